This design comes from an exercise in tuning for small area on the open sky130 flow, not from production work. The RTL was checked by simulation tests, not by an equivalence proof against the original design. The runs stand in the order in which they began. Some may have run side by side, so a run need not build on the results above it, and the first need not be the original design. Some runs may be left out. An edit can pass the tests and still lose a function that they never use. The clock cells of runs 3 to 10 come from the design's own scripts or RTL, not from TritonCTS. No driver is modelled on the clock port, so clock power and skew are understated where the tree is cut down; a real chip needs a root buffer or a tree. No activity file was given, so power comes from the tool's default toggle rates.

==> flow/config.mk <==
export PLATFORM = sky130hd
export DESIGN_NAME = keyboard
export DESIGN_NICKNAME = keyboard
export VERILOG_FILES = /design/flow/design.v
export SDC_FILE = /design/flow/constraint.sdc
export NUM_CORES = 4
export LEC_CHECK = 0
export CAP_MARGIN = 20
export CORE_MARGIN = 2
export CORE_UTILIZATION = 40
export PLACE_DENSITY = 0.6
export SLEW_MARGIN = 20
==> flow/constraint.sdc <==
create_clock -name core_clock -period 10.0 [get_ports {clk}]
set_input_delay 2.0000 -clock core_clock [delete_from_list [all_inputs] [get_ports {clk}]]
set_output_delay 2.0000 -clock core_clock [all_outputs]
set_load 0.01 [all_outputs]
==> flow/design.v <==
module keyboard_scan(
    input                clk,
    input                rstn,
    input        [3 :0]  col,
    output  reg  [3 :0]  row,
    output  reg  [15:0]  key  
);
reg [31:0] cnt;
reg scan_clk;
always@(posedge clk) begin
    if (!rstn) begin
        cnt <= 0;
        scan_clk <= 1'b0;
    end else begin
        if(cnt == 2499) begin
            cnt <= 0;
            scan_clk <= ~scan_clk;
        end else begin
            cnt <= cnt + 1;
        end         
    end
end
wire scan_rise = (cnt == 2499) & ~scan_clk;
wire scan_fall = (cnt == 2499) &  scan_clk;
always@(posedge clk) begin
    if (!rstn)
        row <= 4'b1110;
    else if (scan_rise)
        row <= {row[2:0],row[3]}; 
end
always@(posedge clk) begin
    if (!rstn)
        key <= 16'hffff;
    else if (scan_fall) begin
        case(row)
            4'b1110 : key[3:0] <= col;
            4'b1101 : key[7:4] <= col;
            4'b1011 : key[11:8] <= col;
            4'b0111 : key[15:12] <= col;
            default : key <= 0;
        endcase
    end
end
endmodule
module keyboard_filter(
    input           clk,
    input           rstn,
    input  [15: 0]  key_in,
    output [15: 0]  key_pulse  
);
wire [15: 0] key;
assign key = ~key_in;
reg  [19 : 0] treg0;
reg  [19 : 0] treg1;
reg  [19 : 0] treg2;
reg  [19 : 0] treg3;
reg  [19 : 0] treg4;
reg  [19 : 0] treg5;
reg  [19 : 0] treg6;
reg  [19 : 0] treg7;
reg  [19 : 0] treg8;
reg  [19 : 0] treg9;
reg  [19 : 0] treg10;
reg  [19 : 0] treg11;
reg  [19 : 0] treg12;
reg  [19 : 0] treg13;
reg  [19 : 0] treg14;
reg  [19 : 0] treg15;
wire [19 : 0] treg0_nxt = treg0 + 1'b1;
wire [19 : 0] treg1_nxt = treg1 + 1'b1;
wire [19 : 0] treg2_nxt = treg2 + 1'b1;
wire [19 : 0] treg3_nxt = treg3 + 1'b1;
wire [19 : 0] treg4_nxt = treg4 + 1'b1;
wire [19 : 0] treg5_nxt = treg5 + 1'b1;
wire [19 : 0] treg6_nxt = treg6 + 1'b1;
wire [19 : 0] treg7_nxt = treg7 + 1'b1;
wire [19 : 0] treg8_nxt = treg8 + 1'b1;
wire [19 : 0] treg9_nxt = treg9 + 1'b1;
wire [19 : 0] treg10_nxt = treg10 + 1'b1;
wire [19 : 0] treg11_nxt = treg11 + 1'b1;
wire [19 : 0] treg12_nxt = treg12 + 1'b1;
wire [19 : 0] treg13_nxt = treg13 + 1'b1;
wire [19 : 0] treg14_nxt = treg14 + 1'b1;
wire [19 : 0] treg15_nxt = treg15 + 1'b1;
always @ (posedge clk or negedge rstn) begin
    if (~rstn) begin
        treg0 <= 20'b0;
        treg1 <= 20'b0;
        treg2 <= 20'b0;
        treg3 <= 20'b0;
        treg4 <= 20'b0;
        treg5 <= 20'b0;
        treg6 <= 20'b0;
        treg7 <= 20'b0;
        treg8 <= 20'b0;
        treg9 <= 20'b0;
        treg10 <= 20'b0;
        treg11 <= 20'b0;
        treg12 <= 20'b0;
        treg13 <= 20'b0;
        treg14 <= 20'b0;
        treg15 <= 20'b0;        
    end
    else begin
        if (key[0]) begin 
            if (treg0 != 20'hfffff)
                treg0 <= treg0_nxt;
        end
        else begin
            treg0 <= 20'b0;
        end
        if (key[1]) begin
            if (treg1 != 20'hfffff)
                treg1 <= treg1_nxt;
        end
        else begin   
            treg1 <= 20'b0;
        end
        if (key[2]) begin
            if (treg2 != 20'hfffff)
                treg2 <= treg2_nxt;
        end
        else begin
            treg2 <= 20'b0;
        end
        if (key[3]) begin
            if (treg3 != 20'hfffff) 
                treg3 <= treg3_nxt;
        end
        else begin        
            treg3 <= 20'b0;
        end
        if (key[4]) begin 
            if (treg4 != 20'hfffff)
                treg4 <= treg4_nxt;
        end
        else begin
            treg4 <= 20'b0;
        end
        if (key[5]) begin 
            if (treg5 != 20'hfffff)
                treg5 <= treg5_nxt;
        end
        else begin
            treg5 <= 20'b0;
        end
        if (key[6]) begin 
            if (treg6 != 20'hfffff)
                treg6 <= treg6_nxt;
        end
        else begin
            treg6 <= 20'b0;
        end
        if (key[7]) begin 
            if (treg7 != 20'hfffff)
                treg7 <= treg7_nxt;
        end
        else begin
            treg7 <= 20'b0;
        end
        if (key[8]) begin 
            if (treg8 != 20'hfffff)
                treg8 <= treg8_nxt;
        end
        else begin
            treg8 <= 20'b0;
        end
        if (key[9]) begin
            if (treg9 != 20'hfffff)
                treg9 <= treg9_nxt;
        end
        else begin   
            treg9 <= 20'b0;
        end
        if (key[10]) begin
            if (treg10 != 20'hfffff)
                treg10 <= treg10_nxt;
        end
        else begin
            treg10 <= 20'b0;
        end
        if (key[11]) begin
            if (treg11 != 20'hfffff) 
                treg11 <= treg11_nxt;
        end
        else begin        
            treg11 <= 20'b0;
        end
        if (key[12]) begin 
            if (treg12 != 20'hfffff)
                treg12 <= treg12_nxt;
        end
        else begin
            treg12 <= 20'b0;
        end
        if (key[13]) begin 
            if (treg13 != 20'hfffff)
                treg13 <= treg13_nxt;
        end
        else begin
            treg13 <= 20'b0;
        end
        if (key[14]) begin 
            if (treg14 != 20'hfffff)
                treg14 <= treg14_nxt;
        end
        else begin
            treg14 <= 20'b0;
        end
        if (key[15]) begin 
            if (treg15 != 20'hfffff)
                treg15 <= treg15_nxt;
        end
        else begin
            treg15 <= 20'b0;
        end                
    end
end
assign key_pulse[15] = (treg15 != 20'hfffff) & (treg15_nxt == 20'hfffff); 
assign key_pulse[14] = (treg14 != 20'hfffff) & (treg14_nxt == 20'hfffff);
assign key_pulse[13] = (treg13 != 20'hfffff) & (treg13_nxt == 20'hfffff);
assign key_pulse[12] = (treg12 != 20'hfffff) & (treg12_nxt == 20'hfffff);
assign key_pulse[11] = (treg11 != 20'hfffff) & (treg11_nxt == 20'hfffff); 
assign key_pulse[10] = (treg10 != 20'hfffff) & (treg10_nxt == 20'hfffff);
assign key_pulse[9] = (treg9 != 20'hfffff) & (treg9_nxt == 20'hfffff);
assign key_pulse[8] = (treg8 != 20'hfffff) & (treg8_nxt == 20'hfffff);
assign key_pulse[7] = (treg7 != 20'hfffff) & (treg7_nxt == 20'hfffff); 
assign key_pulse[6] = (treg6 != 20'hfffff) & (treg6_nxt == 20'hfffff);
assign key_pulse[5] = (treg5 != 20'hfffff) & (treg5_nxt == 20'hfffff);
assign key_pulse[4] = (treg4 != 20'hfffff) & (treg4_nxt == 20'hfffff);
assign key_pulse[3] = (treg3 != 20'hfffff) & (treg3_nxt == 20'hfffff); 
assign key_pulse[2] = (treg2 != 20'hfffff) & (treg2_nxt == 20'hfffff);
assign key_pulse[1] = (treg1 != 20'hfffff) & (treg1_nxt == 20'hfffff);
assign key_pulse[0] = (treg0 != 20'hfffff) & (treg0_nxt == 20'hfffff);
endmodule         
module keyboard(
    input             clk,
    input             rstn,
    input    [3 :0]   col,
    output   [3 :0]   row,
    output   [15:0]   key_pulse
);
wire  [15:0]  key;
keyboard_scan keyboard_scan(
     .clk(clk)
    ,.rstn(rstn)
    ,.col(col)
    ,.row(row)
    ,.key(key)
);
keyboard_filter keyboard_filter(
     .clk(clk)
    ,.rstn(rstn)
    ,.key_in(key)
    ,.key_pulse(key_pulse)
);
endmodule
==> flow/run.sh <==
#!/bin/bash
# synth_recipe.tcl (not shown) runs the flow's synth.tcl, then flattens the netlist and writes it again
# the make line also repeats each setting of config.mk as NAME=value (left out here)
make -C /OpenROAD-flow-scripts/flow DESIGN_CONFIG=/design/flow/config.mk WORK_HOME=/design/flow/orfs CLKGATE_MAP_FILE= SYNTH_SCRIPT=/design/flow/synth_recipe.tcl finish
==> impl_metrics.csv, run 1 <==
group,metric,value,unit
sta,finalSetupViolations,0,
clock_network,cts_setup_buffers,0,
sta,slew_viol_final,0,
sta,finalCritPeriodShare,56.2,%
sta,setup_ws,4.38,ns
placed_design,dp.cells,3085,
floorplan,ios,26,
critical_path,cp_data_required_time,8.00,ns
synthesis,yosys.area.top_type,"dfrtp_1",
clock_network,clk_pin_slew,0.06,ns
cells_and_area,stdcell_count,3169,
clock_network,cts_buffers,45,
cells_and_area,largest_reg_flops,32,
critical_path,r2r_slack,7.05,ns
synthesis,netlist_instances,2478,
sta,fmax,178,MHz
cells_and_area,drive_above_1_share,5.96,%
route,routed_wl,48400,um
flow_run,maxCapViolCount,0,
synthesis,synthFlopType,"dfrtp_1",
sta,tightest_slew,0.938,ns
critical_path,crit_path_end_kind,"primary output",
clock_network,clk_latency,0.58,ns
synthesis,syn_area,0.0221,mm2
synthesis,synth_edf_count,0,
global_routing,grt_overflow_total,0,
route,drt_iter0_drc,973,
route,ant_nets,0,
floorplan,num_rows,86,
clock_network,ctsHoldBuffers,0,
synthesis,synth-async-reset-ratio,85.8,%
clock_network,cts_max_level,2,
cells_and_area,fillCellCount,5298,
clock_network,cts_tree,"done",
cells_and_area,area_growth,10.4,%
synthesis,synth_top_cell_area_share,36.3,%
floorplan,initial_core_util,40.2,%
sta,fin_setup_tns,0,ns
cells_and_area,top_register,"keyboard_scan.cnt",
global_routing,grt_max_degree,99,
sta,final.min_clock_period,5.62,ns
synthesis,yosysWarnings,2,
cells_and_area,antenna_cells,0,
synthesis,syn_area_per_cell,8.91,um2
outcome,status,"no timing/DRC/antenna violations",
global_routing,grtUsageTotal,17.0,%
clock_network,clock_sinks,373,
floorplan,die_h,239,um
cells_and_area,layout_common_cells,"dfrtp_1 (320), a21oi_1 (278), nand2_1 (194), xnor2_1 (162), nor2_1 (161)",
cells_and_area,nNetsFinal,2467,
placed_design,portBuffers,25,
route,drc,0,
synthesis,synth-seq-cells,373,
cells_and_area,final_common_cell,"dfrtp_1",
sta,relSlewSlack,37.4,%
critical_path,worstSetupPathType,"reg2out",
placed_design,gp_congestion,0.891,
cells_and_area,multi_input_area,0.0122,mm2
sta,rsz0062_at_grt,"no",
clock_network,cts_buffer_depth,3,
placed_design,pre_cts_slack,4.99,ns
sta,finalHoldViolations,0,
floorplan,coreArea,0.0549,mm2
cells_and_area,final-seq-area,0.00907,mm2
critical_path,cp.arrival,3.62,ns
floorplan,dieArea,0.0571,mm2
synthesis,synth_area_leaders,"dfrtp_1 (36%), xnor2_1 (6.4%), a21oi_1 (6.3%)",
floorplan,chipWidth,239,um
route,firstDrtPassIters,5,
global_routing,grt_pass1_vias,17310,
critical_path,crit_fanout,10,
sta,fin_skew,0.0141,ns
synthesis,ys_seq_area_share,41.1,%
route,wl_per_cell,15.3,um
clock_network,cts_root_buf,"clkbuf_16",
global_routing,antenna_found_initial,0,
placed_design,place_hpwl,32300,um
route,vias,18169,
clock_network,post_cts_resize_count,0,
route,via_per_inst,5.73,
global_routing,grt_pass1_wl,83400,um
synthesis,syn_nets,2517,
critical_path,cp-start-kind,"flip-flop",
worst_hold_path,hold_class,"reg2reg",
synthesis,synth.distinct_cells,95,
routing by layer:
| layer | vias to the layer above | track usage [%] | part of all wire (%) |
|---|---|---|---|
| met3 | 61 | 2.98 | 4.1 |
| met2 | 290 | 27.6 | 46 |
| met5 | - | 0 | 0 |
| met1 | 8801 | 23.3 | 48 |
| met4 | 0 | 4.91 | 1.9 |
| li1 | 9017 | - | - |
critical path, stage by stage, from the launching register on:
cell	delay, ns
dfrtp_1	0.47
ha_1	0.40
nand4_1	0.32
nor4_1	0.58
xor2_1	0.19
o211ai_1	0.11
nor4_1	0.37
clkdlybuf4s50_1	0.61
layout make-up:
class	count	share of cell area, %
clock buffer	67	5.56
multi-input combinational	1905	50.1
timing repair buffer	30	1.20
clock inverter	17	1.23
sequential	373	37.2
tap	704	3.61
inverter	73	1.12
synthesized netlist by cell type, types with 33 or more instances:
cell type,number
a21oi_1,278
a31oi_1,38
and3_1,37
and4_1,38
clkbuf_1,87
dfrtp_1,320
dfxtp_1,53
ha_1,33
inv_1,73
nand2_1,194
nand3_1,139
nand4_1,104
nor2_1,161
nor3_1,72
nor4_1,74
o21ai_0,41
xnor2_1,162
xor2_1,117
final timing paths:
check	endpoint	start	cells after the start
setup / recovery	key_pulse[7]	keyboard_filter.treg7[0]	7
hold / removal	keyboard_scan.cnt[31]	keyboard_scan.cnt[31]	2
setup reg to reg	keyboard_filter.treg7[0]	keyboard_filter.treg7[0]	6
hold reg to reg	keyboard_scan.cnt[31]	keyboard_scan.cnt[31]	2
max in group asynchronous	keyboard_filter.treg1[13]	rstn	3
min in group asynchronous	keyboard_filter.treg7[12]	rstn	1
stage by stage:
step / instance area, um2 / utilization [%] / hold slack, ns
floorplan: 22100 / - / 0.458
global placement: 22700 / 41.4 / 0.478
detailed placement: 22700 / 41.4 / 0.501
CTS: 24400 / 44.4 / 0.514
global route: 24400 / 44.4 / 0.536
finish: 24400 / 44.4 / 0.504
cells by family after synthesis:
| logic type | share of synthesized area [%] |
|---|---|
| simple gates | 26.1 |
| compound gates | 15.6 |
| flops | 41.1 |
| xor+xnor | 11.1 |
| buf+inv | 3.70 |
| fa+ha+maj | 1.87 |
| mux | 0.601 |
Power of run 1 is not shown: the default activity estimate is doubtful for this run.
==> run 2, diff against run 1 <==
==> flow/design.v (replaced) <==
module keyboard_scan(
    input                clk,
    input                rstn,
    input        [3 :0]  col,
    output       [3 :0]  row,
    output reg   [3 :0]  cap,
    output reg           init,
    output               upd,
    output       [1 :0]  sel,
    output       [3 :0]  phase
);
reg [12:0] m;
reg [1:0]  ri;
wire smp = (m == 13'd4999);
wire rot = (m == 13'd2499);
wire pls = (m == 13'd3574);
always @(posedge clk) begin
    if (!rstn) begin
        m    <= 13'd0;
        ri   <= 2'd0;
        init <= 1'b1;
    end else begin
        m <= smp ? 13'd0 : m + 13'd1;
        if (rot) begin
            ri   <= ri + 2'd1;
            init <= 1'b0;
        end
    end
end
always @(posedge clk)
    if (smp) cap <= col;
assign upd   = (m[12:3] == 10'd0) & (m[2] == ri[1]);
assign sel   = m[1:0];
assign row   = ~(4'b0001 << ri);
wire [3:0] oh = 4'b0001 << ri;
assign phase = {4{pls}} & {oh[1:0], oh[3:2]};
endmodule
module keyboard_filter(
    input           clk,
    input  [3 : 0]  cap,
    input           init,
    input           upd,
    input  [1 : 0]  sel,
    input  [3 : 0]  phase,
    output [15: 0]  key_pulse
);
localparam [5:0] REL = 6'd0;
localparam [5:0] SAT = 6'd1;
localparam [5:0] TOP = 6'd56;
reg  [95:0] ring;    
wire [5:0] cur = ring[95:90];
wire       rel = cap[sel];
reg  [5:0] nxt;
always @(*) begin
    if (init | (upd & rel))
        nxt = REL;
    else if (upd)
        nxt = (cur == REL) ? 6'd4 : (cur == TOP || cur == SAT) ? SAT : cur + 6'd1;
    else
        nxt = cur;
end
always @(posedge clk)
    ring <= {ring[89:0], nxt};
genvar c;
generate
    for (c = 0; c < 4; c = c + 1) begin : g_pulse
        wire t01 = &ring[6*(13 - c) + 3 +: 3];
        wire t23 = &ring[6*(9 - c) + 3 +: 3];
        assign key_pulse[c]      = phase[0] & t01;
        assign key_pulse[4 + c]  = phase[1] & t01;
        assign key_pulse[8 + c]  = phase[2] & t23;
        assign key_pulse[12 + c] = phase[3] & t23;
    end
endgenerate
endmodule
module keyboard(
    input             clk,
    input             rstn,
    input    [3 :0]   col,
    output   [3 :0]   row,
    output   [15:0]   key_pulse
);
wire [3:0] cap;
wire       init;
wire       upd;
wire [1:0] sel;
wire [3:0] phase;
keyboard_scan keyboard_scan(
     .clk(clk)
    ,.rstn(rstn)
    ,.col(col)
    ,.row(row)
    ,.cap(cap)
    ,.init(init)
    ,.upd(upd)
    ,.sel(sel)
    ,.phase(phase)
);
keyboard_filter keyboard_filter(
     .clk(clk)
    ,.cap(cap)
    ,.init(init)
    ,.upd(upd)
    ,.sel(sel)
    ,.phase(phase)
    ,.key_pulse(key_pulse)
);
endmodule
==> impl_metrics.csv, run 2 <==
group,metric,value,unit
outcome,status,"no timing/DRC/antenna violations",
power,total_leakage_power,1.61,nW
synthesis,yosys.area.top_type,"dfxtp_1",
critical_path,r2r_cells,3,
global_routing,grtUsageTotal,13.2,%
sta,setup_ws,5.34,ns
global_routing,grt_pass1_vias,1815,
sta,fin_skew,0.00773,ns
clock_network,cts_root_buf,"clkbuf_8",
worst_hold_path,hold_start,"keyboard_filter.ring[79]",
synthesis,netlist_instances,270,
critical_path,crit_family,"simple AND/OR/NAND/NOR gates",
cells_and_area,layout_common_cells,"dfxtp_1 (112), nor2_1 (33), clkdlybuf4s50_1 (25), nand2_1 (16), clkbuf_16 (16)",
placed_design,place_hpwl,3310,um
critical_path,crit_path_end_kind,"primary output",
synthesis,syn_area,0.00333,mm2
cells_and_area,largest_reg_flops,96,
critical_path,cp_num_buf_inv,1,
power,p_per_area,256,mW/mm2
cells_and_area,area_growth,30.0,%
clock_network,clock_sinks,116,
global_routing,antenna_found_initial,0,
placed_design,gp_congestion,0.818,
clock_network,cts_setup_buffers,0,
synthesis,syn_area_per_cell,12.3,um2
sta,rsz0062_at_grt,"no",
cells_and_area,largestRegisters,"keyboard_filter.ring: 96 flops, keyboard_scan.m: 13 flops, keyboard_scan.cap: 4 flops",
route,via_per_inst,4.56,
synthesis,yosysWarnings,2,
clock_network,cts_max_level,4,
sta,final.min_clock_period,4.66,ns
critical_path,crit_fanout,4,
cells_and_area,top_register,"keyboard_filter.ring",
clock_network,cts_tree,"done",
synthesis,synth_top_cell_area_share,67.3,%
critical_path,cp-start-kind,"flip-flop",
synthesis,synthTopCellsByCount,"dfxtp_1 (112), nor2_1 (33), nand2_1 (16), nand3_1 (13), inv_1 (11)",
floorplan,dieArea,0.00907,mm2
clock_network,clk_latency,0.50,ns
global_routing,grt_pass1_wl,8630,um
critical_path,cp.arrival,2.66,ns
critical_path,crit_chain,"or3b_2 > nor4_2 > nand2_1 > nor2_1 > clkdlybuf4s50_1",
route,drc,0,
route,routed_wl,5090,um
sta,finalSetupViolations,0,
route,wl_per_cell,11.9,um
clock_network,clk_pin_slew,0.06,ns
floorplan,coreArea,0.00813,mm2
route,drt_iter0_drc,57,
critical_path,cpPeakStageDelay,0.55,ns
clock_network,cts_buffer_depth,2,
global_routing,grt_overflow_total,0,
worst_hold_path,whs_path_depth,0,
synthesis,synthFlopType,"dfxtp_1",
floorplan,chipWidth,95.3,um
sta,tightest_slew,0.922,ns
worst_hold_path,hold_end,"keyboard_filter.ring[85]",
critical_path,r2r_slack,7.93,ns
global_routing,grt_max_degree,17,
sta,fmax,214,MHz
sta,relSlewSlack,38.0,%
synthesis,synth_most_common_cell,"dfxtp_1",
cells_and_area,final_common_cell,"dfxtp_1",
clock_network,post_cts_resize_count,0,
synthesis,synth-async-reset-ratio,0,%
flow_run,maxCapViolCount,0,
synthesis,synth_edf_count,4,
cells_and_area,fillCellCount,688,
sta,finalHoldViolations,0,
synthesis,ys_seq_area_share,70.9,%
route,firstDrtPassIters,4,
critical_path,r2r-end,"keyboard_scan.cap[2]",
cells_and_area,final_core_utilization,53.2,%
cells_and_area,nNetsFinal,325,
floorplan,num_rows,33,
floorplan,initial_core_util,40.9,%
synthesis,synth_area_leaders,"dfxtp_1 (67%), nor2_1 (3.7%), edfxtp_1 (3.6%)",
route,vias,1953,
floorplan,ios,26,
clock_network,cts_buffers,17,
sta,fin_setup_tns,0,ns
synthesis,synth-seq-cells,116,
critical_path,worstSetupPathType,"reg2out",
route,ant_nets,0,
worst_hold_path,hold_class,"reg2reg",
placed_design,pre_cts_slack,5.84,ns
critical_path,r2r_start,"keyboard_scan.m[10]",
sta,finalCritPeriodShare,46.6,%
power,peakVddDrop,0.203,mV
cells_and_area,drive_above_1_share,13.9,%
synthesis,synth.distinct_cells,40,
synthesis,syn_nets,285,
cells_and_area,antenna_cells,0,
floorplan,die_h,95.3,um
critical_path,cpMaxStageDelayCell,"clkdlybuf4s50_1",
critical_path,cp_data_required_time,8.00,ns
placed_design,portBuffers,25,
sta,slew_viol_final,0,
clock_network,ctsHoldBuffers,0,
==> run 2: metal layers <==
layer  global-route usage [%]  routed length, um
met1                     17.2               2570
met2                     17.8               2200
met3                     6.01                270
met4                     7.97                 46
met5                        0                  0
==> run 2: kinds of logic (layout without fill, tap and decap cells) <==
kind of cell / count (synthesis) / in the layout / share of synthesized area [%]
adder cells (fa/ha/maj): 9 / 9 / 3.38
multiplexers: 5 / 5 / 1.92
flip-flops: 116 / 116 / 70.9
XOR/XNOR: 12 / 12 / 3.16
AND/OR/NAND/NOR: 93 / 93 / 14.8
AO/OA/AOI/OAI: 19 / 19 / 3.91
buffers and inverters: 16 / 69 / 1.88
==> run 2: area by class of cell <==
type | count | area (um2) | area share (%)
clock inverters | 15 | 219 | 5.06
inverters | 11 | 41.3 | 0.954
repair buffers | 26 | 255 | 5.90
clock buffers | 17 | 414 | 9.57
flip-flops and latches | 116 | 2360 | 54.6
multi-input cells | 138 | 906 | 20.9
well taps | 105 | 131 | 3.03
==> run 2: stage by stage <==
stage | cell area [um2] | hold slack, ns | std cells | power, mW
6_report | 4330 | 0.321 | 428 | 1.11
3_3_place_gp | 3690 | 0.310 | 395 | 0.488
2_1_floorplan | 3330 | 0.310 | 270 | 0.484
3_5_place_dp | 3690 | 0.312 | 395 | 0.488
5_1_grt | 4330 | 0.326 | 428 | 1.15
4_1_cts | 4320 | 0.322 | 427 | 1.12
==> run 2: worst max-delay path by stage <==
stage / end / cells after the start / from
floorplan: key_pulse[0] / 4 / keyboard_scan.m[11]
global placement: key_pulse[11] / 5 / keyboard_scan.m[11]
detailed placement: key_pulse[10] / 5 / keyboard_scan.m[11]
CTS: key_pulse[10] / 5 / keyboard_scan.m[11]
global route: key_pulse[5] / 5 / keyboard_scan.m[11]
finish: key_pulse[2] / 5 / keyboard_scan.m[11]
==> run 2: where the power goes <==
part	leakage [nW]	switching [mW]	internal (mW)
clock	0.310	0.220	0.412
combinational	0.365	0.00463	0.00530
sequential	0.938	0.00222	0.466
==> run 2: worst register-to-register path, stage by stage (launching register included) <==
cell     delay [ns]
dfxtp_1        0.37
nor4_4         0.37
nand2_1        0.13
nor4_1         0.81
==> run 3, diff against run 2 <==
--- a/flow/design.v
+++ b/flow/design.v
@@ -9,30 +9,31 @@
     output       [1 :0]  sel,
     output       [3 :0]  phase
 );
-reg [12:0] m;
+reg [11:0] v;
+reg        hp;
 reg [1:0]  ri;
-wire smp = (m == 13'd4999);
-wire rot = (m == 13'd2499);
-wire pls = (m == 13'd3574);
+wire wrap = &v;
+wire rot  = wrap & hp;
 always @(posedge clk) begin
     if (!rstn) begin
-        m    <= 13'd0;
+        v    <= 12'd1596;
+        hp   <= 1'b1;
         ri   <= 2'd0;
         init <= 1'b1;
     end else begin
-        m <= smp ? 13'd0 : m + 13'd1;
-        if (rot) begin
-            ri   <= ri + 2'd1;
+        v <= wrap ? 12'd1596 : v + 12'd1;
+        {ri, hp} <= {ri, hp} + wrap;
+        if (rot)
             init <= 1'b0;
-        end
     end
 end
 always @(posedge clk)
-    if (smp) cap <= col;
-assign upd   = (m[12:3] == 10'd0) & (m[2] == ri[1]);
-assign sel   = m[1:0];
+    if (!hp) cap <= col;
+assign upd   = hp & (v[11:3] == 9'd200) & (v[2] == ri[1]);
+assign sel   = v[1:0];
 assign row   = ~(4'b0001 << ri);
-wire [3:0] oh = 4'b0001 << ri;
+wire       pls = ~hp & (v == 12'd2670);
+wire [3:0] oh  = 4'b0001 << ri;
 assign phase = {4{pls}} & {oh[1:0], oh[3:2]};
 endmodule
 module keyboard_filter(
@@ -64,8 +65,8 @@
 genvar c;
 generate
     for (c = 0; c < 4; c = c + 1) begin : g_pulse
-        wire t01 = &ring[6*(13 - c) + 3 +: 3];
-        wire t23 = &ring[6*(9 - c) + 3 +: 3];
+        wire t01 = &ring[6*((13 - 4 - c) % 16) + 3 +: 3];
+        wire t23 = &ring[6*((13 - 4 - c - 4) % 16) + 3 +: 3];
         assign key_pulse[c]      = phase[0] & t01;
         assign key_pulse[4 + c]  = phase[1] & t01;
         assign key_pulse[8 + c]  = phase[2] & t23;
==> flow/flow/run.sh (new file) <==
#!/bin/bash
# Standard ORFS layout with two changes: a hand-built clock tree
# (flow/clocktree.tcl: one root buffer and CLK_GROUPS leaf buffers) in place of
# TritonCTS, and sky130_fd_sc_hd__buf_1 as the port buffer.
set -euo pipefail
export CLK_GROUPS=6
export CLK_BUF=sky130_fd_sc_hd__clkbuf_8
export CLK_ROOT_BUF=sky130_fd_sc_hd__clkbuf_2
bash standard.sh PRE_CTS_TCL=$(pwd)/flow/clocktree.tcl "BUFFER_PORTS_ARGS=-buffer_cell sky130_fd_sc_hd__buf_1" finish > standard_flow.log 2>&1
==> flow/flow/clocktree.tcl (new file) <==
# Clock tree built by hand: the flip-flops are split into CLK_GROUPS groups by
# place (k-means), and each group gets one CLK_BUF buffer at the group's centre.
# The leaf buffers are driven by the clock port, or, if CLK_ROOT_BUF is set, by
# one CLK_ROOT_BUF buffer at the centre of all flip-flops. It replaces TritonCTS, which builds a 16-leaf
# H-tree with dummy loads for this small design.
proc manual_clock_tree {args} {
  set block [ord::get_db_block]
  set db [ord::get_db]
  set ngroups $::env(CLK_GROUPS)
  set master [$db findMaster $::env(CLK_BUF)]
  set clk_net [$block findNet clk]
  set sinks {}
  foreach it [$clk_net getITerms] {
    set inst [$it getInst]
    lappend sinks [list $it {*}[$inst getLocation]]
  }
  set n [llength $sinks]
  puts "manual clock tree: $n sinks, $ngroups groups of $::env(CLK_BUF)"
  # initial centres: sinks sorted by x, taken evenly
  set sorted [lsort -integer -index 1 $sinks]
  set centres {}
  for {set g 0} {$g < $ngroups} {incr g} {
    set s [lindex $sorted [expr {int(($g + 0.5) * $n / $ngroups)}]]
    lappend centres [list [lindex $s 1] [lindex $s 2]]
  }
  for {set iter 0} {$iter < 50} {incr iter} {
    set assign {}
    for {set g 0} {$g < $ngroups} {incr g} { set sx($g) 0; set sy($g) 0; set sc($g) 0 }
    foreach s $sinks {
      set best 0; set bd 1e30
      for {set g 0} {$g < $ngroups} {incr g} {
        lassign [lindex $centres $g] cx cy
        set d [expr {abs([lindex $s 1] - $cx) + abs([lindex $s 2] - $cy)}]
        if {$d < $bd} { set bd $d; set best $g }
      }
      lappend assign $best
      set sx($best) [expr {$sx($best) + [lindex $s 1]}]
      set sy($best) [expr {$sy($best) + [lindex $s 2]}]
      incr sc($best)
    }
    set centres {}
    for {set g 0} {$g < $ngroups} {incr g} {
      if {$sc($g) > 0} {
        lappend centres [list [expr {$sx($g) / $sc($g)}] [expr {$sy($g) / $sc($g)}]]
      } else {
        lappend centres [list 0 0]
      }
    }
  }
  set drv_net $clk_net
  if {[info exists ::env(CLK_ROOT_BUF)] && $::env(CLK_ROOT_BUF) ne ""} {
    set rx 0; set ry 0
    foreach s $sinks { set rx [expr {$rx + [lindex $s 1]}]; set ry [expr {$ry + [lindex $s 2]}] }
    set root [odb::dbInst_create $block [$db findMaster $::env(CLK_ROOT_BUF)] "clkbuf_manual_root"]
    set drv_net [odb::dbNet_create $block "clknet_manual_root"]
    $drv_net setSigType CLOCK
    $root setLocation [expr {int($rx / $n)}] [expr {int($ry / $n)}]
    $root setPlacementStatus PLACED
    [$root findITerm A] connect $clk_net
    [$root findITerm X] connect $drv_net
    puts "  root $::env(CLK_ROOT_BUF)"
  }
  for {set g 0} {$g < $ngroups} {incr g} {
    set inst [odb::dbInst_create $block $master "clkbuf_manual_$g"]
    set net [odb::dbNet_create $block "clknet_manual_$g"]
    $net setSigType CLOCK
    lassign [lindex $centres $g] cx cy
    $inst setLocation [expr {int($cx)}] [expr {int($cy)}]
    $inst setPlacementStatus PLACED
    [$inst findITerm A] connect $drv_net
    [$inst findITerm X] connect $net
    set nets($g) $net
    puts "  group $g: $sc($g) sinks at ($cx, $cy)"
  }
  foreach s $sinks g $assign {
    set it [lindex $s 0]
    $it disconnect
    $it connect $nets($g)
  }
  set_propagated_clock [all_clocks]
}
rename clock_tree_synthesis tritoncts_unused
proc clock_tree_synthesis {args} { manual_clock_tree }
==> flow/standard.sh (new file) <==
#!/bin/bash
# synth_recipe.tcl (not shown) runs the flow's synth.tcl, then flattens the netlist and writes it again
# the make line also repeats each setting of config.mk as NAME=value (left out here)
make -C /OpenROAD-flow-scripts/flow DESIGN_CONFIG=/design/flow/config.mk WORK_HOME=/design/flow/orfs CLKGATE_MAP_FILE= SYNTH_SCRIPT=/design/flow/synth_recipe.tcl "${@:-finish}"
--- a/flow/config.mk
+++ b/flow/config.mk
@@ -7,6 +7,6 @@
 export LEC_CHECK = 0
 export CAP_MARGIN = 20
 export CORE_MARGIN = 2
-export CORE_UTILIZATION = 40
-export PLACE_DENSITY = 0.6
+export CORE_UTILIZATION = 70
+export PLACE_DENSITY = 0.8
 export SLEW_MARGIN = 20
removed: flow/run.sh
==> impl_metrics.csv, run 3 <==
group,metric,value,unit
power,power_frac_clock,26.6,%
clock_network,clk_latency,0.51,ns
synthesis,syn_area_per_cell,12.6,um2
floorplan,ios,26,
synthesis,synth_compound_area_share,2.91,%
sta,final.min_clock_period,4.82,ns
sta,finalSetupViolations,0,
floorplan,initial_core_util,73.0,%
route,via_per_inst,5.44,
synthesis,synth_most_common_cell,"dfxtp_1",
route,drt_iter0_drc,66,
floorplan,die_h,71.4,um
synthesis,syn_nets,265,
cells_and_area,top_register,"keyboard_filter.ring",
sta,setup_ws,5.18,ns
power,total_leakage_power,1.25,nW
critical_path,crit_fanout,5,
sta,fin_skew,0.0355,ns
route,drc,0,
synthesis,synth.distinct_cells,35,
sta,fin_setup_tns,0,ns
synthesis,synthTopCellsByCount,"dfxtp_1 (112), nor2_1 (23), nand2_1 (17), nand3_1 (17)",
critical_path,cp_data_required_time,8.00,ns
synthesis,synth_xor_area_share,3.03,%
sta,relSlewSlack,51.6,%
synthesis,yosys.area.top_type,"dfxtp_1",
clock_network,cts_setup_buffers,0,
route,firstDrtPassIters,4,
power,p_int,0.526,mW
synthesis,synthAdderAreaFrac,2.76,%
power,peakVddDrop,0.151,mV
floorplan,dieArea,0.00509,mm2
route,routed_wl,4780,um
sta,finalHoldViolations,0,
synthesis,yosysWarnings,2,
synthesis,synth_top_cell_area_share,70.6,%
synthesis,synthFlopType,"dfxtp_1",
cells_and_area,antenna_cells,0,
worst_hold_path,whs_path_depth,0,
power,combPwrFrac,1.4,%
synthesis,synthMuxAreaShare,0.709,%
cells_and_area,fillCellCount,285,
critical_path,r2r_cells,4,
global_routing,antenna_found_initial,0,
placed_design,pre_cts_slack,5.73,ns
sta,finalCritPeriodShare,48.2,%
global_routing,grt_pass1_vias,1609,
sta,slew_viol_final,0,
global_routing,grt_overflow_total,0,
synthesis,syn_area,0.00318,mm2
synthesis,netlist_instances,252,
floorplan,chipWidth,71.4,um
global_routing,grt_pass1_wl,7630,um
sta,rsz0062_at_grt,"no",
power,power.total,0.652,mW
placed_design,gp_congestion,0.933,
critical_path,worstSetupPathType,"reg2out",
synthesis,synth_area_leaders,"dfxtp_1 (71%), edfxtp_1 (3.8%), ha_1 (2.8%)",
cells_and_area,largest_reg_flops,96,
power,switchingPower,0.126,mW
floorplan,coreArea,0.00435,mm2
critical_path,cp-start-kind,"flip-flop",
clock_network,ctsHoldBuffers,0,
cells_and_area,layout_common_cells,"dfxtp_1 (112), buf_1 (25), nor2_1 (23), nand2_1 (17), nand3_1 (17)",
route,ant_nets,0,
critical_path,cp.arrival,2.82,ns
global_routing,grtUsageTotal,18.6,%
route,wl_per_cell,14.4,um
cells_and_area,nNetsFinal,296,
cells_and_area,final_common_cell,"dfxtp_1",
power,power_frac_seq,72.0,%
synthesis,synth_edf_count,4,
cells_and_area,drive_above_1_share,4.27,%
global_routing,grt_max_degree,26,
critical_path,crit_path_end_kind,"primary output",
cells_and_area,largestRegisters,"keyboard_filter.ring: 96 flops, keyboard_scan.v: 12 flops, keyboard_scan.cap: 4 flops",
synthesis,ys_seq_area_share,74.4,%
sta,tightest_slew,0.719,ns
sta,fmax,207,MHz
synthesis,synth_top_family_by_area,"simple AND/OR/NAND/NOR gates",
power,p_sw_share,19.3,%
outcome,status,"no timing/DRC/antenna violations",
clock_network,post_cts_resize_count,0,
flow_run,maxCapViolCount,0,
synthesis,synth-seq-cells,116,
clock_network,clk_pin_slew,0.11,ns
sta,hold_slack,0.325,ns
route,vias,1811,
placed_design,place_hpwl,3320,um
cells_and_area,area_growth,7.21,%
placed_design,portBuffers,25,
floorplan,num_rows,24,
power,p_per_area,192,mW/mm2
worst_hold_path,hold_class,"reg2reg",
synthesis,synth-async-reset-ratio,0,%
synthesis,synth-simple-area-share,14.8,%
run 3: cell types whose count changed after synthesis, sizes merged, moves of 3 or more:
cell / change
a31oi: +3
inv: -4
nor2: -10
nand3: +4
xnor2: -3
a211oi: -3
nand2b: +6
mux2i: -3
run 3: logic make-up after synthesis:
kind of cell / count (synthesis)
XOR/XNOR: 11
AO/OA/AOI/OAI: 15
flip-flops: 116
adder cells (fa/ha/maj): 7
multiplexers: 1
AND/OR/NAND/NOR: 92
buffers and inverters: 10
run 3: worst max-delay path: stages, from the launching register on:
cell     delay (ns)
dfxtp_1        0.42
ha_1           0.18
or3b_2         0.43
nor4_1         0.65
nand3_1        0.29
nor2_1         0.19
buf_1          0.19
run 3: worst paths after layout:
path / slack [ns] / end / from
hold / removal: 0.32 / keyboard_filter.ring[77] / keyboard_filter.ring[71]
setup / recovery: 5.18 / key_pulse[7] / keyboard_scan.v[1]
setup reg to reg: 7.58 / keyboard_filter.ring[5] / keyboard_scan.v[5]
hold reg to reg: 0.32 / keyboard_filter.ring[77] / keyboard_filter.ring[71]
run 3: power by group through the flow:
stage	clock (mW)	combinational (mW)	sequential (mW)
after detailed placement	0	0.00890	0.480
after floorplan	0	0.00729	0.479
after CTS	0.178	0.00900	0.469
after global routing	0.192	0.0107	0.470
final	0.174	0.00899	0.469
after global placement	0	0.00896	0.480
run 3: layer usage:
metal  share of wire, %  vias to the layer above  global-route usage [%]
met5                  0                        -                       0
met4                1.3                        0                    2.10
met3                4.2                        7                    2.81
met2                 49                       45                    32.5
met1                 45                      855                    25.5
li1                   -                      904                       -
run 3: final cells by class:
type / instances / area, um2 / share of cell area, %
Multi-Input combinational cell: 126 / 771 / 22.6
Buffer: 7 / 87.6 / 2.57
Tap cell: 52 / 65.1 / 1.91
Inverter: 7 / 26.3 / 0.771
Sequential cell: 116 / 2360 / 69.4
Timing Repair Buffer: 25 / 93.8 / 2.76
run 3: stage by stage:
step	instance area, um2	std cells	utilization (%)
after floorplan	3180	252	-
after global routing	3410	333	78.2
after CTS	3410	333	78.2
final	3410	333	78.2
after detailed placement	3320	326	76.2
after global placement	3320	326	76.2
==> run 4, diff against run 3 <==
==> flow/flow/run.sh (replaced) <==
#!/bin/bash
# Standard ORFS layout with three changes:
#  - flow/restructure.tcl re-maps the synthesized logic for area (OpenROAD
#    restructure) after floorplanning;
#  - flow/clocktree.tcl builds the clock tree by hand in place of TritonCTS;
#  - the port buffers are sky130_fd_sc_hd__buf_1.
# ORFS keeps each step's log under orfs/logs; make's output goes to
# standard_flow.log.
set -euo pipefail
export CLK_SLEW_TARGET=0.12
export CLK_BUFS="sky130_fd_sc_hd__clkbuf_4 sky130_fd_sc_hd__clkbuf_8 sky130_fd_sc_hd__clkbuf_16"
export CLK_ROOT_BUFS="sky130_fd_sc_hd__clkbuf_2 sky130_fd_sc_hd__clkbuf_4"
export RMP_PASSES=1
bash standard.sh POST_FLOORPLAN_TCL=$(pwd)/flow/restructure.tcl PRE_CTS_TCL=$(pwd)/flow/clocktree.tcl \
  "BUFFER_PORTS_ARGS=-buffer_cell sky130_fd_sc_hd__buf_1" finish > standard_flow.log 2>&1
==> flow/flow/clocktree.tcl (replaced) <==
# Clock tree built by hand, in place of TritonCTS (which builds a 16-leaf
# H-tree with dummy loads for this small design). The flip-flops are split
# into groups by place (k-means); each group gets one leaf buffer at its
# centre. With more than 4 groups, one root buffer (from CLK_ROOT_BUFS) at the centre of
# all flip-flops drives the leaf buffers from the clock port; otherwise the
# port drives them. For each leaf buffer type in CLK_BUFS the number of groups
# grows until the estimated slew at every flip-flop clock pin is at most
# CLK_SLEW_TARGET (ns); the smallest of these trees is kept.
# CLK_PORT_NET names the clock port's net (default clk).

proc ct_kmeans { sinks ngroups } {
  set n [llength $sinks]
  set sorted [lsort -integer -index 1 $sinks]
  set centres {}
  for {set g 0} {$g < $ngroups} {incr g} {
    set s [lindex $sorted [expr {int(($g + 0.5) * $n / $ngroups)}]]
    lappend centres [list [lindex $s 1] [lindex $s 2]]
  }
  for {set iter 0} {$iter < 50} {incr iter} {
    set assign {}
    for {set g 0} {$g < $ngroups} {incr g} { set sx($g) 0; set sy($g) 0; set sc($g) 0 }
    foreach s $sinks {
      set best 0; set bd 1e30
      for {set g 0} {$g < $ngroups} {incr g} {
        lassign [lindex $centres $g] cx cy
        set d [expr {abs([lindex $s 1] - $cx) + abs([lindex $s 2] - $cy)}]
        if {$d < $bd} { set bd $d; set best $g }
      }
      lappend assign $best
      set sx($best) [expr {$sx($best) + [lindex $s 1]}]
      set sy($best) [expr {$sy($best) + [lindex $s 2]}]
      incr sc($best)
    }
    set centres {}
    for {set g 0} {$g < $ngroups} {incr g} {
      if {$sc($g) > 0} {
        lappend centres [list [expr {$sx($g) / $sc($g)}] [expr {$sy($g) / $sc($g)}]]
      } else {
        lappend centres [list 0 0]
      }
    }
  }
  return [list $assign $centres]
}

proc ct_build { sinks ngroups buf rootbuf } {
  set block [ord::get_db_block]
  set db [ord::get_db]
  set clk_net [$block findNet $::env(CLK_PORT_NET)]
  set n [llength $sinks]
  lassign [ct_kmeans $sinks $ngroups] assign centres
  set made {}
  set rx 0; set ry 0
  foreach s $sinks { set rx [expr {$rx + [lindex $s 1]}]; set ry [expr {$ry + [lindex $s 2]}] }
  if {$ngroups <= 4} {
    set root_net $clk_net
  } else {
    set root [odb::dbInst_create $block [$db findMaster $rootbuf] "clkbuf_manual_root"]
    set root_net [odb::dbNet_create $block "clknet_manual_root"]
    $root_net setSigType CLOCK
    $root setLocation [expr {int($rx / $n)}] [expr {int($ry / $n)}]
    $root setPlacementStatus PLACED
    [$root findITerm A] connect $clk_net
    [$root findITerm X] connect $root_net
    lappend made $root $root_net
  }
  for {set g 0} {$g < $ngroups} {incr g} {
    set inst [odb::dbInst_create $block [$db findMaster $buf] "clkbuf_manual_$g"]
    set net [odb::dbNet_create $block "clknet_manual_$g"]
    $net setSigType CLOCK
    lassign [lindex $centres $g] cx cy
    $inst setLocation [expr {int($cx)}] [expr {int($cy)}]
    $inst setPlacementStatus PLACED
    [$inst findITerm A] connect $root_net
    [$inst findITerm X] connect $net
    set nets($g) $net
    lappend made $inst $net
  }
  foreach s $sinks g $assign {
    set it [lindex $s 0]
    $it disconnect
    $it connect $nets($g)
  }
  return $made
}

proc ct_unbuild { sinks made } {
  set block [ord::get_db_block]
  set clk_net [$block findNet $::env(CLK_PORT_NET)]
  foreach s $sinks {
    set it [lindex $s 0]
    $it disconnect
    $it connect $clk_net
  }
  foreach {inst net} $made {
    foreach it [$inst getITerms] { $it disconnect }
    odb::dbInst_destroy $inst
    odb::dbNet_destroy $net
  }
}

proc ct_worst_slew { } {
  estimate_parasitics -placement
  set worst 0
  foreach pin [get_pins -hierarchical */CLK] {
    set s [get_property $pin slew_max]
    if {$s > $worst} { set worst $s }
  }
  return $worst
}

proc manual_clock_tree { args } {
  if {![info exists ::env(CLK_PORT_NET)]} { set ::env(CLK_PORT_NET) clk }
  set block [ord::get_db_block]
  set clk_net [$block findNet $::env(CLK_PORT_NET)]
  set sinks {}
  foreach it [$clk_net getITerms] {
    lappend sinks [list $it {*}[[$it getInst] getLocation]]
  }
  set_propagated_clock [all_clocks]
  set db [ord::get_db]
  set best ""
  foreach rootbuf $::env(CLK_ROOT_BUFS) {
    set rarea [[$db findMaster $rootbuf] getArea]
    foreach buf $::env(CLK_BUFS) {
      set barea [[$db findMaster $buf] getArea]
      for {set ng 1} {$ng <= [llength $sinks] / 4} {incr ng} {
        set area [expr {$ng * $barea + ($ng > 4 ? $rarea : 0)}]
        if {$best ne "" && $area >= [lindex $best 0]} { break }
        set made [ct_build $sinks $ng $buf $rootbuf]
        set worst [ct_worst_slew]
        ct_unbuild $sinks $made
        puts "manual clock tree: [llength $sinks] sinks, $ng x $buf, root $rootbuf, area $area, estimated worst clock pin slew $worst"
        if {$worst <= $::env(CLK_SLEW_TARGET)} {
          set best [list $area $ng $buf $rootbuf]
          break
        }
      }
    }
  }
  lassign $best area ng buf rootbuf
  puts "manual clock tree: using $ng x $buf, root $rootbuf"
  ct_build $sinks $ng $buf $rootbuf
  estimate_parasitics -placement
}

rename clock_tree_synthesis tritoncts_unused
proc clock_tree_synthesis { args } { manual_clock_tree }
==> flow/flow/restructure.tcl (new file) <==
# Area recovery on the synthesized netlist before placement: OpenROAD's
# restructure re-maps the combinational logic with ABC for area.
proc tie_pin { var } {
  set cell [lindex $::env($var) 0]
  set lib [get_name [get_property [lindex [get_lib_cell $cell] 0] library]]
  return $lib/$cell/[lindex $::env($var) 1]
}
set rmp_dir $::env(OBJECTS_DIR)/rmp
file mkdir $rmp_dir
set passes 1
if {[info exists ::env(RMP_PASSES)]} { set passes $::env(RMP_PASSES) }
for {set i 0} {$i < $passes} {incr i} {
  report_design_area
  restructure -target area -liberty_file [lindex $::env(LIB_FILES) 0] \
    -tielo_port [tie_pin TIELO_CELL_AND_PORT] -tiehi_port [tie_pin TIEHI_CELL_AND_PORT] \
    -work_dir $rmp_dir -abc_logfile $rmp_dir/abc_$i.log
}
report_design_area
==> impl_metrics.csv, run 4 <==
group,metric,value,unit
outcome,status,"no timing/DRC/antenna violations",
power,p_per_area,197,mW/mm2
sta,relSlewSlack,32.3,%
cells_and_area,largest_reg_flops,96,
floorplan,chipWidth,71.4,um
power,power_frac_seq,71.7,%
sta,hold_slack,0.321,ns
critical_path,r2r_start,"keyboard_scan.hp",
placed_design,placed_area,0.00322,mm2
global_routing,grt_max_degree,24,
synthesis,synth.distinct_cells,35,
critical_path,cp_num_buf_inv,1,
cells_and_area,finalInstanceArea,0.00331,mm2
critical_path,crit_top_cell,"or3_1",
synthesis,synth_edf_count,4,
sta,fin_skew,0.0231,ns
flow_run,maxCapViolCount,0,
sta,finalCritPeriodShare,43.4,%
placed_design,dp.cells,337,
cells_and_area,final_common_cell,"dfxtp_1",
synthesis,synth-async-reset-ratio,0,%
cells_and_area,largestRegisters,"keyboard_filter.ring: 96 flops, keyboard_scan.v: 12 flops, keyboard_scan.cap: 4 flops",
power,switchingPower,0.124,mW
route,via_per_inst,5.17,
sta,fin_setup_tns,0,ns
critical_path,worstSetupPathType,"reg2out",
floorplan,die_h,71.4,um
floorplan,dieArea,0.00509,mm2
route,drt_iter0_drc,90,
clock_network,ctsHoldBuffers,0,
critical_path,crit_chain,"or3_1 > or4_1 > or3_1 > nor2_1 > buf_1",
synthesis,synthTopCellsByCount,"dfxtp_1 (112), nor2_1 (23), nand2_1 (17), nand3_1 (17)",
power,total_leakage_power,1.21,nW
global_routing,grtUsageTotal,15.7,%
route,ant_nets,0,
global_routing,grt_pass1_wl,6710,um
sta,finalHoldViolations,0,
critical_path,crit_family,"simple AND/OR/NAND/NOR gates",
cells_and_area,stdcell_count,344,
critical_path,cp_data_required_time,8.00,ns
synthesis,syn_area_per_cell,12.6,um2
cells_and_area,antenna_cells,0,
synthesis,ys_seq_area_share,74.4,%
floorplan,num_rows,24,
floorplan,initial_core_util,73.0,%
sta,slew_viol_final,0,
placed_design,portBuffers,25,
synthesis,yosysWarnings,2,
power,power.total,0.652,mW
route,wl_per_cell,12.1,um
critical_path,cp.arrival,2.34,ns
sta,final.min_clock_period,4.34,ns
worst_hold_path,hold_class,"reg2reg",
cells_and_area,top_register,"keyboard_filter.ring",
synthesis,synthFlopType,"dfxtp_1",
sta,rsz0062_at_grt,"no",
power,p_int,0.528,mW
cells_and_area,layout_common_cells,"dfxtp_1 (112), nor2_1 (43), clkinv_1 (30), buf_1 (25), o21ai_0 (13)",
route,drc,0,
synthesis,synth_area_leaders,"dfxtp_1 (71%), edfxtp_1 (3.8%), ha_1 (2.8%)",
floorplan,coreArea,0.00435,mm2
sta,fmax,230,MHz
synthesis,syn_area,0.00318,mm2
synthesis,syn_nets,265,
synthesis,netlist_instances,252,
route,vias,1777,
worst_hold_path,hold_start,"keyboard_filter.ring[63]",
route,routed_wl,4180,um
clock_network,clk_latency,0.41,ns
synthesis,synth_top_cell_area_share,70.6,%
synthesis,yosys.area.top_type,"dfxtp_1",
floorplan,ios,26,
critical_path,startpoint,"keyboard_scan.v[7]",
critical_path,cpPeakStageDelay,0.51,ns
power,p_sw_share,19.0,%
placed_design,place_hpwl,2880,um
sta,tightest_slew,1.01,ns
cells_and_area,drive_above_1_share,2.40,%
cells_and_area,nNetsFinal,300,
global_routing,grt_overflow_total,0,
synthesis,synth-seq-cells,116,
sta,finalSetupViolations,0,
synthesis,synth_most_common_cell,"dfxtp_1",
critical_path,cpMaxStageDelayCell,"or4_1",
clock_network,post_cts_resize_count,0,
placed_design,gp_congestion,0.841,
clock_network,clk_pin_slew,0.12,ns
critical_path,crit_path_end_kind,"primary output",
power,peakVddDrop,0.161,mV
global_routing,grt_pass1_vias,1534,
power,combPwrFrac,1.1,%
global_routing,antenna_found_initial,0,
critical_path,cp-start-kind,"flip-flop",
route,firstDrtPassIters,4,
clock_network,cts_setup_buffers,0,
critical_path,crit_fanout,4,
cells_and_area,area_growth,4.21,%
power,power_frac_clock,27.2,%
run 4: cell type report:
type                            instances  area (um2)
Buffer                                  7        90.1
Multi-Input combinational cell        114         587
Sequential cell                       116        2360
Tap cell                               52        65.1
Inverter                               30         113
Timing Repair Buffer                   25        93.8
Fill cell                             266        1040
run 4: worst reg2reg max path, cell delays in order, from the launching register on:
cell      delay (ns)
dfxtp_1         0.35
clkinv_1        0.19
or4_1           0.54
nor4_1          0.87
clkinv_1        0.42
o21ai_0         0.44
clkinv_1        0.19
o21ai_0         0.12
a31oi_1         0.06
run 4: layer usage:
| metal | wire, um | GRT usage (%) |
|---|---|---|
| met1 | 2110 | 23.5 |
| met4 | 68 | 3.14 |
| met2 | 1780 | 24.6 |
| met5 | 0 | 0 |
| met3 | 223 | 2.39 |
run 4: final timing paths:
check / to / slack, ns / depth (start not counted)
min: keyboard_filter.ring[69] / 0.32 / 0
max: key_pulse[3] / 5.66 / 5
max reg2reg: keyboard_filter.ring[3] / 6.67 / 8
min reg2reg: keyboard_filter.ring[69] / 0.32 / 0
run 4: logic make-up (layout without fill, tap and decap cells):
| logic type | Yosys count | after routing | share of synthesized area (%) |
|---|---|---|---|
| fa+ha+maj | 7 | 0 | 2.76 |
| xor+xnor | 11 | 0 | 3.03 |
| compound gates | 15 | 30 | 2.91 |
| mux | 1 | 0 | 0.709 |
| flops | 116 | 116 | 74.4 |
| simple gates | 92 | 84 | 14.8 |
| buf+inv | 10 | 62 | 1.38 |
run 4: power by group through the flow:
stage	logic, mW	clock network (mW)	registers (mW)
4_1_cts	0.00712	0.180	0.468
5_1_grt	0.00798	0.196	0.468
6_report	0.00704	0.177	0.468
3_5_place_dp	0.00708	0	0.478
2_1_floorplan	0.00729	0	0.479
3_3_place_gp	0.00680	0	0.478
run 4: metrics by stage:
stage,utilization [%],setup WS (ns)
6_report,76.0,5.66
4_1_cts,76.0,5.63
2_1_floorplan,-,6.19
3_3_place_gp,74.0,6.15
5_1_grt,76.0,5.53
3_5_place_dp,74.0,6.09
==> run 5, diff against run 4 <==
==> flow/flow/run.sh (replaced) <==
#!/bin/bash
# Standard ORFS layout with these changes:
#  - after the standard synthesis, flow/remap.tcl re-maps its combinational
#    logic for area with Yosys/ABC (flow/remap.abc); the flip-flops are kept as
#    the standard synthesis made them. The standard netlist is kept as
#    1_2_yosys_standard.v beside the re-mapped 1_2_yosys.v;
#  - optionally (RMP_PASSES > 0) flow/restructure.tcl re-maps the logic again
#    with OpenROAD's restructure after floorplanning;
#  - flow/clocktree.tcl builds the clock tree by hand in place of TritonCTS;
#  - the port buffers are sky130_fd_sc_hd__buf_1.
# Each tool's output goes to a log in this folder (ORFS also keeps its step
# logs under orfs/logs).
set -euo pipefail
here=$(pwd)
res=$here/orfs/results/$FLOW_PLATFORM/keyboard/base
lib=$FLOW_HOME/platforms/$FLOW_PLATFORM/lib/sky130_fd_sc_hd__tt_025C_1v80.lib

bash standard.sh synth > synth.log 2>&1

python3 flow/libmodels.py $lib cell_models.v > libmodels.log 2>&1
cp $res/1_2_yosys.v $res/1_2_yosys_standard.v
dont_use=$(sed -n '/^export DONT_USE_CELLS += /,/^$/p' $FLOW_HOME/platforms/$FLOW_PLATFORM/config.mk | tr -d '\\' | tr ' ' '\n' | grep '^sky130' | tr '\n' ' ')
REMAP_IN=$res/1_2_yosys_standard.v REMAP_OUT=$res/1_2_yosys.v REMAP_CELLS=$here/cell_models.v \
  REMAP_ABC=$here/flow/remap.abc REMAP_LIB=$lib REMAP_DONT_USE="$dont_use" \
  yosys -c flow/remap.tcl > remap.log 2>&1

export CLK_SLEW_TARGET=0.12
export CLK_BUFS="sky130_fd_sc_hd__clkbuf_4 sky130_fd_sc_hd__clkbuf_8 sky130_fd_sc_hd__clkbuf_16"
export CLK_ROOT_BUFS="sky130_fd_sc_hd__clkbuf_2 sky130_fd_sc_hd__clkbuf_4"
export RMP_PASSES=${RMP_PASSES:-0}
hooks="PRE_CTS_TCL=$here/flow/clocktree.tcl"
if [ "$RMP_PASSES" -gt 0 ]; then hooks="$hooks POST_FLOORPLAN_TCL=$here/flow/restructure.tcl"; fi
bash standard.sh $hooks "BUFFER_PORTS_ARGS=-buffer_cell sky130_fd_sc_hd__buf_1" finish > standard_flow.log 2>&1
==> flow/flow/libmodels.py (new file) <==
#!/usr/bin/env python3
# Writes Verilog models of the liberty's combinational cells (from their
# "function" attributes), for re-mapping a netlist's logic with Yosys/ABC.
# Cells with ff/latch groups, or without a function, are written as blackboxes.
import re, sys
lib = open(sys.argv[1]).read()
out = []
def conv(f):
    f = f.replace('!', '~').replace('+', '|').replace('*', '&')
    f = re.sub(r'\)\s*\(', ') & (', f)
    # implicit AND by whitespace between operands
    f = re.sub(r'([A-Za-z0-9_\)])\s+([A-Za-z0-9_~\(])', r'\1 & \2', f)
    return f
for m in re.finditer(r'\n\s*cell\s*\(\s*"?([A-Za-z0-9_]+)"?\s*\)\s*\{', lib):
    name = m.group(1)
    start = m.end(); depth = 1; i = start
    while depth:
        c = lib[i]
        if c == '{': depth += 1
        elif c == '}': depth -= 1
        i += 1
    body = lib[start:i]
    seq = re.search(r'\n\s*(ff|latch|statetable)\s*\(', body) is not None
    pins = []
    for pm in re.finditer(r'\n\s*pin\s*\(\s*"?([A-Za-z0-9_]+)"?\s*\)\s*\{', body):
        pstart = pm.end(); d = 1; j = pstart
        while d:
            c = body[j]
            if c == '{': d += 1
            elif c == '}': d -= 1
            j += 1
        pb = body[pstart:j]
        direction = re.search(r'direction\s*:\s*"?(\w+)"?', pb)
        func = re.search(r'\bfunction\s*:\s*"([^"]*)"', pb)
        pins.append((pm.group(1), direction.group(1) if direction else None, func.group(1) if func else None))
    seen = set(); uniq = []
    for p in pins:
        if p[0] not in seen: seen.add(p[0]); uniq.append(p)
    pins = uniq
    ins = [p for p in pins if p[1] == 'input']
    outs = [p for p in pins if p[1] == 'output']
    ports = [p[0] for p in ins] + [p[0] for p in outs]
    if seq or not outs or any(o[2] is None for o in outs):
        out.append('(* blackbox *)\nmodule %s(%s);\n%s\nendmodule\n' % (name, ', '.join(ports),
            '\n'.join(['  input %s;' % p[0] for p in ins] + ['  output %s;' % p[0] for p in outs])))
        continue
    lines = ['  input %s;' % p[0] for p in ins] + ['  output %s;' % p[0] for p in outs]
    for o in outs:
        lines.append('  assign %s = %s;' % (o[0], conv(o[2])))
    out.append('module %s(%s);\n%s\nendmodule\n' % (name, ', '.join(ports), '\n'.join(lines)))
open(sys.argv[2], 'w').write('\n'.join(out))
==> flow/flow/remap.abc (new file) <==
strash
ifraig
scorr
dc2
strash
&get -n
&deepsyn -T 60
&put
&get -n
&dch -f
&nf -a -R 1000
&put
==> flow/flow/remap.tcl (new file) <==
# Re-maps the combinational logic of the standard synthesis netlist for area
# with ABC; the flip-flops stay as they are (same instances, names and cells).
# env: REMAP_IN, REMAP_OUT, REMAP_CELLS (cell models), REMAP_ABC (script),
#      REMAP_LIB, REMAP_DONT_USE
yosys -import
read_verilog $::env(REMAP_CELLS)
read_verilog $::env(REMAP_IN)
hierarchy -top keyboard
flatten
techmap
opt -fast
set du {}
foreach c $::env(REMAP_DONT_USE) { lappend du -dont_use $c }
abc -liberty $::env(REMAP_LIB) {*}$du -script $::env(REMAP_ABC)
setundef -zero
splitnets
opt_clean -purge
hilomap -singleton -hicell sky130_fd_sc_hd__conb_1 HI -locell sky130_fd_sc_hd__conb_1 LO
insbuf -buf sky130_fd_sc_hd__buf_4 A X
opt_clean -purge
stat -liberty $::env(REMAP_LIB)
write_verilog -noattr -nohex -nodec $::env(REMAP_OUT)
==> impl_metrics.csv, run 5 <==
group,metric,value,unit
cells_and_area,layout_common_cells,"dfxtp_1 (112), nor2_1 (32), buf_1 (25), nand2_1 (11), clkbuf_4 (11)",
global_routing,antenna_found_initial,0,
sta,final.min_clock_period,4.57,ns
synthesis,syn_nets,235,
sta,fin_setup_tns,0,ns
clock_network,clk_pin_slew,0.09,ns
global_routing,grtUsageTotal,17.0,%
floorplan,ios,26,
route,ant_nets,0,
critical_path,cp.arrival,2.57,ns
placed_design,portBuffers,25,
critical_path,crit_fanout,4,
route,routed_wl,3920,um
cells_and_area,antenna_cells,0,
route,vias,1621,
critical_path,cp_num_buf_inv,1,
critical_path,r2r_cells,10,
sta,finalCritPeriodShare,45.7,%
synthesis,netlist_instances,229,
route,drc,0,
floorplan,dieArea,0.00477,mm2
cells_and_area,fillCellCount,259,
clock_network,ctsHoldBuffers,0,
floorplan,initial_core_util,73.5,%
route,drt_iter0_drc,50,
power,peakVddDrop,0.123,mV
critical_path,cpPeakStageDelay,0.53,ns
global_routing,grt_pass1_wl,6820,um
synthesis,syn_area_per_cell,12.9,um2
sta,tightest_slew,0.674,ns
clock_network,post_cts_resize_count,0,
cells_and_area,multi_input_area,579,um2
route,firstDrtPassIters,5,
sta,fin_skew,0.0253,ns
sta,finalSetupViolations,0,
cells_and_area,nNetsFinal,274,
placed_design,place_hpwl,2640,um
placed_design,pre_cts_slack,5.98,ns
placed_design,gp_congestion,0.846,
critical_path,worstSetupPathType,"reg2out",
worst_hold_path,hold_class,"reg2reg",
cells_and_area,area_growth,8.24,%
floorplan,coreArea,0.00403,mm2
outcome,status,"no timing/DRC/antenna violations",
flow_run,maxCapViolCount,0,
global_routing,grt_overflow_total,0,
power,p_per_area,201,mW/mm2
global_routing,grt_max_degree,14,
sta,rsz0062_at_grt,"no",
clock_network,cts_setup_buffers,0,
cells_and_area,final-seq-area,0.00236,mm2
worst_hold_path,whs_path_depth,0,
floorplan,chipWidth,69.0,um
critical_path,cp_data_required_time,8.00,ns
cells_and_area,largestRegisters,"keyboard_filter.ring: 96 flops, keyboard_scan.v: 12 flops, keyboard_scan.cap: 4 flops",
sta,fmax,219,MHz
cells_and_area,final_common_cell,"dfxtp_1",
critical_path,crit_family,"simple AND/OR/NAND/NOR gates",
cells_and_area,largest_reg_flops,96,
synthesis,syn_area,0.00296,mm2
cells_and_area,drive_above_1_share,4.89,%
critical_path,cpMaxStageDelayCell,"nor4_1",
floorplan,num_rows,23,
power,total_leakage_power,1.17,nW
synthesis,yosysWarnings,2,
route,via_per_inst,5.13,
sta,relSlewSlack,54.7,%
floorplan,die_h,69.0,um
critical_path,crit_chain,"nor4b_1 > nand4b_1 > nor4_1 > nand3_1 > nor2_1 > buf_1",
global_routing,grt_pass1_vias,1574,
critical_path,path_depth,6,
route,wl_per_cell,12.4,um
clock_network,clk_latency,0.54,ns
sta,slew_viol_final,0,
sta,setup_ws,5.43,ns
critical_path,cp-start-kind,"flip-flop",
sta,finalHoldViolations,0,
critical_path,crit_path_end_kind,"primary output",
cells_and_area,top_register,"keyboard_filter.ring",
[run 5: report_power, final]
part           leakage (nW)  internal, mW  switching [mW]
sequential            0.939         0.466         0.00258
combinational         0.173       0.00339         0.00291
clock                0.0548        0.0526           0.117
total                  1.17         0.522           0.123
[run 5: path summary, 6_finish.rpt]
path                                          startpoint                       end  slack, ns
worst max-delay path                  keyboard_scan.v[9]              key_pulse[4]       5.43
worst min-delay path            keyboard_filter.ring[12]  keyboard_filter.ring[18]       0.33
worst max register to register        keyboard_scan.v[9]   keyboard_filter.ring[5]       7.45
worst min register to register  keyboard_filter.ring[12]  keyboard_filter.ring[18]       0.33
[run 5: layer usage]
metal / GRT usage (%) / wire length (um) / up-vias
li1: - / - / 845
met1: 23.8 / 1910 / 726
met2: 28.0 / 1750 / 43
met3: 2.92 / 198 / 7
met4: 3.70 / 59 / 0
met5: 0 / 0 / -
[run 5: stage by stage]
step | instance area [um2] | util (%) | total power, mW | hold WS, ns | cells
3_5_place_dp | 3120 | 77.4 | 0.486 | 0.312 | 304
4_1_cts | 3200 | 79.5 | 0.651 | 0.323 | 316
5_1_grt | 3200 | 79.5 | 0.669 | 0.331 | 316
3_3_place_gp | 3120 | 77.4 | 0.486 | 0.310 | 304
2_1_floorplan | 2960 | - | 0.483 | 0.310 | 229
6_report | 3200 | 79.5 | 0.645 | 0.327 | 316
[run 5: layout make-up]
type	instances	share of cell area, %
timing repair buffer	25	2.93
inverter	5	0.586
buffer	12	2.73
multi-input combinational	108	18.1
tap	50	1.95
sequential	116	73.7
==> run 6, diff against run 5 <==
--- a/flow/design.v
+++ b/flow/design.v
@@ -29,10 +29,10 @@
 end
 always @(posedge clk)
     if (!hp) cap <= col;
-assign upd   = hp & (v[11:3] == 9'd200) & (v[2] == ri[1]);
+assign upd   = hp & ~(v[11] | v[8] | v[7] | v[5] | v[4] | v[3]) & (v[2] == ri[1]);
 assign sel   = v[1:0];
 assign row   = ~(4'b0001 << ri);
-wire       pls = ~hp & (v == 12'd2670);
+wire       pls = ~hp & (v[10:0] == 11'd622);
 wire [3:0] oh  = 4'b0001 << ri;
 assign phase = {4{pls}} & {oh[1:0], oh[3:2]};
 endmodule
@@ -46,8 +46,6 @@
     output [15: 0]  key_pulse
 );
 localparam [5:0] REL = 6'd0;
-localparam [5:0] SAT = 6'd1;
-localparam [5:0] TOP = 6'd56;
 reg  [95:0] ring;    
 wire [5:0] cur = ring[95:90];
 wire       rel = cap[sel];
@@ -56,7 +54,7 @@
     if (init | (upd & rel))
         nxt = REL;
     else if (upd)
-        nxt = (cur == REL) ? 6'd4 : (cur == TOP || cur == SAT) ? SAT : cur + 6'd1;
+        nxt = (cur[5] & cur[4] & cur[2] & cur[1]) ? cur : cur + 6'd1;
     else
         nxt = cur;
 end
@@ -65,8 +63,10 @@
 genvar c;
 generate
     for (c = 0; c < 4; c = c + 1) begin : g_pulse
-        wire t01 = &ring[6*((13 - 4 - c) % 16) + 3 +: 3];
-        wire t23 = &ring[6*((13 - 4 - c - 4) % 16) + 3 +: 3];
+        wire [5:0] k01 = ring[6*((13 - 4 - c) % 16) +: 6];
+        wire [5:0] k23 = ring[6*((13 - 4 - c - 4) % 16) +: 6];
+        wire t01 = k01[5] & k01[4] & k01[2] & k01[0];
+        wire t23 = k23[5] & k23[4] & k23[2] & k23[0];
         assign key_pulse[c]      = phase[0] & t01;
         assign key_pulse[4 + c]  = phase[1] & t01;
         assign key_pulse[8 + c]  = phase[2] & t23;
--- a/flow/flow/run.sh
+++ b/flow/flow/run.sh
@@ -25,8 +25,8 @@
   yosys -c flow/remap.tcl > remap.log 2>&1
 
 export CLK_SLEW_TARGET=0.12
-export CLK_BUFS="sky130_fd_sc_hd__clkbuf_4 sky130_fd_sc_hd__clkbuf_8 sky130_fd_sc_hd__clkbuf_16"
-export CLK_ROOT_BUFS="sky130_fd_sc_hd__clkbuf_2 sky130_fd_sc_hd__clkbuf_4"
+export CLK_BUFS="sky130_fd_sc_hd__clkbuf_2 sky130_fd_sc_hd__clkbuf_4 sky130_fd_sc_hd__clkbuf_8 sky130_fd_sc_hd__clkbuf_16"
+export CLK_ROOT_BUFS="sky130_fd_sc_hd__clkbuf_2 sky130_fd_sc_hd__clkbuf_4 sky130_fd_sc_hd__clkbuf_8"
 export RMP_PASSES=${RMP_PASSES:-0}
 hooks="PRE_CTS_TCL=$here/flow/clocktree.tcl"
 if [ "$RMP_PASSES" -gt 0 ]; then hooks="$hooks POST_FLOORPLAN_TCL=$here/flow/restructure.tcl"; fi
==> flow/flow/clocktree.tcl (replaced) <==
# Clock tree built by hand, in place of TritonCTS (which builds a 16-leaf
# H-tree with dummy loads for this small design). The flip-flops are split
# into groups of equal size by recursive bisection of their places; each
# group gets one leaf buffer at its centre, sized to the smallest of
# CLK_BUFS that keeps the estimated slew at each of its clock pins at most
# CLK_SLEW_TARGET (ns). With more than 4 groups, one root buffer (the smallest
# of CLK_ROOT_BUFS that keeps the target) at the centre of all flip-flops
# drives the leaf buffers from the clock port; otherwise the port drives them.
# The number of groups giving the least buffer area is kept.
# CLK_PORT_NET names the clock port's net (default clk).

proc ct_bisect { sinks k } {
  if {$k == 1} { return [list $sinks] }
  set k1 [expr {$k / 2}]
  set xs {}; set ys {}
  foreach s $sinks { lappend xs [lindex $s 1]; lappend ys [lindex $s 2] }
  set xs [lsort -integer $xs]; set ys [lsort -integer $ys]
  set w [expr {[lindex $xs end] - [lindex $xs 0]}]
  set h [expr {[lindex $ys end] - [lindex $ys 0]}]
  set idx [expr {$w >= $h ? 1 : 2}]
  set sorted [lsort -integer -index $idx $sinks]
  set cut [expr {int(round(double([llength $sinks]) * $k1 / $k))}]
  return [concat [ct_bisect [lrange $sorted 0 [expr {$cut - 1}]] $k1] \
                 [ct_bisect [lrange $sorted $cut end] [expr {$k - $k1}]]]
}

proc ct_centre { sinks } {
  set x 0; set y 0
  foreach s $sinks { set x [expr {$x + [lindex $s 1]}]; set y [expr {$y + [lindex $s 2]}] }
  set n [llength $sinks]
  return [list [expr {int($x / $n)}] [expr {int($y / $n)}]]
}

proc ct_add_buf { master name in_net x y } {
  set block [ord::get_db_block]
  set inst [odb::dbInst_create $block $master $name]
  set net [odb::dbNet_create $block "clknet_$name"]
  $net setSigType CLOCK
  $inst setLocation $x $y
  $inst setPlacementStatus PLACED
  [$inst findITerm A] connect $in_net
  [$inst findITerm X] connect $net
  return [list $inst $net]
}

# builds the tree for the given groups with the given buffers; returns
# {root_inst root_net leaf_insts leaf_nets}
proc ct_build { groups bufs rootbuf all } {
  set db [ord::get_db]
  set block [ord::get_db_block]
  set clk_net [$block findNet $::env(CLK_PORT_NET)]
  set root ""; set root_net $clk_net
  if {[llength $groups] > 4} {
    lassign [ct_centre $all] x y
    lassign [ct_add_buf [$db findMaster $rootbuf] clkbuf_manual_root $clk_net $x $y] root root_net
  }
  set insts {}; set nets {}
  set g 0
  foreach grp $groups buf $bufs {
    lassign [ct_centre $grp] x y
    lassign [ct_add_buf [$db findMaster $buf] clkbuf_manual_$g $root_net $x $y] inst net
    foreach s $grp {
      set it [lindex $s 0]
      $it disconnect
      $it connect $net
    }
    lappend insts $inst; lappend nets $net
    incr g
  }
  return [list $root $root_net $insts $nets]
}

proc ct_unbuild { all tree } {
  set block [ord::get_db_block]
  set clk_net [$block findNet $::env(CLK_PORT_NET)]
  lassign $tree root root_net insts nets
  foreach s $all {
    set it [lindex $s 0]
    $it disconnect
    $it connect $clk_net
  }
  foreach inst $insts net $nets {
    foreach it [$inst getITerms] { $it disconnect }
    odb::dbInst_destroy $inst
    odb::dbNet_destroy $net
  }
  if {$root ne ""} {
    foreach it [$root getITerms] { $it disconnect }
    odb::dbInst_destroy $root
    odb::dbNet_destroy $root_net
  }
}

# worst estimated slew over the clock pins of the sinks in each group
proc ct_group_slews { groups } {
  estimate_parasitics -placement
  set res {}
  foreach grp $groups {
    set worst 0
    foreach s $grp {
      set it [lindex $s 0]
      set pin [get_pins [[$it getInst] getName]/[[$it getMTerm] getName]]
      set sl [get_property $pin slew_max]
      if {$sl > $worst} { set worst $sl }
    }
    lappend res $worst
  }
  return $res
}

proc manual_clock_tree { args } {
  if {![info exists ::env(CLK_PORT_NET)]} { set ::env(CLK_PORT_NET) clk }
  set db [ord::get_db]
  set block [ord::get_db_block]
  set clk_net [$block findNet $::env(CLK_PORT_NET)]
  set all {}
  foreach it [$clk_net getITerms] {
    lappend all [list $it {*}[[$it getInst] getLocation]]
  }
  set_propagated_clock [all_clocks]
  set target $::env(CLK_SLEW_TARGET)
  set bufs $::env(CLK_BUFS)
  set big [lindex $bufs end]
  set best ""
  for {set ng 1} {$ng <= [llength $all] / 4} {incr ng} {
    set groups [ct_bisect $all $ng]
    # size each leaf: try each buffer type for all leaves at once, keep per
    # group the smallest that meets the target
    set choice {}
    foreach grp $groups { lappend choice "" }
    set rootbuf [lindex $::env(CLK_ROOT_BUFS) end]
    foreach buf $bufs {
      set tree [ct_build $groups [lrepeat $ng $buf] $rootbuf $all]
      set slews [ct_group_slews $groups]
      ct_unbuild $all $tree
      set new {}
      foreach c $choice sl $slews {
        if {$c eq "" && $sl <= $target} { lappend new $buf } else { lappend new $c }
      }
      set choice $new
    }
    if {[lsearch -exact $choice ""] >= 0} {
      puts "manual clock tree: $ng groups: no leaf buffer meets the target"
      continue
    }
    # smallest root that keeps the target
    set ok 0
    foreach rb $::env(CLK_ROOT_BUFS) {
      set tree [ct_build $groups $choice $rb $all]
      set slews [ct_group_slews $groups]
      ct_unbuild $all $tree
      set worst [tcl::mathfunc::max {*}$slews]
      if {$worst <= $target} { set ok 1; set rootbuf $rb; break }
    }
    if {!$ok} { continue }
    set area 0
    foreach c $choice { set area [expr {$area + [[$db findMaster $c] getArea]}] }
    if {$ng > 4} { set area [expr {$area + [[$db findMaster $rootbuf] getArea]}] }
    puts "manual clock tree: $ng groups, area [expr {$area / 1e6}], leaves $choice, root $rootbuf, worst slew $worst"
    if {$best eq "" || $area < [lindex $best 0]} { set best [list $area $groups $choice $rootbuf] }
  }
  lassign $best area groups choice rootbuf
  puts "manual clock tree: using [llength $groups] groups, area [expr {$area / 1e6}], leaves $choice, root $rootbuf"
  ct_build $groups $choice $rootbuf $all
  estimate_parasitics -placement
}

rename clock_tree_synthesis tritoncts_unused
proc clock_tree_synthesis { args } { manual_clock_tree }
==> impl_metrics.csv, run 6 <==
group,metric,value,unit
placed_design,gp_congestion,0.820,
critical_path,crit_fanout,4,
route,vias,1580,
clock_network,cts_setup_buffers,0,
critical_path,cp.arrival,2.42,ns
placed_design,pre_cts_slack,6.15,ns
cells_and_area,finalInstanceArea,0.00316,mm2
worst_hold_path,hold_class,"reg2reg",
sta,slew_viol_final,0,
clock_network,clk_pin_slew,0.11,ns
outcome,status,"no timing/DRC/antenna violations",
floorplan,coreArea,0.00400,mm2
route,firstDrtPassIters,4,
synthesis,yosysWarnings,2,
critical_path,cpPeakStageDelay,0.50,ns
sta,finalSetupViolations,0,
cells_and_area,final_core_utilization,79.0,%
route,wl_per_cell,13.5,um
clock_network,clk_latency,0.50,ns
synthesis,syn_area,0.00293,mm2
critical_path,cp-start-kind,"flip-flop",
synthesis,netlist_instances,222,
critical_path,worstSetupPathType,"reg2out",
synthesis,syn_nets,228,
route,drt_iter0_drc,44,
flow_run,maxCapViolCount,0,
route,via_per_inst,5.13,
route,drc,0,
placed_design,placed_area,0.00308,mm2
sta,finalHoldViolations,0,
global_routing,grt_max_degree,13,
sta,relSlewSlack,57.7,%
sta,final.min_clock_period,4.42,ns
cells_and_area,largestRegisters,"keyboard_filter.ring: 96 flops, keyboard_scan.v: 12 flops, keyboard_scan.cap: 4 flops",
critical_path,crit_family,"simple AND/OR/NAND/NOR gates",
cells_and_area,antenna_cells,0,
critical_path,cpMaxStageDelayCell,"nor4_1",
sta,fin_skew,0.0162,ns
clock_network,ctsHoldBuffers,0,
cells_and_area,drive_above_1_share,4.65,%
cells_and_area,top_register,"keyboard_filter.ring",
global_routing,grtUsageTotal,18.3,%
global_routing,antenna_found_initial,0,
clock_network,post_cts_resize_count,0,
sta,tightest_slew,0.629,ns
floorplan,ios,26,
cells_and_area,area_growth,8.08,%
floorplan,initial_core_util,73.1,%
sta,rsz0062_at_grt,"no",
floorplan,dieArea,0.00471,mm2
critical_path,crit_chain,"nor3_1 > nand4b_1 > nor4_1 > nand3_1 > nor2_1 > buf_1",
global_routing,grt_pass1_wl,6600,um
critical_path,cp_num_buf_inv,1,
synthesis,syn_area_per_cell,13.2,um2
power,total_leakage_power,1.16,nW
global_routing,grt_overflow_total,0,
sta,setup_ws,5.58,ns
cells_and_area,nNetsFinal,266,
floorplan,num_rows,23,
sta,fin_setup_tns,0,ns
route,routed_wl,4170,um
sta,fmax,226,MHz
floorplan,chipWidth,68.6,um
power,peakVddDrop,0.110,mV
cells_and_area,layout_common_cells,"dfxtp_1 (112), nor2_1 (29), buf_1 (25), nand2_1 (11)",
global_routing,grt_pass1_vias,1492,
critical_path,crit_path_end_kind,"primary output",
power,p_per_area,202,mW/mm2
floorplan,die_h,68.6,um
placed_design,portBuffers,25,
route,ant_nets,0,
sta,finalCritPeriodShare,44.2,%
cells_and_area,largest_reg_flops,96,
cells_and_area,final_common_cell,"dfxtp_1",
placed_design,place_hpwl,2850,um
critical_path,cp_data_required_time,8.00,ns
[run 6: layout make-up]
| cell class | instances | area [um2] |
|---|---|---|
| buffer | 11 | 80.1 |
| fill | 260 | 838 |
| inverter | 4 | 15.0 |
| multi-input combinational | 102 | 548 |
| sequential | 116 | 2360 |
| tap | 50 | 62.6 |
| timing repair buffer | 25 | 93.8 |
[run 6: worst paths after layout]
path / start / end / slack, ns / cells after the start
hold / removal: keyboard_filter.ring[73] / keyboard_filter.ring[79] / 0.33 / 0
setup / recovery: keyboard_scan.v[4] / key_pulse[7] / 5.58 / 6
hold reg to reg: keyboard_filter.ring[73] / keyboard_filter.ring[79] / 0.33 / 0
setup reg to reg: keyboard_scan.v[0] / keyboard_scan.ri[1] / 7.38 / 10
[run 6: report_power, final]
group	total [mW]	switching [mW]	internal, mW
registers	0.468	0.00250	0.466
logic	0.00586	0.00307	0.00279
clock network	0.165	0.117	0.0483
[run 6: routing by layer]
| metal | wire [um] | global-route usage [%] | up-vias |
|---|---|---|---|
| li1 | - | - | 818 |
| met1 | 2070 | 25.7 | 731 |
| met2 | 1950 | 30.4 | 27 |
| met3 | 115 | 2.27 | 4 |
| met4 | 42 | 4.50 | 0 |
| met5 | 0 | 0 | - |
[run 6: through the flow]
step,hold slack [ns],std cells,power [mW]
2_1_floorplan,0.310,222,0.482
3_3_place_gp,0.311,297,0.484
3_5_place_dp,0.312,297,0.485
4_1_cts,0.336,308,0.644
5_1_grt,0.333,308,0.661
6_report,0.331,308,0.640
==> run 7, diff against run 6 <==
--- a/flow/design.v
+++ b/flow/design.v
@@ -9,19 +9,26 @@
     output       [1 :0]  sel,
     output       [3 :0]  phase
 );
-reg [11:0] v;
-reg        hp;
-reg [1:0]  ri;
-wire wrap = &v;
+reg [1:0] l;
+reg [9:0] h;
+reg       hp;
+reg [1:0] ri;
+wire h_end = h[7] & h[6] & h[4] & h[3] & ~h[2] & h[0];                  
+wire h_pls = ~h[9] & h[8] & ~h[7] & ~h[4] & ~h[3] & h[2] & ~h[1] & h[0];  
+wire h_wa  = h[9] & h[8] & h[7] & h[5] & h[4] & h[1];                    
+wire h_wb  = h[9] & h[7] & h[4] & h[3] & h[1] & h[0];                    
+wire wrap = h_end & (l == 2'd3);
 wire rot  = wrap & hp;
 always @(posedge clk) begin
     if (!rstn) begin
-        v    <= 12'd1596;
+        l    <= 2'd0;
+        h    <= 10'd0;
         hp   <= 1'b1;
         ri   <= 2'd0;
         init <= 1'b1;
     end else begin
-        v <= wrap ? 12'd1596 : v + 12'd1;
+        l <= l + 2'd1;
+        h <= h_end ? 10'd0 : {h[8:0], ~(h[9] ^ h[2])};
         {ri, hp} <= {ri, hp} + wrap;
         if (rot)
             init <= 1'b0;
@@ -29,10 +36,10 @@
 end
 always @(posedge clk)
     if (!hp) cap <= col;
-assign upd   = hp & ~(v[11] | v[8] | v[7] | v[5] | v[4] | v[3]) & (v[2] == ri[1]);
-assign sel   = v[1:0];
+assign upd   = hp & (ri[1] ? h_wb : h_wa);
+assign sel   = l;
 assign row   = ~(4'b0001 << ri);
-wire       pls = ~hp & (v[10:0] == 11'd622);
+wire       pls = ~hp & (l == 2'd2) & h_pls;
 wire [3:0] oh  = 4'b0001 << ri;
 assign phase = {4{pls}} & {oh[1:0], oh[3:2]};
 endmodule
@@ -60,11 +67,17 @@
 end
 always @(posedge clk)
     ring <= {ring[89:0], nxt};
+localparam integer M01 = 299;
+localparam integer M23 = 327;
 genvar c;
 generate
     for (c = 0; c < 4; c = c + 1) begin : g_pulse
-        wire [5:0] k01 = ring[6*((13 - 4 - c) % 16) +: 6];
-        wire [5:0] k23 = ring[6*((13 - 4 - c - 4) % 16) +: 6];
+        localparam integer Q01 = (c + 4 - M01 % 4) % 4;
+        localparam integer Q23 = (c + 4 - M23 % 4) % 4;
+        localparam integer P01 = (13 + 32 - M01 % 16 - Q01) % 16;
+        localparam integer P23 = (13 + 32 - M23 % 16 - Q23) % 16;
+        wire [5:0] k01 = ring[6*P01 +: 6];
+        wire [5:0] k23 = ring[6*P23 +: 6];
         wire t01 = k01[5] & k01[4] & k01[2] & k01[0];
         wire t23 = k23[5] & k23[4] & k23[2] & k23[0];
         assign key_pulse[c]      = phase[0] & t01;
==> impl_metrics.csv, run 7 <==
group,metric,value,unit
sta,finalSetupViolations,0,
sta,tightest_slew,0.613,ns
sta,fin_setup_tns,0,ns
sta,fin_skew,0.0146,ns
sta,slew_viol_final,0,
cells_and_area,layout_common_cells,"dfxtp_1 (112), buf_1 (25), nor2_1 (23), nand4_1 (11)",
placed_design,gp_congestion,0.783,
route,drc,0,
worst_hold_path,hold_class,"reg2reg",
cells_and_area,area_growth,8.49,%
route,drt_iter0_drc,72,
power,peakVddDrop,0.137,mV
floorplan,num_rows,23,
floorplan,chipWidth,68.1,um
sta,hold_slack,0.321,ns
clock_network,clk_latency,0.52,ns
critical_path,crit_fanout,4,
sta,rsz0062_at_grt,"no",
route,ant_nets,0,
floorplan,ios,26,
cells_and_area,final_core_utilization,78.5,%
floorplan,dieArea,0.00463,mm2
global_routing,grt_overflow_total,0,
critical_path,worstSetupPathType,"reg2out",
floorplan,die_h,68.1,um
sta,finalCritPeriodShare,44.7,%
route,via_per_inst,5.23,
sta,fmax,224,MHz
cells_and_area,largestRegisters,"keyboard_filter.ring: 96 flops, keyboard_scan.h: 10 flops, keyboard_scan.cap: 4 flops",
flow_run,maxCapViolCount,0,
route,routed_wl,4200,um
clock_network,ctsHoldBuffers,0,
placed_design,portBuffers,25,
sta,final.min_clock_period,4.47,ns
route,wl_per_cell,14.1,um
floorplan,initial_core_util,72.3,%
outcome,status,"no timing/DRC/antenna violations",
sta,finalHoldViolations,0,
clock_network,clk_pin_slew,0.11,ns
power,total_leakage_power,1.13,nW
cells_and_area,final_common_cell,"dfxtp_1",
synthesis,yosysWarnings,2,
power,power.total,0.638,mW
global_routing,grtUsageTotal,18.1,%
route,firstDrtPassIters,4,
placed_design,placed_area,0.00304,mm2
global_routing,grt_pass1_wl,6440,um
cells_and_area,top_register,"keyboard_filter.ring",
cells_and_area,drive_above_1_share,5.24,%
placed_design,place_hpwl,2770,um
critical_path,crit_path_end_kind,"primary output",
synthesis,syn_area_per_cell,13.6,um2
route,vias,1558,
global_routing,antenna_found_initial,0,
clock_network,post_cts_resize_count,0,
power,p_per_area,205,mW/mm2
clock_network,cts_setup_buffers,0,
floorplan,coreArea,0.00397,mm2
cells_and_area,nNetsFinal,256,
synthesis,syn_nets,217,
critical_path,cp_data_required_time,8.00,ns
sta,relSlewSlack,58.6,%
critical_path,cp.arrival,2.47,ns
cells_and_area,finalInstanceArea,0.00312,mm2
cells_and_area,largest_reg_flops,96,
global_routing,grt_pass1_vias,1455,
critical_path,cp-start-kind,"flip-flop",
synthesis,syn_area,0.00287,mm2
cells_and_area,antenna_cells,0,
synthesis,netlist_instances,211,
global_routing,grt_max_degree,13,
[run 7: worst paths after layout]
path,start,end,slack [ns],cells past startpoint
worst min-delay path,keyboard_filter.ring[51],keyboard_filter.ring[57],0.32,0
worst max register to register,keyboard_scan.ri[1],keyboard_filter.ring[3],7.87,7
worst max-delay path,keyboard_scan.hp,key_pulse[11],5.53,6
worst min register to register,keyboard_filter.ring[51],keyboard_filter.ring[57],0.32,0
[run 7: cell type report]
cell class / count / area, um2
sequential: 116 / 2360
fill: 238 / 855
multi-input combinational: 90 / 492
timing repair buffer: 26 / 101
buffer: 11 / 80.1
tap: 50 / 62.6
inverter: 5 / 18.8
[run 7: where the power goes]
group	total [mW]	internal (mW)	switching (mW)	leakage [nW]
Combinational	0.00376	0.00199	0.00176	0.137
Sequential	0.468	0.466	0.00190	0.939
Clock	0.166	0.0483	0.118	0.0502
[run 7: through the flow]
step	std cells	worst slack, ns
after CTS	298	5.51
after global placement	287	6.19
after global routing	298	5.34
after floorplan	211	6.42
after detailed placement	287	6.10
final	298	5.53
[run 7: critical path: stages, from the launching register on]
cell     delay (ns)
dfxtp_1        0.36
nor4b_1        0.31
nand4_1        0.13
nor4b_1        0.54
nand2_1        0.25
nor2_1         0.19
buf_1          0.17
[run 7: per-layer routing]
layer	track usage, %	wire (um)	vias up
met5	0	0	-
met2	30.0	1880	45
met4	5.25	95	0
met1	25.5	2030	723
li1	-	-	779
met3	1.81	197	11
==> run 8, diff against run 7 <==
--- a/flow/design.v
+++ b/flow/design.v
@@ -61,7 +61,7 @@
     if (init | (upd & rel))
         nxt = REL;
     else if (upd)
-        nxt = (cur[5] & cur[4] & cur[2] & cur[1]) ? cur : cur + 6'd1;
+        nxt = (cur[5] & cur[4] & cur[3] & cur[1] & cur[0]) ? cur : {cur[4:0], ~(cur[5] ^ cur[0])};
     else
         nxt = cur;
 end
@@ -78,8 +78,8 @@
         localparam integer P23 = (13 + 32 - M23 % 16 - Q23) % 16;
         wire [5:0] k01 = ring[6*P01 +: 6];
         wire [5:0] k23 = ring[6*P23 +: 6];
-        wire t01 = k01[5] & k01[4] & k01[2] & k01[0];
-        wire t23 = k23[5] & k23[4] & k23[2] & k23[0];
+        wire t01 = k01[5] & k01[4] & k01[3] & k01[2];
+        wire t23 = k23[5] & k23[4] & k23[3] & k23[2];
         assign key_pulse[c]      = phase[0] & t01;
         assign key_pulse[4 + c]  = phase[1] & t01;
         assign key_pulse[8 + c]  = phase[2] & t23;
==> impl_metrics.csv, run 8 <==
group,metric,value,unit
route,ant_nets,0,
critical_path,r2r_slack,8.24,ns
floorplan,coreArea,0.00397,mm2
cells_and_area,area_growth,8.31,%
sta,tightest_slew,0.628,ns
cells_and_area,antenna_cells,0,
global_routing,grtUsageTotal,18.4,%
placed_design,portBuffers,25,
clock_network,cts_setup_buffers,0,
cells_and_area,largestRegisters,"keyboard_filter.ring: 96 flops, keyboard_scan.h: 10 flops, keyboard_scan.cap: 4 flops",
placed_design,gp_congestion,0.951,
power,power.total,0.637,mW
route,firstDrtPassIters,4,
power,peakVddDrop,0.120,mV
cells_and_area,fillCellCount,245,
sta,final.min_clock_period,4.32,ns
cells_and_area,final_core_utilization,78.0,%
route,drt_iter0_drc,53,
flow_run,maxCapViolCount,0,
global_routing,grt_pass1_vias,1447,
cells_and_area,nNetsFinal,250,
cells_and_area,largest_reg_flops,96,
global_routing,grt_max_degree,14,
floorplan,chipWidth,67.9,um
placed_design,place_hpwl,2720,um
critical_path,cp_data_required_time,8.00,ns
global_routing,antenna_found_initial,0,
critical_path,cp-start-kind,"flip-flop",
power,total_leakage_power,1.12,nW
cells_and_area,final_common_cell,"dfxtp_1",
route,wl_per_cell,14.0,um
critical_path,r2r_start,"keyboard_scan.ri[1]",
outcome,status,"no timing/DRC/antenna violations",
critical_path,cp.arrival,2.32,ns
sta,fin_skew,0.0317,ns
global_routing,grt_overflow_total,0,
synthesis,syn_area,0.00286,mm2
sta,finalHoldViolations,0,
worst_hold_path,hold_class,"reg2reg",
sta,finalSetupViolations,0,
floorplan,initial_core_util,72.0,%
route,vias,1498,
critical_path,crit_end,"key_pulse[11]",
global_routing,grt_pass1_wl,6560,um
floorplan,ios,26,
cells_and_area,drive_above_1_share,4.55,%
critical_path,worstSetupPathType,"reg2out",
clock_network,clk_latency,0.42,ns
route,drc,0,
synthesis,yosysWarnings,2,
sta,slew_viol_final,0,
clock_network,clk_pin_slew,0.12,ns
cells_and_area,top_register,"keyboard_filter.ring",
route,via_per_inst,5.13,
critical_path,startpoint,"keyboard_scan.hp",
critical_path,r2r-end,"keyboard_filter.ring[5]",
sta,finalCritPeriodShare,43.2,%
sta,rsz0062_at_grt,"no",
power,p_per_area,206,mW/mm2
sta,fmax,231,MHz
floorplan,die_h,67.9,um
critical_path,crit_path_end_kind,"primary output",
synthesis,syn_nets,213,
critical_path,crit_fanout,4,
critical_path,r2r_cells,4,
cells_and_area,stdcell_count,292,
synthesis,syn_area_per_cell,13.8,um2
floorplan,num_rows,23,
synthesis,netlist_instances,207,
clock_network,post_cts_resize_count,0,
sta,fin_setup_tns,0,ns
cells_and_area,layout_common_cells,"dfxtp_1 (112), nor2_1 (26), buf_1 (25), and2_0 (10), clkbuf_4 (9)",
floorplan,dieArea,0.00461,mm2
placed_design,dp.cells,282,
route,routed_wl,4090,um
clock_network,ctsHoldBuffers,0,
sta,relSlewSlack,57.6,%
[run 8: layout make-up]
class / instances / area (um2) / share of cell area, %
Buffer: 10 / 81.3 / 2.63
Inverter: 5 / 18.8 / 0.606
Sequential cell: 116 / 2360 / 76.3
Tap cell: 50 / 62.6 / 2.02
Timing Repair Buffer: 25 / 93.8 / 3.03
Multi-Input combinational cell: 86 / 479 / 15.5
[run 8: per-layer routing]
| layer | wire [um] | vias to the layer above | GRT usage [%] |
|---|---|---|---|
| met5 | 0 | - | 0 |
| met4 | 40 | 0 | 4.00 |
| met3 | 190 | 6 | 2.47 |
| met2 | 1970 | 39 | 30.9 |
| met1 | 1890 | 692 | 25.7 |
| li1 | - | 761 | - |
[run 8: critical path: stages, from the launching register on]
cell and delay (ns):
dfxtp_1 0.35, nor4b_1 0.29, nand4_1 0.13, nor4b_1 0.55, nand2_1 0.26, nor2_1 0.15
buf_1 0.16
[run 8: worst min-delay path by stage]
stage                     cells past startpoint  slack, ns                startpoint                  endpoint
after floorplan                               0       0.31   keyboard_filter.ring[6]  keyboard_filter.ring[12]
after CTS                                     0       0.33  keyboard_filter.ring[17]  keyboard_filter.ring[23]
after detailed placement                      0       0.31  keyboard_filter.ring[63]  keyboard_filter.ring[69]
final                                         0       0.33  keyboard_filter.ring[81]  keyboard_filter.ring[87]
after global routing                          0       0.33  keyboard_filter.ring[17]  keyboard_filter.ring[23]
after global placement                        0       0.31  keyboard_filter.ring[59]  keyboard_filter.ring[65]
[run 8: metrics by stage]
stage / instance area [um2] / setup slack, ns / hold slack [ns]
CTS: 3100 / 5.63 / 0.331
detailed placement: 3020 / 6.12 / 0.312
global route: 3100 / 5.45 / 0.332
floorplan: 2860 / 6.42 / 0.310
finish: 3100 / 5.68 / 0.330
global placement: 3020 / 6.20 / 0.310
[run 8: where the power goes]
part | switching [mW] | leakage, nW | internal [mW]
registers | 0.00189 | 0.939 | 0.466
logic | 0.00191 | 0.132 | 0.00196
clock network | 0.115 | 0.0486 | 0.0509
total | 0.119 | 1.12 | 0.519
==> run 9, diff against run 8 <==
--- a/flow/design.v
+++ b/flow/design.v
@@ -10,25 +10,25 @@
     output       [3 :0]  phase
 );
 reg [1:0] l;
-reg [9:0] h;
+reg [9:0] hs;                        
+wire [9:0] h = hs ^ 10'b1010101010;
 reg       hp;
 reg [1:0] ri;
 wire h_end = h[7] & h[6] & h[4] & h[3] & ~h[2] & h[0];                  
 wire h_pls = ~h[9] & h[8] & ~h[7] & ~h[4] & ~h[3] & h[2] & ~h[1] & h[0];  
-wire h_wa  = h[9] & h[8] & h[7] & h[5] & h[4] & h[1];                    
-wire h_wb  = h[9] & h[7] & h[4] & h[3] & h[1] & h[0];                    
+wire h_w   = h[9] & h[7] & h[6] & h[4] & ~h[2] & ~h[1] & h[0];           
 wire wrap = h_end & (l == 2'd3);
 wire rot  = wrap & hp;
 always @(posedge clk) begin
     if (!rstn) begin
         l    <= 2'd0;
-        h    <= 10'd0;
+        hs   <= 10'b1010101010;      
         hp   <= 1'b1;
         ri   <= 2'd0;
         init <= 1'b1;
     end else begin
         l <= l + 2'd1;
-        h <= h_end ? 10'd0 : {h[8:0], ~(h[9] ^ h[2])};
+        hs <= (h_end ? 10'd0 : {h[8:0], ~(h[9] ^ h[2])}) ^ 10'b1010101010;
         {ri, hp} <= {ri, hp} + wrap;
         if (rot)
             init <= 1'b0;
@@ -36,7 +36,7 @@
 end
 always @(posedge clk)
     if (!hp) cap <= col;
-assign upd   = hp & (ri[1] ? h_wb : h_wa);
+assign upd   = hp & h_w & (h[5] ^ ri[1]);    
 assign sel   = l;
 assign row   = ~(4'b0001 << ri);
 wire       pls = ~hp & (l == 2'd2) & h_pls;
@@ -67,8 +67,8 @@
 end
 always @(posedge clk)
     ring <= {ring[89:0], nxt};
-localparam integer M01 = 299;
-localparam integer M23 = 327;
+localparam integer M01 = 90;
+localparam integer M23 = 310;
 genvar c;
 generate
     for (c = 0; c < 4; c = c + 1) begin : g_pulse
==> impl_metrics.csv, run 9 <==
group,metric,value,unit
route,via_per_inst,5.13,
critical_path,cp_num_buf_inv,1,
global_routing,grt_overflow_total,0,
placed_design,place_hpwl,2750,um
clock_network,ctsHoldBuffers,0,
cells_and_area,largestRegisters,"keyboard_filter.ring: 96 flops, keyboard_scan.hs: 10 flops, keyboard_scan.cap: 4 flops",
critical_path,crit_fanout,7,
clock_network,post_cts_resize_count,0,
sta,finalSetupViolations,0,
sta,final.min_clock_period,3.92,ns
floorplan,ios,26,
cells_and_area,final_core_utilization,78.0,%
cells_and_area,finalInstanceArea,0.00308,mm2
critical_path,worstSetupPathType,"reg2out",
sta,fin_setup_tns,0,ns
route,wl_met2,1820,um
critical_path,cp.arrival,1.92,ns
critical_path,cpMaxStageDelayCell,"or4_1",
floorplan,initial_core_util,72.2,%
floorplan,dieArea,0.00459,mm2
route,dr_wl_met3,192,um
sta,finalHoldViolations,0,
cells_and_area,antenna_cells,0,
power,total_leakage_power,1.12,nW
placed_design,placed_area,0.00300,mm2
route,vias,1497,
clock_network,clk_pin_slew,0.12,ns
critical_path,crit_path_end_kind,"primary output",
sta,rsz0062_at_grt,"no",
cells_and_area,area_growth,8.14,%
cells_and_area,fillCellCount,239,
critical_path,crit_chain,"nand4b_1 > or4_1 > nor2_1 > buf_1",
outcome,status,"no timing/DRC/antenna violations",
route,firstDrtPassIters,4,
critical_path,crit_family,"simple AND/OR/NAND/NOR gates",
cells_and_area,top_register,"keyboard_filter.ring",
route,drc,0,
critical_path,cp_data_required_time,8.00,ns
sta,slew_viol_final,0,
global_routing,antenna_found_initial,0,
sta,relSlewSlack,64.6,%
global_routing,grt_max_degree,14,
sta,fmax,255,MHz
critical_path,cpPeakStageDelay,0.58,ns
power,p_per_area,206,mW/mm2
synthesis,yosysWarnings,2,
floorplan,chipWidth,67.8,um
synthesis,syn_area_per_cell,13.7,um2
synthesis,syn_area,0.00285,mm2
cells_and_area,largest_reg_flops,96,
route,drt_iter0_drc,45,
clock_network,clk_latency,0.43,ns
sta,tightest_slew,0.526,ns
cells_and_area,nNetsFinal,250,
route,routed_wl,4050,um
route,ant_nets,0,
global_routing,grtUsageTotal,19.0,%
worst_hold_path,hold_class,"reg2reg",
sta,finalCritPeriodShare,39.2,%
global_routing,grt_pass1_wl,6700,um
flow_run,maxCapViolCount,0,
floorplan,num_rows,23,
cells_and_area,drive_above_1_share,4.55,%
cells_and_area,final_common_cell,"dfxtp_1",
sta,fin_skew,0.0151,ns
global_routing,grt_pass1_vias,1475,
synthesis,netlist_instances,207,
sta,hold_slack,0.331,ns
route,wl_met1,1960,um
route,dr.max_layer_used,"met4",
critical_path,cp-start-kind,"flip-flop",
route,wl_per_cell,13.9,um
clock_network,cts_setup_buffers,0,
floorplan,coreArea,0.00394,mm2
cells_and_area,layout_common_cells,"dfxtp_1 (112), nor2_1 (31), buf_1 (25), nand2_1 (10), clkbuf_4 (10)",
power,peakVddDrop,0.130,mV
placed_design,portBuffers,25,
synthesis,syn_nets,213,
placed_design,gp_congestion,0.796,
floorplan,die_h,67.8,um
==> run 9: layout make-up <==
type                    instances  area (um2)  area share [%]
well taps                      50        62.6            2.03
plain buffers                  10        75.1            2.44
flip-flops and latches        116        2360            76.8
repair buffers                 25        93.8            3.05
multi-input cells              87         468            15.2
inverters                       4        15.0           0.488
==> run 9: worst paths after layout <==
kind	from	endpoint	slack [ns]	cells past startpoint
hold reg to reg	keyboard_filter.ring[76]	keyboard_filter.ring[82]	0.33	0
setup reg to reg	keyboard_scan.hs[4]	keyboard_filter.ring[2]	7.74	6
hold / removal	keyboard_filter.ring[76]	keyboard_filter.ring[82]	0.33	0
setup / recovery	keyboard_scan.l[0]	key_pulse[2]	6.08	4
==> run 9: where the power goes <==
group,internal (mW),switching [mW],total (mW)
clock,0.0467,0.117,0.164
sequential,0.466,0.00191,0.468
combinational,0.00192,0.00181,0.00373
total,0.514,0.121,0.635
==> run 9: through the flow <==
step	power [mW]	instances	setup WS, ns
2_1_floorplan	0.480	207	6.74
3_3_place_gp	0.482	282	6.60
3_5_place_dp	0.482	282	6.55
4_1_cts	0.639	292	6.06
5_1_grt	0.659	292	5.87
6_report	0.635	292	6.08
==> run 9: routing by layer <==
metal / vias up / GRT usage, %
li1: 759 / -
met1: 694 / 27.2
met2: 34 / 30.6
met3: 10 / 2.83
met4: 0 / 4.34
met5: - / 0
==> run 10, diff against run 9 <==
--- a/flow/design.v
+++ b/flow/design.v
@@ -39,7 +39,7 @@
 assign upd   = hp & h_w & (h[5] ^ ri[1]);    
 assign sel   = l;
 assign row   = ~(4'b0001 << ri);
-wire       pls = ~hp & (l == 2'd2) & h_pls;
+wire       pls = ~hp & (l == 2'd2) & h_pls & rstn;
 wire [3:0] oh  = 4'b0001 << ri;
 assign phase = {4{pls}} & {oh[1:0], oh[3:2]};
 endmodule
==> impl_metrics.csv, run 10 <==
group,metric,value,unit
outcome,status,"no timing/DRC/antenna violations",
route,routed_wl,4090,um
cells_and_area,largest_reg_flops,96,
critical_path,crit_fanout,10,
critical_path,cp-start-kind,"input pin",
power,p_sw_share,19.0,%
placed_design,dp.cells,282,
sta,finalCritPeriodShare,53.4,%
critical_path,worstSetupPathType,"in2out",
worst_hold_path,hold_class,"reg2reg",
cells_and_area,top_register,"keyboard_filter.ring",
global_routing,grt_overflow_total,0,
placed_design,place_hpwl,2830,um
floorplan,coreArea,0.00394,mm2
critical_path,crit_path_end_kind,"primary output",
power,combPwrFrac,0.6,%
clock_network,clk_latency,0.43,ns
global_routing,grt_max_degree,13,
sta,final.min_clock_period,5.34,ns
route,drc,0,
floorplan,chipWidth,67.7,um
route,via_per_inst,5.13,
cells_and_area,largestRegisters,"keyboard_filter.ring: 96 flops, keyboard_scan.hs: 10 flops, keyboard_scan.cap: 4 flops",
cells_and_area,stdcell_count,293,
sta,tightest_slew,0.504,ns
clock_network,post_cts_resize_count,0,
sta,rsz0062_at_grt,"no",
synthesis,syn_area,0.00284,mm2
floorplan,die_h,67.7,um
floorplan,dieArea,0.00459,mm2
critical_path,cp.arrival,3.34,ns
power,power_frac_seq,73.0,%
power,switchingPower,0.121,mW
synthesis,syn_area_per_cell,13.7,um2
power,p_per_area,208,mW/mm2
power,total_leakage_power,1.12,nW
global_routing,antenna_found_initial,0,
sta,relSlewSlack,66.1,%
global_routing,grtUsageTotal,19.3,%
route,wl_per_cell,14.0,um
power,p_int,0.519,mW
route,vias,1504,
sta,finalHoldViolations,0,
placed_design,portBuffers,25,
global_routing,grt_pass1_wl,6820,um
route,drt_iter0_drc,44,
floorplan,ios,26,
synthesis,netlist_instances,207,
floorplan,initial_core_util,72.1,%
global_routing,grt_pass1_vias,1509,
cells_and_area,nNetsFinal,251,
cells_and_area,final_common_cell,"dfxtp_1",
placed_design,gp_congestion,0.828,
sta,fin_setup_tns,0,ns
sta,finalSetupViolations,0,
clock_network,ctsHoldBuffers,0,
cells_and_area,area_growth,8.40,%
sta,fin_skew,0.0151,ns
power,power_frac_clock,26.4,%
cells_and_area,drive_above_1_share,4.94,%
synthesis,syn_nets,213,
synthesis,yosysWarnings,2,
critical_path,cp_data_required_time,8.00,ns
sta,slew_viol_final,0,
power,peakVddDrop,0.119,mV
route,ant_nets,0,
clock_network,cts_setup_buffers,0,
cells_and_area,antenna_cells,0,
floorplan,num_rows,23,
route,firstDrtPassIters,4,
sta,fmax,187,MHz
flow_run,maxCapViolCount,0,
cells_and_area,layout_common_cells,"dfxtp_1 (112), nor2_1 (30), buf_1 (25), nand2_1 (12), clkbuf_4 (11)",
clock_network,clk_pin_slew,0.11,ns
[run 10: metal layers]
| layer | vias to the layer above | global-route usage, % | share of wire [%] |
|---|---|---|---|
| met1 | 693 | 26.2 | 46 |
| met4 | 0 | 4.85 | 1.4 |
| met2 | 36 | 32.8 | 48 |
| met3 | 8 | 2.67 | 4.6 |
| met5 | - | 0 | 0 |
| li1 | 767 | - | - |
[run 10: final timing paths]
check | start | endpoint | slack, ns | cells after the start
max | rstn | key_pulse[0] | 4.66 | 5
min | keyboard_filter.ring[68] | keyboard_filter.ring[74] | 0.33 | 0
max reg2reg | keyboard_scan.hs[2] | keyboard_scan.ri[1] | 8.12 | 6
min reg2reg | keyboard_filter.ring[68] | keyboard_filter.ring[74] | 0.33 | 0
[run 10: area by class of cell]
cell class	instances	area [um2]
fill	241	860
inverter	3	11.3
tap	50	62.6
multi-input combinational	88	470
sequential	116	2360
timing repair buffer	25	93.8
buffer	11	82.6
[run 10: per-stage QoR]
stage / cell area (um2) / hold slack, ns / setup WS [ns] / power (mW) / utilization, %
2_1_floorplan: 2840 / 0.310 / 5.17 / 0.480 / -
3_3_place_gp: 3000 / 0.310 / 4.71 / 0.482 / 76.1
3_5_place_dp: 3000 / 0.312 / 4.67 / 0.482 / 76.1
4_1_cts: 3080 / 0.331 / 4.66 / 0.645 / 78.2
5_1_grt: 3080 / 0.332 / 4.50 / 0.664 / 78.2
6_report: 3080 / 0.331 / 4.66 / 0.640 / 78.2
[run 10: power groups by stage]
stage	logic, mW	clock network (mW)	registers [mW]
2_1_floorplan	0.00254	0	0.478
3_3_place_gp	0.00391	0	0.478
3_5_place_dp	0.00402	0	0.478
4_1_cts	0.00404	0.173	0.467
5_1_grt	0.00462	0.191	0.468
6_report	0.00402	0.169	0.467
[run 10: critical path: stages]
cell	delay, ns
buf_1	0.28
nand4_1	0.16
or4_1	0.61
nor2_1	0.13
buf_1	0.16

what the ideal ports hide:
The flow's constraints put no driver on any port. The routed layouts listed below were extracted and timed again, unchanged, in two steps. Step 1 (the two cells are an assumption about what drives the block):
set clk [get_ports {clk}]
set_driving_cell -lib_cell sky130_fd_sc_hd__clkbuf_16 $clk
set_driving_cell -lib_cell sky130_fd_sc_hd__buf_2 [delete_from_list [all_inputs] $clk]
Step 2 also shifts input and output timing later by t, the mid clock arrival at the registers, as if the neighbouring blocks saw the same clock. a / b / c = ideal / step 1 / step 2; a / b = the first two.
run | t (ns) | setup WS [ns] | worst hold slack (ns) | worst setup path after step 2 | worst register clock-pin slew, ns
run 1 | 0.625 | 4.377 / 4.317 / 4.943 | 0.504 / 0.504 / 0.504 | register to output | 0.06 / 0.06
run 2 | 0.526 | 5.335 / 5.306 / 5.833 | 0.321 / 0.321 / 0.321 | register to output | 0.06 / 0.06
run 3 | 0.513 | 5.176 / 5.152 / 5.665 | 0.325 / 0.325 / 0.325 | register to output | 0.12 / 0.12
run 4 | 0.419 | 5.657 / 5.632 / 6.051 | 0.321 / 0.321 / 0.321 | register to output | 0.12 / 0.12
run 5 | 0.548 | 5.425 / 5.402 / 5.950 | 0.327 / 0.327 / 0.327 | register to output | 0.11 / 0.11
run 6 | 0.524 | 5.584 / 5.561 / 6.085 | 0.331 / 0.331 / 0.331 | register to output | 0.12 / 0.12
run 7 | 0.532 | 5.532 / 5.509 / 6.040 | 0.321 / 0.321 / 0.321 | register to output | 0.11 / 0.11
run 8 | 0.425 | 5.679 / 5.657 / 6.082 | 0.330 / 0.330 / 0.330 | register to output | 0.12 / 0.12
run 9 | 0.443 | 6.083 / 6.059 / 6.502 | 0.331 / 0.331 / 0.331 | register to output | 0.12 / 0.12
run 10 | 0.452 | 4.656 / 4.632 / 4.632 | 0.331 / 0.331 / 0.331 | input to output | 0.11 / 0.11
After both steps every run listed still meets setup and hold. The setup slack of run 10, which loses most, moves by -0.024 ns with the drivers and by -0.024 ns with both steps.
